From an optimization exercise on the open Yosys and OpenROAD flow, aimed at small area; shortcuts taken in it are not production practice. At most, simulation tests tie the RTL to the original design; equivalence was not proved. The runs stand in the order in which they began. Some may have run side by side, so a run need not build on the results above it, and the first need not be the original design. Some runs may be left out. An edit can pass the tests and still lose a function that they never use. The RTL of run 2 was laid out without a check of its function. No activity file was given, so power comes from the tool's default toggle rates.

==> design/flow/design.v <==
module count_fifo #(
    parameter DATA_WIDTH = 8,
    parameter FIFO_DEPTH = 4
) (
    input logic clk,
    input logic rst,
    input logic wr_en,
    input logic rd_en,
    input logic [DATA_WIDTH-1:0] wdata,
    output logic [DATA_WIDTH-1:0] rdata,
    output logic full,
    output logic empty
);
  localparam ADDR_WIDTH = $clog2(FIFO_DEPTH);
  logic [DATA_WIDTH-1:0] fifo_mem[FIFO_DEPTH];
  logic [ADDR_WIDTH-1:0] write_ptr, read_ptr;
  logic [ADDR_WIDTH-1:0] fifo_count;
  always_ff @(posedge clk) begin
    if (rst) begin
      write_ptr  <= 0;
      read_ptr   <= 0;
      fifo_count <= 0;
    end else begin
      case ({
        wr_en, rd_en
      })
        2'b10:   fifo_count <= fifo_count + 1;
        2'b01:   fifo_count <= fifo_count - 1;
        default: fifo_count <= fifo_count;
      endcase
      if (wr_en && !full) begin
        fifo_mem[write_ptr] <= wdata;
        write_ptr <= write_ptr + 1;
      end
      if (rd_en && !empty) begin
        rdata <= fifo_mem[read_ptr];
        read_ptr <= read_ptr + 1;
      end
    end
  end
  assign full  = (fifo_count == FIFO_DEPTH);
  assign empty = (fifo_count == 0);
endmodule
module le_fifo #(
    parameter DATA_WIDTH = 8,
    parameter FIFO_DEPTH = 4
) (
    input logic clk,
    input logic rst,
    input logic wr_en,
    input logic rd_en,
    input logic [DATA_WIDTH-1:0] wdata,
    output logic [DATA_WIDTH-1:0] rdata,
    output logic full,
    output logic empty
);
  localparam ADDR_WIDTH = $clog2(FIFO_DEPTH);
  logic [DATA_WIDTH-1:0] fifo_mem[FIFO_DEPTH];
  logic [ADDR_WIDTH-1:0] write_ptr, read_ptr;
  always_ff @(posedge clk) begin
    if (rst) begin
      write_ptr <= 0;
      read_ptr  <= 0;
    end else begin
      if (wr_en && !full) begin
        fifo_mem[write_ptr] <= wdata;
        write_ptr <= write_ptr + 1;
      end
      if (rd_en && !empty) begin
        rdata <= fifo_mem[read_ptr];
        read_ptr <= read_ptr + 1;
      end
    end
  end
  assign full  = ((write_ptr + 1'b1) == read_ptr);
  assign empty = (write_ptr == read_ptr);
endmodule
module wbit_fifo #(
    parameter DATA_WIDTH = 8,
    parameter FIFO_DEPTH = 4
) (
    input logic clk,
    input logic rst,
    input logic wr_en,
    input logic rd_en,
    input logic [DATA_WIDTH-1:0] wdata,
    output logic [DATA_WIDTH-1:0] rdata,
    output logic full,
    output logic empty
);
  localparam ADDR_WIDTH = $clog2(FIFO_DEPTH);
  logic [DATA_WIDTH-1:0] fifo_mem[FIFO_DEPTH];
  logic [ADDR_WIDTH:0] write_ptr, read_ptr;
  logic wrap_around;
  always_ff @(posedge clk) begin
    if (rst) begin
      write_ptr <= 0;
      read_ptr  <= 0;
      rdata     <= '0;
    end else begin
      if (wr_en && !full) begin
        fifo_mem[write_ptr[ADDR_WIDTH-1:0]] <= wdata;
        write_ptr <= write_ptr + 1;
      end
      if (rd_en && !empty) begin
        rdata <= fifo_mem[read_ptr[ADDR_WIDTH-1:0]];
        read_ptr <= read_ptr + 1;
      end
    end
  end
  assign wrap_around = (write_ptr[ADDR_WIDTH] ^ read_ptr[ADDR_WIDTH]);
  assign full = wrap_around & (write_ptr[ADDR_WIDTH-1:0] == read_ptr[ADDR_WIDTH-1:0]);
  assign empty = (write_ptr == read_ptr);
endmodule
`timescale 1ns / 1ps
module uart_tx #(
    parameter DATA_WIDTH = 8,
    parameter FIFO_DEPTH = 16
) (
    input  logic        clk_i,
    input  logic        rst_ni,
    input  logic [15:0] baud_div_i,
    input  logic        tx_wen_i,     
    input  logic        tx_en_i,      
    input  logic [ 7:0] din_i,        
    output logic        empty_o,
    output logic        full_o,
    output logic        tx_bit_o
);
  logic        rd_en;
  logic [ 7:0] data;
  logic [ 7:0] data_q;   
  logic [ 3:0] bit_counter;   
  logic        baud_clk;
  logic [15:0] baud_counter;   
  typedef enum logic [1:0] {
    IDLE,
    SENDING_START,
    SENDING_DATA,
    SENDING_STOP
  } state_t;
  state_t state, nextstate;
  wbit_fifo #(
      .DATA_WIDTH(DATA_WIDTH),
      .FIFO_DEPTH(FIFO_DEPTH)
  ) uut (
      .clk  (clk_i),
      .rst  (!rst_ni),
      .wr_en(tx_wen_i),
      .rd_en(rd_en),
      .wdata(din_i),
      .rdata(data),
      .full (full_o),
      .empty(empty_o)
  );   
  always_comb begin
    nextstate = state;
    rd_en     = 1'b0;
    case (state)
      IDLE: begin
        if (tx_en_i && !empty_o) begin
          nextstate = SENDING_START;   
          rd_en = 1'b1;   
        end
      end
      SENDING_START: begin
        if (baud_counter == baud_div_i - 16'b1) begin   
          nextstate = SENDING_DATA;
        end
      end
      SENDING_DATA: begin
        if (baud_counter == baud_div_i - 16'b1 && (bit_counter == 7)) begin
          nextstate = SENDING_STOP;
        end
      end
      SENDING_STOP: begin
        if (baud_counter == baud_div_i - 16'b1) begin
          if (tx_en_i && !empty_o) begin
            nextstate = SENDING_START;
            rd_en = 1'b1;
          end else begin
            nextstate = IDLE;
            rd_en = 1'b0;
          end
        end
      end
    endcase
    case (state)
      IDLE:          tx_bit_o = 1'b1;
      SENDING_START: tx_bit_o = 1'b0;
      SENDING_DATA:  tx_bit_o = data_q[bit_counter];
      SENDING_STOP:  tx_bit_o = 1'b1;
    endcase
  end
  always_ff @(posedge clk_i) begin
    if (!rst_ni) begin
      state        <= IDLE;
      bit_counter  <= 4'd0;
      baud_counter <= 16'd0;
      data_q       <= '0;
    end else begin
      state <= nextstate;
      if (state != IDLE) begin
        if (baud_counter == baud_div_i - 1) begin
          baud_counter <= 0;
        end else begin
          baud_counter <= baud_counter + 1;
        end
      end else begin
        bit_counter <= 0;
      end
      if (baud_counter == baud_div_i - 1) begin
        case (state)
          IDLE: begin
            bit_counter <= 0;
          end
          SENDING_START: begin
            bit_counter <= 0;
            data_q <= data;
          end
          SENDING_DATA: begin
            if (bit_counter == 7) begin
              bit_counter <= 0;
            end else begin
              bit_counter <= bit_counter + 1;
            end
          end
          SENDING_STOP: begin
            bit_counter <= 0;
          end
        endcase
      end
    end
  end
endmodule
module uart_rx #(
    parameter DATA_WIDTH = 8,
    parameter FIFO_DEPTH = 16
) (
    input logic        clk_i,        
    input logic        rst_ni,       
    input logic [15:0] baud_div_i,   
    input logic        rx_ren_i,     
    input logic        rx_en_i,      
    input logic        rx_bit_i,     
    output logic [DATA_WIDTH-1:0] dout_o,    
    output logic                  empty_o,   
    output logic                  full_o     
);
  localparam COUNTER_WIDTH = $clog2(DATA_WIDTH + 1);
  logic                      rx_we;   
  logic [   DATA_WIDTH -1:0] rx_data_reg;   
  logic [COUNTER_WIDTH -1:0] bit_counter;   
  logic [              15:0] baud_counter;   
  typedef enum logic [2:0] {
    IDLE,
    START_BIT,
    DATA_BITS,
    STOP_BIT
  } state_t;
  state_t state, next_state;
  logic mid_tick;
  logic end_tick;
  assign mid_tick = (baud_counter == (baud_div_i >> 1) - 1);   
  assign end_tick = (baud_counter == baud_div_i - 1);
  wbit_fifo #(
      .DATA_WIDTH(DATA_WIDTH),
      .FIFO_DEPTH(FIFO_DEPTH)
  ) rx_buffer (
      .clk  (clk_i),
      .rst  (!rst_ni),
      .wr_en(rx_we),
      .rd_en(rx_ren_i),
      .wdata(rx_data_reg),
      .rdata(dout_o),
      .full (full_o),
      .empty(empty_o)
  );
  assign rx_we = (state == STOP_BIT) && end_tick;
  always_comb begin
    next_state = state;
    case (state)
      IDLE: begin
        if (rx_en_i && !rx_bit_i && !full_o) begin   
          next_state = START_BIT;
        end
      end
      START_BIT: begin
        if (mid_tick) begin   
          if (!rx_bit_i) begin
            next_state = DATA_BITS;
          end else begin
            next_state = IDLE;
          end
        end
      end
      DATA_BITS: begin
        if (mid_tick && (bit_counter == DATA_WIDTH - 1)) begin
          next_state = STOP_BIT;
        end
      end
      STOP_BIT: begin
        if (mid_tick) begin
          if (rx_bit_i == 1'b1) begin   
            next_state = IDLE;
          end
        end
      end
    endcase
  end
  always_ff @(posedge clk_i) begin
    if (!rst_ni) begin
      state        <= IDLE;
      baud_counter <= '0;
      bit_counter  <= '0;
      rx_data_reg  <= '0;
    end else begin
      state <= next_state;
      if (state == IDLE || end_tick) begin
        baud_counter <= '0;
      end else begin
        baud_counter <= baud_counter + 1'b1;
      end
    end
    if (mid_tick) begin
      if (state == DATA_BITS) begin
        rx_data_reg[bit_counter] <= rx_bit_i;
        if (bit_counter < DATA_WIDTH - 1) begin
          bit_counter <= bit_counter + 1'b1;
        end
      end else if (state == START_BIT) begin
        bit_counter <= '0;
      end
    end
  end
endmodule
module uart #(
    parameter DATA_WIDTH = 8,
    parameter FIFO_DEPTH = 16
) (
    input  logic        clk_i,        
    input  logic        rst_ni,       
    input  logic        stb_i,        
    input  logic [ 1:0] adr_i,        
    input  logic [ 3:0] byte_sel_i,   
    input  logic        we_i,         
    input  logic [31:0] data_i,       
    output logic [31:0] data_o,       
    input  logic        uart_rx_i,    
    output logic        uart_tx_o     
);
  logic                                                                                                               [          15:0] baud_div_reg;   
  logic                                                                                                                                tx_en_reg;   
  logic                                                                                                                                rx_en_reg;   
  logic                                                                                                                                tx_full_o;   
  logic                                                                                                                                rx_full_o;   
  logic                                                                                                                                tx_empty_o;   
  logic                                                                                                                                rx_empty_o;   
  logic                                                                                                                                rx_frame_error;   
  logic                                                                                                                                tx_wen;   
  logic                                                                                                                                rx_ren;   
  logic                                                                                                               [DATA_WIDTH-1:0] dout_0;   
  logic                                                                                                               [          31:0] rdata;
  logic                                                                                                                                rd_state;
  enum logic [1:0] {UART_BAUD_ADDR = 2'b00, UART_CTRL_ADDR = 2'b01, UART_STATUS_ADDR = 2'b10, UART_DATA_ADDR = 2'b11}                  uart_reg_e;
  uart_tx #(
      .DATA_WIDTH(DATA_WIDTH),
      .FIFO_DEPTH(FIFO_DEPTH)
  ) uart_tx_inst (
      .clk_i     (clk_i),
      .rst_ni    (rst_ni),
      .baud_div_i(baud_div_reg),
      .tx_wen_i  (tx_wen),
      .tx_en_i   (tx_en_reg),
      .din_i     (data_i[DATA_WIDTH-1:0]),
      .empty_o   (tx_empty_o),
      .full_o    (tx_full_o),
      .tx_bit_o  (uart_tx_o)
  );
  uart_rx #(
      .DATA_WIDTH(DATA_WIDTH),
      .FIFO_DEPTH(FIFO_DEPTH)
  ) uart_rx_inst (
      .clk_i     (clk_i),
      .rst_ni    (rst_ni),
      .baud_div_i(baud_div_reg),
      .rx_ren_i  (rx_ren),
      .rx_en_i   (rx_en_reg),
      .dout_o    (dout_0),
      .empty_o   (rx_empty_o),
      .full_o    (rx_full_o),
      .rx_bit_i  (uart_rx_i)
  );
  always_ff @(posedge clk_i) begin
    if (!rst_ni) begin
      baud_div_reg <= 16'd0;
      tx_en_reg    <= 1'b0;
      rx_en_reg    <= 1'b0;
    end else if (stb_i && we_i) begin
      unique case (adr_i)
        UART_BAUD_ADDR: begin
          if (byte_sel_i[0] || byte_sel_i[1]) baud_div_reg <= data_i[15:0];
        end
        UART_CTRL_ADDR: begin
          if (byte_sel_i[0]) begin
            tx_en_reg <= data_i[0];
            rx_en_reg <= data_i[1];
          end
        end
        default: ;   
      endcase
    end
  end
  always_comb begin
    tx_wen = 1'b0;
    rx_ren = 1'b0;
    if (stb_i) begin
      unique case (adr_i)
        UART_DATA_ADDR: begin
          if (we_i) begin
            tx_wen = ~tx_full_o;
          end else begin
            rx_ren = ~rx_empty_o;
          end
        end
        default: ;
      endcase
    end
  end
  always_ff @(posedge clk_i) begin
    if (!rst_ni) begin
      rdata <= '0;
      rd_state <= '0;   
    end else begin
      rdata <= rdata;
      rd_state <= stb_i && adr_i == UART_DATA_ADDR && !we_i;
      if (stb_i) begin
        unique case (adr_i)
          UART_BAUD_ADDR:   rdata <= {16'b0, baud_div_reg};
          UART_CTRL_ADDR:   rdata <= {29'b0, rx_en_reg, tx_en_reg};
          UART_STATUS_ADDR: rdata <= {27'b0, rx_frame_error, rx_empty_o, rx_full_o, tx_empty_o, tx_full_o};
          default:          rdata <= '0;
        endcase
      end
    end
  end
  assign data_o = rd_state ? {{(32 - DATA_WIDTH) {1'b0}}, dout_0} : rdata;
  assign rx_frame_error = 1'b0;   
endmodule
==> design/flow/run.sh <==
#!/bin/bash
# synth_recipe.tcl (not shown) runs the flow's synth.tcl, then flattens the netlist and writes it again
# the make line also repeats each setting of config.mk as NAME=value (left out here)
make -C /OpenROAD-flow-scripts/flow DESIGN_CONFIG=/design/flow/config.mk WORK_HOME=/design/flow/orfs CLKGATE_MAP_FILE= SYNTH_SCRIPT=/design/flow/synth_recipe.tcl finish
==> design/flow/config.mk <==
export PLATFORM = sky130hd
export DESIGN_NAME = uart
export DESIGN_NICKNAME = uart
export VERILOG_FILES = /design/flow/design.v
export SDC_FILE = /design/flow/constraint.sdc
export NUM_CORES = 4
export LEC_CHECK = 0
export CAP_MARGIN = 20
export CORE_MARGIN = 2
export CORE_UTILIZATION = 40
export SLEW_MARGIN = 20
==> design/flow/constraint.sdc <==
create_clock -name core_clock -period 5.0 [get_ports {clk_i}]
set_input_delay 1.0000 -clock core_clock [delete_from_list [all_inputs] [get_ports {clk_i}]]
set_output_delay 1.0000 -clock core_clock [all_outputs]
set_load 0.01 [all_outputs]
==> notes.md, run 1 <==
----------------------------------------------------
[Status]
  Status ... complete, no violations

[Floorplanning]
  Std cell rows ... 77
  Num ports ... 76
  Core footprint ... 0.04441 mm²
  Initial Utilization ... 40.74%
  Area of the die ... 0.04696 mm²
  Die Wd ... 216.7 µm
  Die height ... 216.7 µm

[Cells and area]
  Post-synthesis to final-layout area growth ... 13.52%
  Top library cells by usage in the layout, fill and taps aside ... 256 x edfxtp_1, 129 x dfxtp_1, 119 x nor2_1
  Nets ... 1528
  Final non-filler cell total ... 2078
  Most frequent standard cell in the layout excluding fill and tap cells ... edfxtp_1
  Fillcell total ... 3979
  Area of all placed cells without fillers ... 0.02054 mm²
  Largest registers ... uart_rx_inst.rx_buffer.fifo_mem x128, uart_tx_inst.uut.fifo_mem x128
  Share of layout cells above drive strength 1 ... 15.69%

[GRT]
  Antenna violations before repair ... 0
  Number of global-route vias before repair ... 10930
  Overall global routing resource usage ... 17.66%
  Largest net degree at the start of global routing ... 53
  GR Overflow Total ... 0
  First-pass GRT wire length ... 64050 µm

[Pwr]
  Share of total power consumed by net switching ... 22.55%
  Proportion of power drawn by flip-flops and latches ... 49.1%
  Part of the total power dissipated in combinational logic ... 5.6%
  Leakage dissipation ... 0.006914 µW
  Maximum VDD drop ... 371.2 µV
  Total power density per cell area ... 339.5 mW/mm²
  Clock power share ... 45.3%
  Switching power ... 1573 µW
  Int Power ... 5401 µW

[Synthesis]
  Flops & latches, synth ... 387
  Synth unique cells ... 80
  Number of warnings issued by yosys ... 4
  Most used DFF post-synth ... edfxtp_1
  Sequential cell area fraction in the yosys report ... 56.97%
  Number of cells produced by synthesis ... 1419
  Share of synthesized flip-flops with an asynchronous set or reset ... 0%
  Mapped Area ... 0.01810 mm²
  Synth Area per Inst ... 12.75 µm²
  Number of flops mapped to enable cells by yosys ... 256

[Timing]
  Period Utilization, post-route ... 82.69%
  RSZ-0062 raised after global routing ... no
  Setup TNS after final layout ... 0 ns
  Clk_skew ... 0.03931 ns
  Achievable clock frequency ... 0.2419 GHz
  Pins over their slew limit ... 0
  Final setup fails ... 0
  Minimum period implied by the final worst setup slack ... 4.134 ns
  Worst-Margin Slew ... 0.8266 ns
  Final number of hold-violating endpoints ... 0
  Headroom to the max-slew limit ... 44.69%

[Clocking]
  Clock latency (worst-skew pair) ... 0.60 ns
  Setup fix buffers added after clock tree synthesis ... 0
  CTS tree ... done
  Clk sink count ... 387
  Max Buffers Root-to-Sink ... 3
  Cell chosen for the clock root ... clkbuf_16
  Total of cells resized after clock tree synthesis ... 0
  Hold_buf cts ... 0
  H-tree level count ... 2
  Number of clock buffers inserted by TritonCTS ... 43
  Register clock-pin slew on the reported worst setup and hold paths ... 0.06 ns

[Route]
  Detailed-route DRC error count ... 0
  Vias per Instance ... 5.349
  Number of nets with antenna violations after detailed routing ... 0
  Routed wire per std cell ... 19.81 µm
  Via count ... 11120
  Wire length after detailed routing ... 41170 µm
  First-pass iteration count of the detailed router ... 7
  Iteration-0 DRC count of the detailed router ... 747

[Setup path]
  End of the worst register-to-register path ... uart_rx_inst.rx_buffer.fifo_mem[7][4]
  Launching point of the worst reg2reg path ... baud_div_reg[0]
  Worst EP arrival ... 4.43 ns
  Startpoint-to-endpoint class of the critical path ... flip-flop to flip-flop
  Data required time at the worst endpoint ... 5.30 ns
  Crit. End Element ... flip-flop
  Startpoint Class ... flip-flop
  Worst setup path end ... uart_rx_inst.rx_buffer.fifo_mem[7][4]
  R2r setup slk ... 0.87 ns
  Crit-path max FO ... 12
  Worst r2r path cells ... 11
  Crit. Startpoint ... baud_div_reg[0]

[Place]
  Port buffer count ... 41
  Placed Instances ... 2001
  Weighted congestion at the end of routability-driven global placement ... 0.9134
  DP Wirelength ... 27910 µm
  Total placed instance area ... 0.01912 mm²

[Worst hold path]
  Min-delay worst type ... flip-flop to flip-flop

[Flow run]
  MaxCap Viol Count ... 0

----------------------------------------------------
-- area by class of cell --
| type | count | area (µm²) | area share [%] |
|---|---|---|---|
| antenna | 1 | 2.502 | 0.01218 |
| multi-input combinational | 897 | 7191 | 35.00 |
| inverter | 42 | 157.7 | 0.7674 |
| timing repair buffer | 83 | 720.7 | 3.508 |
| clock buffer | 54 | 1147 | 5.585 |
| tap | 592 | 740.7 | 3.606 |
| sequential | 387 | 10310 | 50.20 |
| clock inverter | 22 | 271.5 | 1.322 |
-- synthesized netlist by cell type (all sizes together), types with 21 or more instances --
| cell | n | area, µm² |
|---|---|---|
| edfxtp | 256 | 7687 |
| dfxtp | 131 | 2623 |
| nor2 | 119 | 446.7 |
| nand2 | 102 | 382.9 |
| mux4 | 82 | 1847 |
| clkbuf | 70 | 262.8 |
| xnor2 | 66 | 578.1 |
| a21oi | 59 | 295.3 |
| nand3 | 44 | 220.2 |
| inv | 42 | 157.7 |
| buf | 38 | 236.5 |
| o21ai | 38 | 190.2 |
| xor2 | 38 | 332.8 |
| nor2b | 32 | 200.2 |
| ha | 31 | 387.9 |
| nor3 | 31 | 200.2 |
| mux2i | 24 | 240.2 |
| o21a | 21 | 157.7 |
-- worst min-delay path by stage --
stage                                            to  cells past startpoint  slack (ns)                      start
after floorplan           uart_tx_inst.uut.rdata[7]                      2        0.45  uart_tx_inst.uut.rdata[7]
after global placement    uart_tx_inst.uut.rdata[5]                      2        0.46  uart_tx_inst.uut.rdata[5]
after detailed placement  uart_tx_inst.uut.rdata[4]                      2        0.47  uart_tx_inst.uut.rdata[4]
after CTS                 uart_tx_inst.uut.rdata[5]                      2        0.48  uart_tx_inst.uut.rdata[5]
after global routing      uart_tx_inst.uut.rdata[7]                      2        0.51  uart_tx_inst.uut.rdata[7]
final                     uart_tx_inst.uut.rdata[5]                      2        0.47  uart_tx_inst.uut.rdata[5]
-- kinds of logic after synthesis --
logic type | Yosys count | share of synthesized area (%)
simple gates | 446 | 12.92
fa+ha+maj | 32 | 2.199
xor+xnor | 109 | 5.656
other cells | 1 | 0.02072
buf+inv | 150 | 3.630
mux | 119 | 12.34
compound gates | 175 | 6.264
flops | 387 | 56.97
-- critical path, cell delays in order (launching register included) --
cell     delay, ns
dfxtp_1       0.63
inv_1         0.14
ha_1          0.37
or3b_2        0.33
nor3_1        0.13
nor2_1        0.17
o21ai_0       0.10
or4_1         0.52
or4_1         0.61
or2_1         0.42
nor3_2        0.22
buf_4         0.22
-- stage by stage --
| step | util (%) | power [µW] | setup WS [ns] | hold slack, ns |
|---|---|---|---|---|
| after floorplan | - | 3757 | 0.9687 | 0.4539 |
| after global placement | 43.05 | 3877 | 0.9391 | 0.4642 |
| after detailed placement | 43.05 | 3881 | 0.8868 | 0.4696 |
| after CTS | 46.25 | 7051 | 0.8960 | 0.4771 |
| after global routing | 46.25 | 7210 | 0.6293 | 0.5140 |
| final | 46.25 | 6974 | 0.8657 | 0.4737 |
-- power groups by stage --
stage	sequential (µW)	combinational [µW]	clock, µW
finish	3420	392	3160
global route	3420	431	3350
CTS	3420	393	3240
detailed placement	3490	390	0
global placement	3490	387	0
floorplan	3480	275	0
-- per-layer routing --
| layer | up-vias | routed length (µm) | track usage (%) |
|---|---|---|---|
| li1 | 5279 | - | - |
| met1 | 5514 | 18710 | 24.01 |
| met2 | 266 | 19550 | 29.04 |
| met3 | 56 | 2016 | 3.284 |
| met4 | 0 | 892 | 4.886 |
| met5 | - | 0 | 0 |
==> run 2: changes to the inputs <==
==> design/flow/design.v (replaced) <==
module regfile16x8 (
    input  logic       clk,
    input  logic       we,
    input  logic [3:0] waddr,
    input  logic [7:0] wdata,
    input  logic [3:0] raddr,
    output logic [7:0] rdata
);
  logic [7:0] mem[16];
  always_ff @(posedge clk) begin
    if (we) mem[waddr] <= wdata;
  end
  assign rdata = mem[raddr];
endmodule
module uart_tx (
    input  logic        clk_i,
    input  logic        rst_ni,
    input  logic [15:0] baud_div_i,
    input  logic        tx_wen_i,     
    input  logic        tx_en_i,
    input  logic [ 7:0] din_i,
    output logic        empty_o,
    output logic        full_o,
    output logic        tx_bit_o
);
  localparam logic [1:0] IDLE = 2'd0, START = 2'd1, DATA = 2'd2, STOP = 2'd3;
  logic [1:0] state;
  logic [4:0] wptr, rptr;
  logic [7:0] rd;
  logic [7:0] shreg;
  logic [2:0] bit_cnt;
  logic [15:0] cnt;
  logic tick, pop, push;
  assign empty_o = (wptr == rptr);
  assign full_o  = (wptr[4] != rptr[4]) && (wptr[3:0] == rptr[3:0]);
  assign push    = tx_wen_i && !full_o;
  regfile16x8 mem (
      .clk  (clk_i),
      .we   (push),
      .waddr(wptr[3:0]),
      .wdata(din_i),
      .raddr(rptr[3:0]),
      .rdata(rd)
  );
  assign tick = (cnt == baud_div_i - 16'd1);
  assign pop  = tx_en_i && !empty_o && (state == IDLE || (state == STOP && tick));
  always_ff @(posedge clk_i) begin
    if (!rst_ni) begin
      state   <= IDLE;
      wptr    <= '0;
      rptr    <= '0;
      bit_cnt <= '0;
      cnt     <= '0;
    end else begin
      if (push) wptr <= wptr + 5'd1;
      if (pop) rptr <= rptr + 5'd1;
      if (state != IDLE) cnt <= tick ? 16'd0 : cnt + 16'd1;
      if (state == DATA && tick) bit_cnt <= bit_cnt + 3'd1;
      case (state)
        IDLE:  if (pop) state <= START;
        START: if (tick) state <= DATA;
        DATA:  if (tick && bit_cnt == 3'd7) state <= STOP;
        STOP:  if (tick) state <= pop ? START : IDLE;
      endcase
    end
  end
  always_ff @(posedge clk_i) begin
    if (pop) shreg <= rd;
  end
  always_comb begin
    case (state)
      START:   tx_bit_o = 1'b0;
      DATA:    tx_bit_o = shreg[bit_cnt];
      default: tx_bit_o = 1'b1;
    endcase
  end
endmodule
module uart_rx (
    input  logic        clk_i,
    input  logic        rst_ni,
    input  logic [15:0] baud_div_i,
    input  logic        rx_ren_i,     
    input  logic        rx_en_i,
    input  logic        rx_bit_i,
    output logic [ 7:0] last_o,       
    output logic        empty_o,
    output logic        full_o
);
  localparam logic [1:0] IDLE = 2'd0, START = 2'd1, DATA = 2'd2, STOP = 2'd3;
  logic [1:0] state;
  logic [4:0] wq, lq;
  logic [7:0] rd;
  logic [7:0] shreg;
  logic [2:0] bit_cnt;
  logic [15:0] cnt;
  logic popped;
  logic mid, fin, push, pop;
  logic [4:0] wnext;
  assign empty_o = (wq == lq);
  assign full_o  = (wq[4] != lq[4]) && (wq[3:0] == lq[3:0]);
  assign mid  = (cnt == (baud_div_i >> 1) - 16'd1);
  assign fin  = (cnt == baud_div_i - 16'd1);
  assign push = (state == STOP) && fin && !full_o;
  assign pop  = rx_ren_i && !empty_o;
  assign wnext = wq + 5'd1;
  regfile16x8 mem (
      .clk  (clk_i),
      .we   (push),
      .waddr(wnext[3:0]),
      .wdata(shreg),
      .raddr(lq[3:0]),
      .rdata(rd)
  );
  assign last_o = popped ? rd : 8'd0;
  always_ff @(posedge clk_i) begin
    if (!rst_ni) begin
      state   <= IDLE;
      wq      <= '1;
      lq      <= '1;
      popped  <= 1'b0;
      bit_cnt <= '0;
      cnt     <= '0;
    end else begin
      if (push) wq <= wnext;
      if (pop) begin
        lq     <= lq + 5'd1;
        popped <= 1'b1;
      end
      cnt <= (state == IDLE || fin) ? 16'd0 : cnt + 16'd1;
      if (state == DATA && mid) bit_cnt <= bit_cnt + 3'd1;
      case (state)
        IDLE:  if (rx_en_i && !rx_bit_i && !full_o) state <= START;
        START: if (mid) state <= rx_bit_i ? IDLE : DATA;
        DATA:  if (mid && bit_cnt == 3'd7) state <= STOP;
        STOP:  if (mid && rx_bit_i) state <= IDLE;
      endcase
    end
  end
  always_ff @(posedge clk_i) begin
    if (state == DATA && mid) shreg <= {rx_bit_i, shreg[7:1]};
  end
endmodule
module uart #(
    parameter DATA_WIDTH = 8,
    parameter FIFO_DEPTH = 16
) (
    input  logic        clk_i,
    input  logic        rst_ni,
    input  logic        stb_i,
    input  logic [ 1:0] adr_i,
    input  logic [ 3:0] byte_sel_i,
    input  logic        we_i,
    input  logic [31:0] data_i,
    output logic [31:0] data_o,
    input  logic        uart_rx_i,
    output logic        uart_tx_o
);
  logic [15:0] baud_div_reg;
  logic tx_en_reg, rx_en_reg;
  logic tx_full, tx_empty, rx_full, rx_empty;
  logic [7:0] rx_last;
  logic [1:0] adr_q;
  logic [3:0] status_q;
  uart_tx uart_tx_inst (
      .clk_i     (clk_i),
      .rst_ni    (rst_ni),
      .baud_div_i(baud_div_reg),
      .tx_wen_i  (stb_i && we_i && adr_i == 2'd3),
      .tx_en_i   (tx_en_reg),
      .din_i     (data_i[7:0]),
      .empty_o   (tx_empty),
      .full_o    (tx_full),
      .tx_bit_o  (uart_tx_o)
  );
  uart_rx uart_rx_inst (
      .clk_i     (clk_i),
      .rst_ni    (rst_ni),
      .baud_div_i(baud_div_reg),
      .rx_ren_i  (stb_i && !we_i && adr_i == 2'd3),
      .rx_en_i   (rx_en_reg),
      .rx_bit_i  (uart_rx_i),
      .last_o    (rx_last),
      .empty_o   (rx_empty),
      .full_o    (rx_full)
  );
  always_ff @(posedge clk_i) begin
    if (!rst_ni) begin
      baud_div_reg <= 16'd0;
      tx_en_reg    <= 1'b0;
      rx_en_reg    <= 1'b0;
    end else if (stb_i && we_i) begin
      if (adr_i == 2'd0 && (byte_sel_i[0] || byte_sel_i[1])) baud_div_reg <= data_i[15:0];
      if (adr_i == 2'd1 && byte_sel_i[0]) begin
        tx_en_reg <= data_i[0];
        rx_en_reg <= data_i[1];
      end
    end
  end
  always_ff @(posedge clk_i) begin
    adr_q    <= adr_i;
    status_q <= {rx_empty, rx_full, tx_empty, tx_full};
  end
  always_comb begin
    case (adr_q)
      2'd0:    data_o = {16'b0, baud_div_reg};
      2'd1:    data_o = {30'b0, rx_en_reg, tx_en_reg};
      2'd2:    data_o = {28'b0, status_q};
      default: data_o = {24'b0, rx_last};
    endcase
  end
endmodule
--- a/design/flow/config.mk
+++ b/design/flow/config.mk
@@ -5,7 +5,10 @@
 export SDC_FILE = /design/flow/constraint.sdc
 export NUM_CORES = 4
 export LEC_CHECK = 0
+export ABC_AREA = 1
 export CAP_MARGIN = 20
 export CORE_MARGIN = 2
-export CORE_UTILIZATION = 40
+export CORE_UTILIZATION = 60
+export CTS_BUF_LIST = sky130_fd_sc_hd__clkbuf_4 sky130_fd_sc_hd__clkbuf_8
+export CTS_CLUSTER_SIZE = 30
 export SLEW_MARGIN = 20
==> notes.md, run 2 <==
----------------------------------------------------
[Status]
  Status ... complete, no violations

[Synthesis]
  Number of cells produced by synthesis ... 1608 (+13%)
  Number of flops mapped to enable cells by yosys ... 272 (+6.3%)
  Top post-synthesis cells by area ... edfxtp_1 50%, dfxtp_1 11%, nor2_1 6.2%, o21ai_0 4.8%, nand2_1 4.7%
  Simple-gate share of the synthesized area ... 17.18% (+4.3 points)
  Share of synthesized flip-flops with an asynchronous set or reset ... 0% (unchanged)
  Mapped Area ... 0.01635 mm² (-9.7%)
  Adder and majority gate portion of the synthesized area ... 2.143% (-0.056 points)
  Mux contribution to synthesized area ... 0.7959% (-12 points)
  Post-Synth XOR/XNOR Area ... 3.252% (-2.4 points)
  Synthesized-area fraction occupied by ao, oa, aoi and oai cells ... 10.39% (+4.1 points)
  Number of warnings issued by yosys ... 4 (unchanged)
  Portion of synthesized cell area occupied by the leading cell type ... 49.96% (+7.5 points)
  Synth unique cells ... 52 (-35%)
  Sequential cell area fraction in the yosys report ... 61.10% (+4.1 points)
  Dominant cell by count in the synthesized netlist ... edfxtp_1
  Flops & latches, synth ... 363 (-6.2%)
  Commonest cells in the netlist ... 272 x edfxtp_1, 268 x nor2_1, 206 x nand2_1
  Largest area contributor in the synthesized netlist ... edfxtp_1
  Most used DFF post-synth ... edfxtp_1
  Synth Area per Inst ... 10.17 µm² (-20%)
  Main combinational cell family by area after synthesis ... simple AND/OR/NAND/NOR gates

[Floorplanning]
  Area of the die ... 0.02858 mm² (-39%)
  Num ports ... 76 (unchanged)
  Die Wd ... 169.1 µm (-22%)
  Initial Utilization ... 60.83% (+20 points)
  Std cell rows ... 60 (-22%)
  Die height ... 169.1 µm (-22%)
  Core footprint ... 0.02688 mm² (-39%)

[Setup path]
  Crit. End Element ... output port
  Data required time at the worst endpoint ... 4.00 ns (-1.30 ns)
  R2r setup slk ... 1.79 ns (+0.92 ns)
  Top cell by count, worst path ... o21ai_0
  Cell-by-cell trace of the critical path ... inv_2, buf_4, o21ai_0, o22ai_1, o21ai_0, o22ai_1, nand2_1, o21ai_0, clkdlybuf4s50_1
  Startpoint-to-endpoint class of the critical path ... flip-flop to output port
  Crit-path max FO ... 36 (+24)
  End of the worst register-to-register path ... uart_rx_inst.mem.mem[8][1]
  Top cell family by delay on the critical path ... buffers and inverters
  Buf+Inv Stages, Crit Path ... 3 (+1)
  Worst r2r path cells ... 13 (+2)
  Cell with the largest stage delay on the worst path ... clkdlybuf4s50_1
  Worst EP arrival ... 3.33 ns (-1.10 ns)
  Startpoint Class ... flip-flop
  Delay of the slowest cell on the worst path ... 0.62 ns (about the same)
  Launching point of the worst reg2reg path ... baud_div_reg[1]
  WP depth ... 9 (-2)

[Pwr]
  Leakage dissipation ... 0.006738 µW (-2.5%)
  Total power density per cell area ... 346.3 mW/mm² (+2.0%)
  Maximum VDD drop ... 283.8 µV (-24%)

[Clocking]
  CTS tree ... done
  Register clock-pin slew on the reported worst setup and hold paths ... 0.06 ns (about the same)
  Max Buffers Root-to-Sink ... 3 (unchanged)
  Clk sink count ... 363 (-6.2%)
  Clock latency (worst-skew pair) ... 0.62 ns (+0.02 ns)
  Cell chosen for the clock root ... clkbuf_8
  H-tree level count ... 2 (unchanged)
  Total of cells resized after clock tree synthesis ... 0 (unchanged)
  Setup fix buffers added after clock tree synthesis ... 0 (unchanged)
  Number of clock buffers inserted by TritonCTS ... 61 (+42%)
  Hold_buf cts ... 0 (unchanged)

[Route]
  Number of nets with antenna violations after detailed routing ... 0 (unchanged)
  Via count ... 11750 (+5.7%)
  Wire length after detailed routing ... 38320 µm (-6.9%)
  Vias per Instance ... 5.672 (+6.0%)
  Detailed-route DRC error count ... 0 (unchanged)
  Iteration-0 DRC count of the detailed router ... 851 (+14%)
  First-pass iteration count of the detailed router ... 5 (-2)
  Routed wire per std cell ... 18.50 µm (-6.6%)

[Cells and area]
  Largest registers ... uart_rx_inst.mem.mem x128, uart_tx_inst.mem.mem x128
  Final non-filler cell total ... 2071 (-0.34%)
  Antenna diodes ... 0 (-1)
  Area of all placed cells without fillers ... 0.01832 mm² (-11%)
  Post-synthesis to final-layout area growth ... 12.04%
  Share of layout cells above drive strength 1 ... 10.00% (-5.7 points)
  Fillcell total ... 2131 (-46%)
  Most frequent standard cell in the layout excluding fill and tap cells ... edfxtp_1
  Nets ... 1751 (+15%)
  Top library cells by usage in the layout, fill and taps aside ... 272 x edfxtp_1, 268 x nor2_1, 206 x nand2_1

[GRT]
  Largest net degree at the start of global routing ... 69 (+30%)
  First-pass GRT wire length ... 59400 µm (-7.3%)
  GR Overflow Total ... 0 (unchanged)
  Overall global routing resource usage ... 26.93% (+9.3 points)
  Antenna violations before repair ... 0 (unchanged)
  Number of global-route vias before repair ... 11030 (+0.86%)

[Timing]
  Headroom to the max-slew limit ... 34.21% (-10 points)
  Final worst hold slack ... 0.4663 ns (-0.007374 ns)
  RSZ-0062 raised after global routing ... no
  Setup TNS after final layout ... 0 ns (unchanged)
  Final setup fails ... 0 (unchanged)
  Worst-Margin Slew ... 0.9845 ns (+0.1578 ns)
  Period Utilization, post-route ... 86.58% (+3.9 points)
  Pins over their slew limit ... 0 (unchanged)
  Clk_skew ... 0.02853 ns (-0.01077 ns)
  Minimum period implied by the final worst setup slack ... 4.329 ns (+0.1947 ns)
  Final number of hold-violating endpoints ... 0 (unchanged)
  Achievable clock frequency ... 0.2310 GHz (-4.5%)

[Worst hold path]
  Worst Hold Endpoint ... uart_rx_inst.popped
  Beginning of the worst hold path ... uart_rx_inst.popped
  Min-delay worst type ... flip-flop to flip-flop
  Hold path cells ... 2 (unchanged)

[Place]
  Weighted congestion at the end of routability-driven global placement ... 0.8868 (-2.9%)
  DP Wirelength ... 25720 µm (-7.9%)
  Total placed instance area ... 0.01710 mm² (-11%)
  Port buffer count ... 41 (unchanged)
  Placed Instances ... 1958 (-2.1%)

[Flow run]
  MaxCap Viol Count ... 0 (unchanged)

----------------------------------------------------
[run 2: changes by cell type after synthesis, moves of 24 or more]
cell	delta
nor2_1	+149
o21ai_0	+122
nand2_1	+104
mux4_2	-82
inv_1	+75
nand3_1	+58
xnor2_1	-42
dfxtp_1	-40
nor2b_1	-32
a21oi_1	-24
[run 2: worst max path at each step]
stage | start | to | slack, ns
finish | flip-flop | data_o[7] | 0.67
global route | flip-flop | data_o[7] | 0.45
CTS | flip-flop | data_o[3] | 0.65
detailed placement | flip-flop | data_o[3] | 1.32
global placement | flip-flop | data_o[3] | 1.33
floorplan | baud_div_reg[1] | uart_rx_inst.mem.mem[10][0] | 2.09
[run 2: report_power, final]
part           switching (µW)  internal, µW  total (µW)
combinational             319           170         488
sequential               34.7          3240        3280
clock                    1160          1420        2580
[run 2: cell families (layout without fill, tap and decap cells)]
family          after synthesis  after routing
other cells                   1             16
xor+xnor                     59             59
mux                          13             13
compound gates              286            286
fa+ha+maj                    28             28
flops                       363            363
simple gates                657            657
buf+inv                     201            308
[run 2: cell type report]
| cell class | instances | area [µm²] | area share, % |
|---|---|---|---|
| inverter | 126 | 474.2 | 2.589 |
| sequential | 363 | 9993 | 54.56 |
| multi-input combinational | 1059 | 5580 | 30.46 |
| tap | 341 | 426.7 | 2.329 |
| timing repair buffer | 69 | 620.6 | 3.388 |
| clock buffer | 92 | 1104 | 6.025 |
| clock inverter | 21 | 118.9 | 0.6489 |
[run 2: metal layers]
layer	up-vias	part of all wire [%]	GRT usage (%)
met1	5565	44	37.47
met3	73	5.6	3.998
met2	368	47	43.92
li1	5741	-	-
met5	-	0	0
met4	0	2.8	9.067
[run 2: through the flow]
step	worst slack [ns]	total power [µW]	utilization (%)
3_5_place_dp	1.323	3823	63.61
5_1_grt	0.4466	6587	68.16
4_1_cts	0.6503	6389	68.16
6_report	0.6710	6343	68.16
3_3_place_gp	1.334	3813	63.61
2_1_floorplan	2.089	3675	-
[run 2: worst min-delay path, stage by stage (launching register included)]
cell,delay (ns)
dfxtp_1,0.29
inv_1,0.06
a21oi_1,0.06
==> run 3: changes to the inputs <==
--- a/design/flow/design.v
+++ b/design/flow/design.v
@@ -10,7 +10,10 @@
   always_ff @(posedge clk) begin
     if (we) mem[waddr] <= wdata;
   end
-  assign rdata = mem[raddr];
+  always_comb begin
+    rdata = '0;
+    for (int i = 0; i < 16; i++) rdata = rdata | (mem[i] & {8{raddr == 4'(i)}});
+  end
 endmodule
 module uart_tx (
     input  logic        clk_i,
@@ -23,14 +26,13 @@
     output logic        full_o,
     output logic        tx_bit_o
 );
-  localparam logic [1:0] IDLE = 2'd0, START = 2'd1, DATA = 2'd2, STOP = 2'd3;
-  logic [1:0] state;
+  localparam logic [3:0] IDLE = 4'b0110, START = 4'b0111, STOP = 4'b0000;
+  logic [3:0] seq;
   logic [4:0] wptr, rptr;
   logic [7:0] rd;
   logic [7:0] shreg;
-  logic [2:0] bit_cnt;
-  logic [15:0] cnt;
-  logic tick, pop, push;
+  logic [15:0] cnt;   
+  logic idle, stop, tick, pop, push;
   assign empty_o = (wptr == rptr);
   assign full_o  = (wptr[4] != rptr[4]) && (wptr[3:0] == rptr[3:0]);
   assign push    = tx_wen_i && !full_o;
@@ -42,38 +44,30 @@
       .raddr(rptr[3:0]),
       .rdata(rd)
   );
-  assign tick = (cnt == baud_div_i - 16'd1);
-  assign pop  = tx_en_i && !empty_o && (state == IDLE || (state == STOP && tick));
+  assign idle = (seq == IDLE);
+  assign stop = (seq == STOP);
+  assign tick = (cnt == 16'd1);
+  assign pop  = tx_en_i && !empty_o && (idle || (stop && tick));
   always_ff @(posedge clk_i) begin
     if (!rst_ni) begin
-      state   <= IDLE;
-      wptr    <= '0;
-      rptr    <= '0;
-      bit_cnt <= '0;
-      cnt     <= '0;
+      seq  <= IDLE;
+      wptr <= '0;
+      rptr <= '0;
     end else begin
       if (push) wptr <= wptr + 5'd1;
       if (pop) rptr <= rptr + 5'd1;
-      if (state != IDLE) cnt <= tick ? 16'd0 : cnt + 16'd1;
-      if (state == DATA && tick) bit_cnt <= bit_cnt + 3'd1;
-      case (state)
-        IDLE:  if (pop) state <= START;
-        START: if (tick) state <= DATA;
-        DATA:  if (tick && bit_cnt == 3'd7) state <= STOP;
-        STOP:  if (tick) state <= pop ? START : IDLE;
-      endcase
+      if (stop) begin
+        if (tick) seq <= {3'b011, pop};
+      end else if (idle ? pop : tick) begin
+        seq <= seq + 4'd1;
+      end
     end
   end
   always_ff @(posedge clk_i) begin
+    cnt <= (idle || tick) ? baud_div_i : cnt - 16'd1;
     if (pop) shreg <= rd;
   end
-  always_comb begin
-    case (state)
-      START:   tx_bit_o = 1'b0;
-      DATA:    tx_bit_o = shreg[bit_cnt];
-      default: tx_bit_o = 1'b1;
-    endcase
-  end
+  assign tx_bit_o = seq[3] ? shreg[seq[2:0]] : !seq[0];
 endmodule
 module uart_rx (
     input  logic        clk_i,
@@ -86,21 +80,23 @@
     output logic        empty_o,
     output logic        full_o
 );
-  localparam logic [1:0] IDLE = 2'd0, START = 2'd1, DATA = 2'd2, STOP = 2'd3;
-  logic [1:0] state;
+  localparam logic [3:0] IDLE = 4'b0110, START = 4'b0111, STOP = 4'b0000;
+  logic [3:0] seq;
   logic [4:0] wq, lq;
   logic [7:0] rd;
   logic [7:0] shreg;
-  logic [2:0] bit_cnt;
-  logic [15:0] cnt;
+  logic [14:0] cnt;
+  logic half;   
   logic popped;
-  logic mid, fin, push, pop;
+  logic idle, zhi, mid, fin, push, pop;
   logic [4:0] wnext;
   assign empty_o = (wq == lq);
   assign full_o  = (wq[4] != lq[4]) && (wq[3:0] == lq[3:0]);
-  assign mid  = (cnt == (baud_div_i >> 1) - 16'd1);
-  assign fin  = (cnt == baud_div_i - 16'd1);
-  assign push = (state == STOP) && fin && !full_o;
+  assign idle = (seq == IDLE);
+  assign zhi  = (cnt[14:1] == 14'd0);
+  assign mid  = !half && zhi && cnt[0];
+  assign fin  = half && zhi && (cnt[0] != baud_div_i[0]);
+  assign push = (seq == STOP) && fin && !full_o;
   assign pop  = rx_ren_i && !empty_o;
   assign wnext = wq + 5'd1;
   regfile16x8 mem (
@@ -114,30 +110,30 @@
   assign last_o = popped ? rd : 8'd0;
   always_ff @(posedge clk_i) begin
     if (!rst_ni) begin
-      state   <= IDLE;
-      wq      <= '1;
-      lq      <= '1;
-      popped  <= 1'b0;
-      bit_cnt <= '0;
-      cnt     <= '0;
+      seq    <= IDLE;
+      wq     <= '1;
+      lq     <= '1;
+      popped <= 1'b0;
     end else begin
       if (push) wq <= wnext;
       if (pop) begin
         lq     <= lq + 5'd1;
         popped <= 1'b1;
       end
-      cnt <= (state == IDLE || fin) ? 16'd0 : cnt + 16'd1;
-      if (state == DATA && mid) bit_cnt <= bit_cnt + 3'd1;
-      case (state)
-        IDLE:  if (rx_en_i && !rx_bit_i && !full_o) state <= START;
-        START: if (mid) state <= rx_bit_i ? IDLE : DATA;
-        DATA:  if (mid && bit_cnt == 3'd7) state <= STOP;
-        STOP:  if (mid && rx_bit_i) state <= IDLE;
-      endcase
+      if (idle) begin
+        if (rx_en_i && !rx_bit_i && !full_o) seq <= START;
+      end else if (mid) begin
+        if (seq == START && rx_bit_i) seq <= IDLE;
+        else if (seq == STOP) begin
+          if (rx_bit_i) seq <= IDLE;
+        end else seq <= seq + 4'd1;
+      end
     end
   end
   always_ff @(posedge clk_i) begin
-    if (state == DATA && mid) shreg <= {rx_bit_i, shreg[7:1]};
+    cnt  <= (idle || mid || fin) ? baud_div_i[15:1] : cnt - 15'd1;
+    half <= idle ? 1'b0 : half ^ (mid || fin);
+    if (seq[3] && mid) shreg <= {rx_bit_i, shreg[7:1]};
   end
 endmodule
 module uart #(
==> design/flow/flow/run.sh (new file) <==
#!/bin/bash
set -euo pipefail
bash standard.sh "CTS_ARGS=-sink_clustering_enable -repair_clock_nets -dont_use_dummy_load -buf_list {sky130_fd_sc_hd__clkbuf_4 sky130_fd_sc_hd__clkbuf_8}" finish > standard.log 2>&1
==> design/flow/standard.sh (new file) <==
#!/bin/bash
# synth_recipe.tcl (not shown) runs the flow's synth.tcl, then flattens the netlist and writes it again
# the make line also repeats each setting of config.mk as NAME=value (left out here)
make -C /OpenROAD-flow-scripts/flow DESIGN_CONFIG=/design/flow/config.mk WORK_HOME=/design/flow/orfs CLKGATE_MAP_FILE= SYNTH_SCRIPT=/design/flow/synth_recipe.tcl "${@:-finish}"
--- a/design/flow/config.mk
+++ b/design/flow/config.mk
@@ -9,6 +9,4 @@
 export CAP_MARGIN = 20
 export CORE_MARGIN = 2
 export CORE_UTILIZATION = 60
-export CTS_BUF_LIST = sky130_fd_sc_hd__clkbuf_4 sky130_fd_sc_hd__clkbuf_8
-export CTS_CLUSTER_SIZE = 30
 export SLEW_MARGIN = 20
removed: design/flow/run.sh
==> notes.md, run 3 <==
----------------------------------------------------
[Status]
  Status ... complete, no violations

[Synthesis]
  Number of flops mapped to enable cells by yosys ... 272 (unchanged)
  Flops & latches, synth ... 357 (-1.7%)
  Largest area contributor in the synthesized netlist ... edfxtp_1
  Number of warnings issued by yosys ... 4 (unchanged)
  Number of cells produced by synthesis ... 1403 (-13%)
  Sequential cell area fraction in the yosys report ... 65.79% (+4.7 points)
  Synth Area per Inst ... 10.69 µm² (+5.2%)
  Top post-synthesis cells by area ... edfxtp_1 54%, dfxtp_1 11%, nand2_1 9.2%, nor2_1 4.0%, nand3_1 2.6%
  Commonest cells in the netlist ... 369 x nand2_1, 272 x edfxtp_1, 158 x nor2_1
  Share of synthesized flip-flops with an asynchronous set or reset ... 0% (unchanged)
  Main combinational cell family by area after synthesis ... simple AND/OR/NAND/NOR gates
  Simple-gate share of the synthesized area ... 20.97% (+3.8 points)
  Synthesized-area fraction occupied by ao, oa, aoi and oai cells ... 4.854% (-5.5 points)
  Adder and majority gate portion of the synthesized area ... 2.168% (+0.026 points)
  Post-Synth XOR/XNOR Area ... 2.160% (-1.1 points)
  Portion of synthesized cell area occupied by the leading cell type ... 54.45% (+4.5 points)
  Most used DFF post-synth ... edfxtp_1
  Mapped Area ... 0.01500 mm² (-8.2%)
  Dominant cell by count in the synthesized netlist ... nand2_1
  Synth unique cells ... 48 (-7.7%)
  Mux contribution to synthesized area ... 0% (-0.80 points)

[Pwr]
  Share of total power consumed by net switching ... 21.56% (-2.3 points)
  Proportion of power drawn by flip-flops and latches ... 58.6% (+6.9 points)
  Part of the total power dissipated in combinational logic ... 5.4% (-2.3 points)
  Clock power share ... 35.9% (-4.7 points)
  Switching power ... 1183 µW (-22%)
  Total power density per cell area ... 333.2 mW/mm² (-3.8%)
  Int Power ... 4304 µW (-11%)
  Overall Power ... 5487 µW (-13%)
  Leakage dissipation ... 0.006050 µW (-10%)
  Maximum VDD drop ... 259.0 µV (-8.7%)

[Setup path]
  Worst EP arrival ... 3.35 ns (+0.02 ns)
  Startpoint-to-endpoint class of the critical path ... flip-flop to output port
  Cell with the largest stage delay on the worst path ... nor2_1
  Top cell by count, worst path ... nand2_1
  Delay of the slowest cell on the worst path ... 0.67 ns (+0.05 ns)
  Startpoint Class ... flip-flop
  Crit-path max FO ... 7 (-81%)
  Cell-by-cell trace of the critical path ... ha_1, inv_1, nor2_1, nand2_1, nand4_1, nor2_1, nand2_1, nand2_1, o21ai_1, clkdlybuf4s50_1
  Crit. End Element ... output port
  Data required time at the worst endpoint ... 4.00 ns (about the same)

[Clocking]
  Number of clock buffers inserted by TritonCTS ... 57 (-6.6%)
  Total of cells resized after clock tree synthesis ... 0 (unchanged)
  H-tree level count ... 2 (unchanged)
  Hold_buf cts ... 0 (unchanged)
  Register clock-pin slew on the reported worst setup and hold paths ... 0.05 ns (about the same)
  Clock latency (worst-skew pair) ... 0.61 ns (about the same)
  Max Buffers Root-to-Sink ... 3 (unchanged)
  Setup fix buffers added after clock tree synthesis ... 0 (unchanged)
  CTS tree ... done
  Clk sink count ... 357 (-1.7%)
  Cell chosen for the clock root ... clkbuf_8

[Floorplanning]
  Core footprint ... 0.02446 mm² (-9.0%)
  Area of the die ... 0.02628 mm² (-8.0%)
  Die height ... 162.1 µm (-4.1%)
  Std cell rows ... 57 (-5.0%)
  Die Wd ... 162.1 µm (-4.1%)
  Initial Utilization ... 61.33% (+0.49 points)
  Num ports ... 76 (unchanged)

[Route]
  First-pass iteration count of the detailed router ... 5 (unchanged)
  Detailed-route DRC error count ... 0 (unchanged)
  Routed wire per std cell ... 18.88 µm (+2.0%)
  Iteration-0 DRC count of the detailed router ... 991 (+16%)
  Vias per Instance ... 5.558 (-2.0%)
  Via count ... 10060 (-14%)
  Wire length after detailed routing ... 34160 µm (-11%)
  Number of nets with antenna violations after detailed routing ... 0 (unchanged)

[Worst hold path]
  Min-delay worst type ... flip-flop to flip-flop

[Place]
  DP Wirelength ... 23520 µm (-8.5%)
  Weighted congestion at the end of routability-driven global placement ... 0.8389 (-5.4%)
  Port buffer count ... 41 (unchanged)

[Timing]
  Setup TNS after final layout ... 0 ns (unchanged)
  Period Utilization, post-route ... 87.02% (+0.44 points)
  Worst-Margin Slew ... 1.025 ns (+0.04021 ns)
  Headroom to the max-slew limit ... 31.44% (-2.8 points)
  Final setup fails ... 0 (unchanged)
  Pins over their slew limit ... 0 (unchanged)
  Minimum period implied by the final worst setup slack ... 4.351 ns (+0.02181 ns)
  Final number of hold-violating endpoints ... 0 (unchanged)
  Achievable clock frequency ... 0.2298 GHz (-0.50%)
  Clk_skew ... 0.07747 ns (+0.04894 ns)
  RSZ-0062 raised after global routing ... no

[Cells and area]
  Post-synthesis to final-layout area growth ... 9.783%
  Top library cells by usage in the layout, fill and taps aside ... 369 x nand2_1, 272 x edfxtp_1, 156 x nor2_1
  Antenna diodes ... 0 (unchanged)
  Most frequent standard cell in the layout excluding fill and tap cells ... nand2_1
  Share of layout cells above drive strength 1 ... 7.609% (-2.4 points)
  Nets ... 1556 (-11%)
  Largest registers ... uart_rx_inst.mem.mem x128, uart_tx_inst.mem.mem x128

[GRT]
  Antenna violations before repair ... 0 (unchanged)
  Number of global-route vias before repair ... 9747 (-12%)
  First-pass GRT wire length ... 53130 µm (-11%)
  Largest net degree at the start of global routing ... 39 (-43%)
  Overall global routing resource usage ... 26.66% (-0.27 points)
  GR Overflow Total ... 0 (unchanged)

[Flow run]
  MaxCap Viol Count ... 0 (unchanged)

----------------------------------------------------
[run 3: critical path, delay by kind of cell (launching register included)]
kind / cells / cell delay (ns)
AND/OR/NAND/NOR: 6 / 1.18
buffers and inverters: 2 / 0.70
flip-flops: 1 / 0.45
adder cells (fa/ha/maj): 1 / 0.28
AO/OA/AOI/OAI: 1 / 0.19
[run 3: logic make-up (layout without fill, tap and decap cells)]
| family | count (synthesis) | count (layout) |
|---|---|---|
| AND/OR/NAND/NOR | 718 | 718 |
| flip-flops | 357 | 357 |
| buffers and inverters | 139 | 206 |
| AO/OA/AOI/OAI | 125 | 125 |
| XOR/XNOR | 37 | 37 |
| adder cells (fa/ha/maj) | 26 | 26 |
| other | 1 | 16 |
[run 3: worst paths after layout]
check / slack (ns) / cells after the start / endpoint / from
hold reg to reg: 0.46 / 2 / uart_tx_inst.cnt[12] / baud_div_reg[12]
hold / removal: 0.46 / 2 / uart_tx_inst.cnt[12] / baud_div_reg[12]
setup reg to reg: 2.48 / 9 / uart_rx_inst.mem.mem[11][1] / uart_rx_inst.cnt[5]
setup / recovery: 0.65 / 10 / data_o[5] / uart_rx_inst.lq[0]
[run 3: power by group through the flow]
stage	Sequential (µW)	Combinational, µW	Clock (µW)
6_report	3220	299	1970
5_1_grt	3220	338	2110
4_1_cts	3220	299	2000
3_5_place_dp	3280	297	0
3_3_place_gp	3280	291	0
2_1_floorplan	3270	218	0
[run 3: per-layer routing]
layer  track usage [%]  vias up  wire length (µm)  part of all wire [%]
li1                  -     4874                 -                     -
met1             38.79     4748             15200                    44
met2             41.03      377             15280                    45
met3             5.107       56              2917                   8.5
met4             8.568        0               766                   2.2
met5                 0        -                 0                     0
[run 3: through the flow]
step	util, %	cell area [µm²]	setup WS (ns)	instances	hold slack [ns]
5_1_grt	67.33	16470	0.5097	1809	0.5037
3_5_place_dp	64.10	15680	1.299	1752	0.4538
4_1_cts	67.31	16460	0.7071	1809	0.4667
3_3_place_gp	64.10	15680	1.335	1752	0.4437
6_report	67.33	16470	0.6492	1809	0.4642
2_1_floorplan	-	15060	2.544	1418	0.4283
[run 3: cell type report]
| class | count | area [µm²] |
|---|---|---|
| Clock buffer | 57 | 784.5 |
| Fill cell | 1921 | 7993 |
| Timing Repair Buffer | 42 | 417.9 |
| Tap cell | 324 | 405.4 |
| Sequential cell | 357 | 9869 |
| Multi-Input combinational cell | 922 | 4588 |
| Inverter | 107 | 404.1 |
==> run 4: changes to the inputs <==
==> design/flow/flow/run.sh (replaced) <==
#!/bin/bash
set -euo pipefail
bash standard.sh "CTS_ARGS=-sink_clustering_enable -repair_clock_nets -dont_use_dummy_load -buf_list {sky130_fd_sc_hd__clkbuf_16} -sink_clustering_size 40 -sink_clustering_max_diameter 60" finish > standard.log 2>&1
==> notes.md, run 4 <==
----------------------------------------------------
[Synthesis]
  Flops & latches, synth ... 357 (unchanged)
  Share of synthesized flip-flops with an asynchronous set or reset ... 0% (unchanged)
  Portion of synthesized cell area occupied by the leading cell type ... 54.45% (unchanged)
  Dominant cell by count in the synthesized netlist ... nand2_1
  Largest area contributor in the synthesized netlist ... edfxtp_1
  Mapped Area ... 0.01500 mm² (unchanged)
  Number of cells produced by synthesis ... 1403 (unchanged)
  Number of warnings issued by yosys ... 4 (unchanged)
  Mux contribution to synthesized area ... 0% (unchanged)
  Adder and majority gate portion of the synthesized area ... 2.168% (unchanged)
  Number of flops mapped to enable cells by yosys ... 272 (unchanged)
  Simple-gate share of the synthesized area ... 20.97% (unchanged)
  Synthesized-area fraction occupied by ao, oa, aoi and oai cells ... 4.854% (unchanged)
  Synth Area per Inst ... 10.69 µm² (unchanged)
  Most used DFF post-synth ... edfxtp_1
  Post-Synth XOR/XNOR Area ... 2.160% (unchanged)
  Top post-synthesis cells by area ... edfxtp_1 54%, dfxtp_1 11%, nand2_1 9.2%, nor2_1 4.0%, nand3_1 2.6%
  Synth unique cells ... 48 (unchanged)
  Sequential cell area fraction in the yosys report ... 65.79% (unchanged)
  Main combinational cell family by area after synthesis ... simple AND/OR/NAND/NOR gates
  Commonest cells in the netlist ... 369 x nand2_1, 272 x edfxtp_1, 158 x nor2_1

[Setup path]
  Delay of the slowest cell on the worst path ... 0.67 ns (about the same)
  Cell with the largest stage delay on the worst path ... nor2_1
  End of the worst register-to-register path ... uart_rx_inst.mem.mem[8][1]
  Cell-by-cell trace of the critical path ... ha_1, inv_1, nor2_1, nand2_1, nand4_1, nor2_1, nand2_1, nand2_1, o21ai_1, clkdlybuf4s50_1
  R2r setup slk ... 2.46 ns (-0.02 ns)
  Launching point of the worst reg2reg path ... uart_rx_inst.cnt[5]
  Startpoint Class ... flip-flop
  Crit. End Element ... output port
  Crit-path max FO ... 7 (unchanged)
  Crit. Startpoint ... uart_rx_inst.lq[0]
  Worst r2r path cells ... 9 (unchanged)
  Worst EP arrival ... 3.33 ns (-0.02 ns)
  Data required time at the worst endpoint ... 4.00 ns (about the same)
  Worst setup path end ... data_o[4]
  Startpoint-to-endpoint class of the critical path ... flip-flop to output port
  Top cell by count, worst path ... nand2_1

[Route]
  Detailed-route DRC error count ... 0 (unchanged)
  Wire length after detailed routing ... 33960 µm (-0.59%)
  Routed wire per std cell ... 19.09 µm (+1.1%)
  First-pass iteration count of the detailed router ... 5 (unchanged)
  Iteration-0 DRC count of the detailed router ... 1011 (+2.0%)
  Via count ... 9950 (-1.0%)
  Vias per Instance ... 5.593 (+0.62%)
  Number of nets with antenna violations after detailed routing ... 0 (unchanged)

[Floorplanning]
  Initial Utilization ... 61.33% (unchanged)
  Core footprint ... 0.02446 mm² (unchanged)
  Die height ... 162.1 µm (unchanged)
  Num ports ... 76 (unchanged)
  Std cell rows ... 57 (unchanged)
  Area of the die ... 0.02628 mm² (unchanged)
  Die Wd ... 162.1 µm (unchanged)

[GRT]
  Overall global routing resource usage ... 26.38% (-0.28 points)
  GR Overflow Total ... 0 (unchanged)
  Antenna violations before repair ... 0 (unchanged)
  Largest net degree at the start of global routing ... 39 (unchanged)
  First-pass GRT wire length ... 52760 µm (-0.70%)
  Number of global-route vias before repair ... 9498 (-2.6%)

[Cells and area]
  Fillcell total ... 1922 (+0.052%)
  Most frequent standard cell in the layout excluding fill and tap cells ... nand2_1
  Nets ... 1526 (-1.9%)
  Top library cells by usage in the layout, fill and taps aside ... 369 x nand2_1, 272 x edfxtp_1, 156 x nor2_1
  Area of all placed cells without fillers ... 0.01636 mm² (-0.66%)
  Sequential cell area ... 0.009869 mm² (unchanged)
  Largest registers ... uart_rx_inst.mem.mem x128, uart_tx_inst.mem.mem x128
  Antenna diodes ... 0 (unchanged)
  Area of combinational cells with multiple inputs ... 0.004588 mm² (unchanged)
  Share of layout cells above drive strength 1 ... 5.704% (-1.9 points)
  Post-synthesis to final-layout area growth ... 9.058%

[Clocking]
  Clk sink count ... 357 (unchanged)
  Setup fix buffers added after clock tree synthesis ... 0 (unchanged)
  CTS tree ... done
  Number of clock buffers inserted by TritonCTS ... 27 (-53%)
  Register clock-pin slew on the reported worst setup and hold paths ... 0.08 ns (+0.03 ns)
  Hold_buf cts ... 0 (unchanged)
  Cell chosen for the clock root ... clkbuf_16
  Max Buffers Root-to-Sink ... 3 (unchanged)
  Clock latency (worst-skew pair) ... 0.57 ns (-0.04 ns)
  H-tree level count ... 1 (-1)
  Total of cells resized after clock tree synthesis ... 0 (unchanged)

[Timing]
  Minimum period implied by the final worst setup slack ... 4.329 ns (-0.02221 ns)
  Setup TNS after final layout ... 0 ns (unchanged)
  RSZ-0062 raised after global routing ... no
  Final setup fails ... 0 (unchanged)
  Headroom to the max-slew limit ... 31.96% (+0.53 points)
  Clk_skew ... 0.05163 ns (-0.02584 ns)
  Worst-Margin Slew ... 1.017 ns (-0.007890 ns)
  Final number of hold-violating endpoints ... 0 (unchanged)
  Pins over their slew limit ... 0 (unchanged)
  Achievable clock frequency ... 0.2310 GHz (+0.51%)
  Period Utilization, post-route ... 86.57% (-0.44 points)

[Pwr]
  Leakage dissipation ... 0.005973 µW (-1.3%)
  Total power density per cell area ... 329.1 mW/mm² (-1.2%)
  Maximum VDD drop ... 275.0 µV (+6.2%)

[Place]
  Weighted congestion at the end of routability-driven global placement ... 0.8389 (unchanged)
  DP Wirelength ... 23520 µm (unchanged)
  Port buffer count ... 41 (unchanged)
  Total placed instance area ... 0.01568 mm² (unchanged)

[Status]
  Status ... complete, no violations

[Worst hold path]
  Min-delay worst type ... flip-flop to flip-flop

[Flow run]
  MaxCap Viol Count ... 0 (unchanged)

----------------------------------------------------
## run 4: cell counts after synthesis
Identical to the previous run, type by type.
## run 4: cell families (layout without fill, tap and decap cells)
| logic type | count (synthesis) | count (layout) |
|---|---|---|
| other | 1 | 16 |
| adder cells (fa/ha/maj) | 26 | 26 |
| AND/OR/NAND/NOR | 718 | 718 |
| XOR/XNOR | 37 | 37 |
| flip-flops | 357 | 357 |
| buffers and inverters | 139 | 176 |
| AO/OA/AOI/OAI | 125 | 125 |
## run 4: area by class of cell
class	count	share of cell area (%)
repair buffers	42	2.554
flip-flops and latches	357	60.32
inverters	107	2.470
well taps	324	2.478
clock buffers	27	4.130
multi-input cells	922	28.04
## run 4: through the flow
stage	util [%]	hold WS [ns]	std cells	worst slack, ns	total power, µW
floorplan	-	0.4283	1418	2.544	3489
global placement	64.10	0.4437	1752	1.335	3568
detailed placement	64.10	0.4538	1752	1.299	3575
CTS	66.86	0.4721	1779	0.7049	5401
global route	66.88	0.5126	1779	0.5041	5546
finish	66.88	0.4710	1779	0.6714	5384
## run 4: worst max-delay path, delay by kind of cell, from the launching register on
kind	cells	cell delay, ns
buf+inv	2	0.70
fa+ha+maj	1	0.28
simple gates	6	1.18
compound gates	1	0.17
flops	1	0.45
## run 4: per-layer routing
layer / part of all wire (%) / vias to the layer above / track usage (%)
met5: 0 / - / 0
met4: 2.1 / 0 / 6.557
met3: 8.0 / 44 / 5.031
met2: 45 / 348 / 40.81
met1: 45 / 4736 / 39.02
li1: - / 4822 / -
## run 4: worst min path at each step
stage | startpoint | to | slack [ns] | depth (start not counted)
global route | baud_div_reg[2] | uart_rx_inst.cnt[1] | 0.51 | 2
finish | baud_div_reg[2] | uart_rx_inst.cnt[1] | 0.47 | 2
detailed placement | baud_div_reg[2] | uart_rx_inst.cnt[1] | 0.45 | 2
floorplan | baud_div_reg[2] | uart_rx_inst.cnt[1] | 0.43 | 2
CTS | baud_div_reg[2] | uart_rx_inst.cnt[1] | 0.47 | 2
global placement | baud_div_reg[2] | uart_rx_inst.cnt[1] | 0.44 | 2
## run 4: power breakdown
| group | internal (µW) | total [µW] | switching [µW] | leakage [µW] |
|---|---|---|---|---|
| sequential | 3190 | 3210 | 22.4 | 0.00313 |
| clock | 948 | 1870 | 925 | 0.000333 |
| combinational | 111 | 299 | 188 | 0.00251 |
==> run 5: changes to the inputs <==
==> design/flow/flow/run.sh (replaced) <==
#!/bin/bash
set -euo pipefail
bash standard.sh "CTS_ARGS=-sink_clustering_enable -repair_clock_nets -dont_use_dummy_load -buf_list {sky130_fd_sc_hd__clkbuf_8} -sink_clustering_size 16 -sink_clustering_max_diameter 50" finish > standard.log 2>&1
==> notes.md, run 5 <==
----------------------------------------------------
[Status]
  Status ... complete, no violations

[Cells and area]
  Antenna diodes ... 0 (unchanged)
  Top library cells by usage in the layout, fill and taps aside ... 369 x nand2_1, 272 x edfxtp_1, 156 x nor2_1
  Share of layout cells above drive strength 1 ... 6.220% (+0.52 points)
  Nets ... 1534 (+0.52%)
  Post-synthesis to final-layout area growth ... 7.765%
  Most frequent standard cell in the layout excluding fill and tap cells ... nand2_1
  Final core utilization ... 66.09% (-0.79 points)
  Fillcell total ... 1959 (+1.9%)
  Largest registers ... uart_rx_inst.mem.mem x128, uart_tx_inst.mem.mem x128

[Floorplanning]
  Die Wd ... 162.1 µm (unchanged)
  Std cell rows ... 57 (unchanged)
  Die height ... 162.1 µm (unchanged)
  Core footprint ... 0.02446 mm² (unchanged)
  Initial Utilization ... 61.33% (unchanged)
  Area of the die ... 0.02628 mm² (unchanged)
  Num ports ... 76 (unchanged)

[Clocking]
  Clk sink count ... 357 (unchanged)
  Max Buffers Root-to-Sink ... 3 (unchanged)
  Hold_buf cts ... 0 (unchanged)
  Register clock-pin slew on the reported worst setup and hold paths ... 0.08 ns (about the same)
  Setup fix buffers added after clock tree synthesis ... 0 (unchanged)
  Total of cells resized after clock tree synthesis ... 0 (unchanged)
  CTS tree ... done
  Cell chosen for the clock root ... clkbuf_8
  Clock latency (worst-skew pair) ... 0.56 ns (about the same)
  H-tree level count ... 2 (+1)
  Number of clock buffers inserted by TritonCTS ... 35 (+30%)

[Synthesis]
  Number of flops mapped to enable cells by yosys ... 272 (unchanged)
  Most used DFF post-synth ... edfxtp_1
  Synth Area per Inst ... 10.69 µm² (unchanged)
  Portion of synthesized cell area occupied by the leading cell type ... 54.45% (unchanged)
  Number of warnings issued by yosys ... 4 (unchanged)
  Largest area contributor in the synthesized netlist ... edfxtp_1
  Sequential cell area fraction in the yosys report ... 65.79% (unchanged)
  Flops & latches, synth ... 357 (unchanged)
  Commonest cells in the netlist ... 369 x nand2_1, 272 x edfxtp_1, 158 x nor2_1
  Top post-synthesis cells by area ... edfxtp_1 54%, dfxtp_1 11%, nand2_1 9.2%, nor2_1 4.0%, nand3_1 2.6%
  Dominant cell by count in the synthesized netlist ... nand2_1
  Number of cells produced by synthesis ... 1403 (unchanged)
  Share of synthesized flip-flops with an asynchronous set or reset ... 0% (unchanged)
  Synth unique cells ... 48 (unchanged)
  Mapped Area ... 0.01500 mm² (unchanged)

[GRT]
  Antenna violations before repair ... 0 (unchanged)
  Largest net degree at the start of global routing ... 39 (unchanged)
  Number of global-route vias before repair ... 9496 (-0.021%)
  Overall global routing resource usage ... 26.55% (+0.17 points)
  GR Overflow Total ... 0 (unchanged)
  First-pass GRT wire length ... 52830 µm (+0.14%)

[Worst hold path]
  Min-delay worst type ... flip-flop to flip-flop
  Hold path cells ... 2 (unchanged)

[Timing]
  RSZ-0062 raised after global routing ... no
  Achievable clock frequency ... 0.2342 GHz (+1.4%)
  Worst-Margin Slew ... 1.038 ns (+0.02133 ns)
  Clk_skew ... 0.04561 ns (-0.006026 ns)
  Headroom to the max-slew limit ... 30.54% (-1.4 points)
  Minimum period implied by the final worst setup slack ... 4.269 ns (-0.05942 ns)
  Final setup fails ... 0 (unchanged)
  Setup TNS after final layout ... 0 ns (unchanged)
  Period Utilization, post-route ... 85.38% (-1.2 points)
  Pins over their slew limit ... 0 (unchanged)
  Final setup margin ... 0.7308 ns (+0.05942 ns)
  Final number of hold-violating endpoints ... 0 (unchanged)

[Setup path]
  Worst EP arrival ... 3.27 ns (-0.06 ns)
  Data required time at the worst endpoint ... 4.00 ns (about the same)
  Crit. End Element ... output port
  Worst r2r path cells ... 9 (unchanged)
  Crit-path max FO ... 7 (unchanged)
  Startpoint Class ... flip-flop
  Startpoint-to-endpoint class of the critical path ... flip-flop to output port

[Place]
  Place WS ... 1.299 ns (unchanged)
  Weighted congestion at the end of routability-driven global placement ... 0.8389 (unchanged)
  Port buffer count ... 41 (unchanged)
  DP Wirelength ... 23520 µm (unchanged)

[Route]
  Number of nets with antenna violations after detailed routing ... 0 (unchanged)
  Via count ... 9966 (+0.16%)
  First-pass iteration count of the detailed router ... 5 (unchanged)
  Detailed-route DRC error count ... 0 (unchanged)
  Iteration-0 DRC count of the detailed router ... 1038 (+2.7%)
  Wire length after detailed routing ... 34000 µm (+0.11%)
  Routed wire per std cell ... 19.02 µm (-0.34%)
  Vias per Instance ... 5.577 (-0.29%)

[Pwr]
  Maximum VDD drop ... 261.1 µV (-5.1%)
  Total power density per cell area ... 311.3 mW/mm² (-5.4%)
  Leakage dissipation ... 0.005891 µW (-1.4%)

[Flow run]
  MaxCap Viol Count ... 0 (unchanged)

----------------------------------------------------
## run 5: metal layers
layer | global-route usage (%) | up-vias | part of all wire [%] | routed length [µm]
met5 | 0 | - | 0 | 0
met4 | 6.919 | 0 | 2.2 | 740
met3 | 5.669 | 58 | 8.8 | 2978
met2 | 40.54 | 389 | 45 | 15130
met1 | 39.22 | 4690 | 45 | 15150
li1 | - | 4829 | - | -
## run 5: final cells by class
cell class / instances / area [µm²] / area share, %
flip-flops and latches: 357 / 9869 / 61.05
repair buffers: 42 / 417.9 / 2.585
inverters: 107 / 404.1 / 2.500
well taps: 324 / 405.4 / 2.508
multi-input cells: 922 / 4588 / 28.38
clock buffers: 35 / 481.7 / 2.980
## run 5: final timing paths
check                      startpoint                          to  slack, ns
hold / removal        baud_div_reg[2]         uart_rx_inst.cnt[1]       0.47
hold reg to reg       baud_div_reg[2]         uart_rx_inst.cnt[1]       0.47
setup / recovery   uart_rx_inst.lq[0]                   data_o[0]       0.73
setup reg to reg  uart_rx_inst.cnt[5]  uart_rx_inst.mem.mem[8][1]       2.45
## run 5: through the flow
stage	total power [µW]	cell area, µm²	cells	hold slack [ns]
4_1_cts	5060	16160	1787	0.4785
3_5_place_dp	3575	15680	1752	0.4538
6_report	5033	16170	1787	0.4740
3_3_place_gp	3568	15680	1752	0.4437
5_1_grt	5203	16170	1787	0.5083
2_1_floorplan	3489	15060	1418	0.4283
## run 5: where the power goes
| group | switching [µW] | internal, µW |
|---|---|---|
| clock network | 896 | 627 |
| registers | 22.3 | 3190 |
| logic | 188 | 111 |
## run 5: critical path: stages, from the launching register on
cell and delay, ns:
dfxtp_1 0.45, ha_1 0.28, inv_1 0.12, nor2_1 0.62
nand2_1 0.12, nand4_1 0.13, nor2_1 0.09, nand2_1 0.14
nand2_1 0.07, nand3_1 0.15, clkdlybuf4s50_1 0.57
## run 5: cell families after synthesis
group | after synthesis | share of synthesized area (%)
AO/OA/AOI/OAI | 125 | 4.854
XOR/XNOR | 37 | 2.160
adder cells (fa/ha/maj) | 26 | 2.168
buffers and inverters | 139 | 4.037
flip-flops | 357 | 65.79
other | 1 | 0.02500
AND/OR/NAND/NOR | 718 | 20.97
==> run 6: changes to the inputs <==
==> design/flow/flow/run.sh (replaced) <==
#!/bin/bash
set -euo pipefail
bash standard.sh "CTS_ARGS=-sink_clustering_enable -repair_clock_nets -dont_use_dummy_load -buf_list {sky130_fd_sc_hd__clkbuf_8} -sink_clustering_size 16 -sink_clustering_max_diameter 50" REMOVE_ABC_BUFFERS=1 POST_FLOORPLAN_TCL=$PWD/flow/downsize.tcl finish > standard.log 2>&1
==> design/flow/flow/downsize.tcl (new file) <==
# Swap every standard cell for the smallest cell of its family (same
# function and pins, another drive strength). The placement and CTS repair
# steps that follow size up whatever then needs it.
set db [ord::get_db]
set block [[$db getChip] getBlock]
set dont_use {}
if {[info exists ::env(DONT_USE_CELLS)]} { set dont_use $::env(DONT_USE_CELLS) }
array set best {}
foreach lib [$db getLibs] {
  foreach m [$lib getMasters] {
    set n [$m getName]
    if {![regexp {^(sky130_fd_sc_hd__[a-z0-9]+)_([0-9]+)$} $n -> base drive]} { continue }
    set skip 0
    foreach p $dont_use { if {[string match $p $n]} { set skip 1 } }
    if {$skip} { continue }
    set a [expr {[$m getWidth] * [$m getHeight]}]
    # smallest area; on a tie the stronger drive
    if {![info exists best($base)] || $a < [lindex $best($base) 0] ||
        ($a == [lindex $best($base) 0] && $drive > [lindex $best($base) 2])} {
      set best($base) [list $a $m $drive]
    }
  }
}
set swapped 0
set saved 0
foreach inst [$block getInsts] {
  set m [$inst getMaster]
  set n [$m getName]
  if {![regexp {^(sky130_fd_sc_hd__[a-z0-9]+)_([0-9]+)$} $n -> base drive]} { continue }
  if {[string match "*tap*" $base] || [string match "*fill*" $base] || [string match "*decap*" $base]} { continue }
  if {![info exists best($base)]} { continue }
  set nm [lindex $best($base) 1]
  if {[$nm getName] eq $n} { continue }
  set a0 [expr {[$m getWidth] * [$m getHeight]}]
  if {[$inst swapMaster $nm]} {
    incr swapped
    set saved [expr {$saved + $a0 - [lindex $best($base) 0]}]
  }
}
puts "downsize: swapped $swapped cells, area saved [expr {$saved / 1e6}] um2"
==> notes.md, run 6 <==
----------------------------------------------------
[Timing]
  Worst-Margin Slew ... 1.195 ns (+0.1568 ns)
  Period Utilization, post-route ... 88.64% (+3.3 points)
  Minimum period implied by the final worst setup slack ... 4.432 ns (+0.1627 ns)
  Final worst hold slack ... 0.4507 ns (-0.02325 ns)
  Clk_skew ... 0.05150 ns (+0.005891 ns)
  Achievable clock frequency ... 0.2256 GHz (-3.7%)
  Final setup fails ... 0 (unchanged)
  Headroom to the max-slew limit ... 20.05% (-10 points)
  RSZ-0062 raised after global routing ... no
  Final number of hold-violating endpoints ... 0 (unchanged)
  Final setup margin ... 0.5682 ns (-0.1627 ns)
  Pins over their slew limit ... 0 (unchanged)
  Setup TNS after final layout ... 0 ns (unchanged)

[Route]
  First-pass iteration count of the detailed router ... 5 (unchanged)
  Highest Signal Layer ... met4
  Via count ... 10040 (+0.74%)
  Met1 layer wirelength in the final routing ... 15340 µm (+1.3%)
  Iteration-0 DRC count of the detailed router ... 924 (-11%)
  Number of nets with antenna violations after detailed routing ... 0 (unchanged)
  Vias per Instance ... 5.615 (+0.69%)
  Wire length on met3 ... 2880 µm (-3.3%)
  Wire length after detailed routing ... 33440 µm (-1.6%)
  Routed wire per std cell ... 18.70 µm (-1.7%)
  Detailed-route DRC error count ... 0 (unchanged)
  Met2 wirelength from detailed routing ... 14590 µm (-3.6%)

[Place]
  Weighted congestion at the end of routability-driven global placement ... 0.8771 (+4.6%)
  Port buffer count ... 41 (unchanged)
  Total placed instance area ... 0.01551 mm² (-1.1%)
  DP Wirelength ... 23190 µm (-1.4%)
  Place WS ... 1.022 ns (-0.2769 ns)

[Floorplanning]
  Initial Utilization ... 61.33% (unchanged)
  Die Wd ... 162.1 µm (unchanged)
  Std cell rows ... 57 (unchanged)
  Die height ... 162.1 µm (unchanged)
  Num ports ... 76 (unchanged)
  Area of the die ... 0.02628 mm² (unchanged)
  Core footprint ... 0.02446 mm² (unchanged)

[Clocking]
  Hold_buf cts ... 0 (unchanged)
  Total of cells resized after clock tree synthesis ... 0 (unchanged)
  Number of clock buffers inserted by TritonCTS ... 35 (unchanged)
  Setup fix buffers added after clock tree synthesis ... 0 (unchanged)
  Register clock-pin slew on the reported worst setup and hold paths ... 0.05 ns (-0.03 ns)
  Cell chosen for the clock root ... clkbuf_8
  Clock latency (worst-skew pair) ... 0.55 ns (about the same)
  Max Buffers Root-to-Sink ... 3 (unchanged)
  H-tree level count ... 2 (unchanged)
  Clk sink count ... 357 (unchanged)
  CTS tree ... done

[Pwr]
  Proportion of power drawn by flip-flops and latches ... 64.1% (+0.3 points)
  Share of total power consumed by net switching ... 21.69% (-0.29 points)
  Part of the total power dissipated in combinational logic ... 5.7% (-0.2 points)
  Switching power ... 1087 µW (-1.8%)
  Maximum VDD drop ... 272.3 µV (+4.3%)
  Int Power ... 3924 µW (about the same)
  Clock power share ... 30.2% (about the same)
  Leakage dissipation ... 0.005803 µW (-1.5%)
  Total power density per cell area ... 313.3 mW/mm² (+0.65%)

[GRT]
  Overall global routing resource usage ... 26.12% (-0.43 points)
  Largest net degree at the start of global routing ... 39 (unchanged)
  First-pass GRT wire length ... 51850 µm (-1.9%)
  Number of global-route vias before repair ... 9282 (-2.3%)
  Antenna violations before repair ... 0 (unchanged)
  GR Overflow Total ... 0 (unchanged)

[Setup path]
  Data required time at the worst endpoint ... 4.00 ns (about the same)
  Worst EP arrival ... 3.43 ns (+0.16 ns)
  Startpoint-to-endpoint class of the critical path ... flip-flop to output port
  Crit-path max FO ... 8 (+1)
  Crit. End Element ... output port
  Startpoint Class ... flip-flop

[Cells and area]
  Nets ... 1535 (+0.065%)
  Fillcell total ... 1930 (-1.5%)
  Post-synthesis to final-layout area growth ... 6.597%
  Share of layout cells above drive strength 1 ... 10.04% (+3.8 points)
  Antenna diodes ... 0 (unchanged)
  Top library cells by usage in the layout, fill and taps aside ... 382 x nand2_1, 272 x edfxtp_1, 177 x nor2_1
  Area of all placed cells without fillers ... 0.01599 mm² (-1.1%)
  Most frequent standard cell in the layout excluding fill and tap cells ... nand2_1
  Largest registers ... uart_rx_inst.mem.mem x128, uart_tx_inst.mem.mem x128
  Final core utilization ... 65.37% (-0.72 points)

[Synthesis]
  Number of warnings issued by yosys ... 4 (unchanged)
  Portion of synthesized cell area occupied by the leading cell type ... 54.45% (unchanged)
  Synth unique cells ... 48 (unchanged)
  Flops & latches, synth ... 357 (unchanged)
  Number of cells produced by synthesis ... 1403 (unchanged)
  Commonest cells in the netlist ... 369 x nand2_1, 272 x edfxtp_1, 158 x nor2_1
  Number of flops mapped to enable cells by yosys ... 272 (unchanged)
  Top post-synthesis cells by area ... edfxtp_1 54%, dfxtp_1 11%, nand2_1 9.2%, nor2_1 4.0%, nand3_1 2.6%
  Largest area contributor in the synthesized netlist ... edfxtp_1
  Dominant cell by count in the synthesized netlist ... nand2_1
  Share of synthesized flip-flops with an asynchronous set or reset ... 0% (unchanged)
  Mapped Area ... 0.01500 mm² (unchanged)
  Sequential cell area fraction in the yosys report ... 65.79% (unchanged)
  Most used DFF post-synth ... edfxtp_1
  Synth Area per Inst ... 10.69 µm² (unchanged)

[Worst hold path]
  Min-delay worst type ... flip-flop to flip-flop

[Flow run]
  MaxCap Viol Count ... 0 (unchanged)

[Status]
  Status ... complete, no violations

----------------------------------------------------
[run 6: cell counts after synthesis]
Identical to the previous run, type by type.
[run 6: worst paths after layout]
check | cells after the start | start | to | slack [ns]
setup / recovery | 10 | uart_rx_inst.lq[0] | data_o[7] | 0.57
hold / removal | 2 | uart_rx_inst.popped | uart_rx_inst.popped | 0.45
setup reg to reg | 8 | uart_rx_inst.cnt[13] | uart_rx_inst.mem.mem[8][7] | 1.89
hold reg to reg | 2 | uart_rx_inst.popped | uart_rx_inst.popped | 0.45
[run 6: metal layers]
layer	GRT usage [%]	vias up
met5	0	-
met4	5.953	0
met3	4.316	50
met2	39.09	384
met1	40.54	4759
li1	-	4847
[run 6: cells by family after synthesis]
logic type	Yosys count	synth area share [%]
xor+xnor	37	2.160
simple gates	718	20.97
flops	357	65.79
buf+inv	139	4.037
other cells	1	0.02500
compound gates	125	4.854
fa+ha+maj	26	2.168
[run 6: final cells by class]
| type | count | area [µm²] | area share [%] |
|---|---|---|---|
| clock buffers | 35 | 481.7 | 3.012 |
| repair buffers | 43 | 425.4 | 2.660 |
| well taps | 324 | 405.4 | 2.535 |
| multi-input cells | 922 | 4408 | 27.56 |
| flip-flops and latches | 357 | 9869 | 61.72 |
| inverters | 107 | 401.6 | 2.512 |
[run 6: power by group through the flow]
stage | registers, µW | logic [µW] | clock network (µW)
2_1_floorplan | 3270 | 203 | 0
3_3_place_gp | 3280 | 280 | 0
5_1_grt | 3220 | 322 | 1670
4_1_cts | 3210 | 286 | 1560
3_5_place_dp | 3280 | 285 | 0
6_report | 3210 | 284 | 1520
[run 6: worst max-delay path: stages, from the launching register on]
cell	delay (ns)
dfxtp_1	0.47
ha_1	0.29
inv_2	0.08
nor2_1	0.75
nand2_1	0.10
nand4_1	0.20
nor2_1	0.07
nand2_1	0.06
nand2_1	0.10
o21ai_1	0.21
clkdlybuf4s50_1	0.59
[run 6: stage by stage]
step           power, µW  instances
2_1_floorplan       3475       1386
3_3_place_gp        3558       1753
3_5_place_dp        3563       1753
4_1_cts             5054       1788
5_1_grt             5206       1788
6_report            5011       1788
==> run 7: changes to the inputs <==
==> design/flow/flow/run.sh (replaced) <==
#!/bin/bash
set -euo pipefail
bash standard.sh "CTS_ARGS=-sink_clustering_enable -repair_clock_nets -dont_use_dummy_load -buf_list {sky130_fd_sc_hd__clkbuf_4} -sink_clustering_size 12 -sink_clustering_max_diameter 40" REMOVE_ABC_BUFFERS=1 POST_FLOORPLAN_TCL=$PWD/flow/downsize.tcl finish > standard.log 2>&1
==> notes.md, run 7 <==
----------------------------------------------------
[Status]
  Status ... complete, no violations

[Timing]
  Clk_skew ... 0.07897 ns (+0.02747 ns)
  Minimum period implied by the final worst setup slack ... 4.625 ns (+0.1931 ns)
  RSZ-0062 raised after global routing ... no
  Final worst hold slack ... 0.4520 ns (+0.001254 ns)
  Pins over their slew limit ... 0 (unchanged)
  Setup TNS after final layout ... 0 ns (unchanged)
  Headroom to the max-slew limit ... 18.10% (-1.9 points)
  Period Utilization, post-route ... 92.50% (+3.9 points)
  Achievable clock frequency ... 0.2162 GHz (-4.2%)
  Final number of hold-violating endpoints ... 0 (unchanged)
  Worst-Margin Slew ... 1.224 ns (+0.02913 ns)
  Final setup fails ... 0 (unchanged)

[Floorplanning]
  Core footprint ... 0.02446 mm² (unchanged)
  Area of the die ... 0.02628 mm² (unchanged)
  Std cell rows ... 57 (unchanged)
  Die height ... 162.1 µm (unchanged)
  Initial Utilization ... 61.33% (unchanged)
  Num ports ... 76 (unchanged)
  Die Wd ... 162.1 µm (unchanged)

[Setup path]
  Worst r2r path cells ... 8 (unchanged)
  Startpoint-to-endpoint class of the critical path ... flip-flop to output port
  Crit-path max FO ... 8 (unchanged)
  Crit. End Element ... output port
  Launching point of the worst reg2reg path ... uart_rx_inst.cnt[13]
  Crit. Startpoint ... uart_rx_inst.lq[0]
  Data required time at the worst endpoint ... 4.00 ns (about the same)
  R2r setup slk ... 1.86 ns (-0.03 ns)
  Worst EP arrival ... 3.62 ns (+0.19 ns)
  End of the worst register-to-register path ... uart_rx_inst.mem.mem[8][4]
  Startpoint Class ... flip-flop
  Worst setup path end ... data_o[7]

[Synthesis]
  Commonest cells in the netlist ... 369 x nand2_1, 272 x edfxtp_1, 158 x nor2_1
  Flops & latches, synth ... 357 (unchanged)
  Sequential cell area fraction in the yosys report ... 65.79% (unchanged)
  Adder and majority gate portion of the synthesized area ... 2.168% (unchanged)
  Dominant cell by count in the synthesized netlist ... nand2_1
  Mux contribution to synthesized area ... 0% (unchanged)
  Number of warnings issued by yosys ... 4 (unchanged)
  Simple-gate share of the synthesized area ... 20.97% (unchanged)
  Main combinational cell family by area after synthesis ... simple AND/OR/NAND/NOR gates
  Post-Synth XOR/XNOR Area ... 2.160% (unchanged)
  Share of synthesized flip-flops with an asynchronous set or reset ... 0% (unchanged)
  Number of cells produced by synthesis ... 1403 (unchanged)
  Portion of synthesized cell area occupied by the leading cell type ... 54.45% (unchanged)
  Top post-synthesis cells by area ... edfxtp_1 54%, dfxtp_1 11%, nand2_1 9.2%, nor2_1 4.0%, nand3_1 2.6%
  Synthesized-area fraction occupied by ao, oa, aoi and oai cells ... 4.854% (unchanged)
  Most used DFF post-synth ... edfxtp_1
  Largest area contributor in the synthesized netlist ... edfxtp_1
  Number of flops mapped to enable cells by yosys ... 272 (unchanged)
  Mapped Area ... 0.01500 mm² (unchanged)
  Synth unique cells ... 48 (unchanged)
  Synth Area per Inst ... 10.69 µm² (unchanged)

[GRT]
  Largest net degree at the start of global routing ... 39 (unchanged)
  Number of global-route vias before repair ... 9401 (+1.3%)
  Overall global routing resource usage ... 26.17% (+0.051 points)
  GR Overflow Total ... 0 (unchanged)
  First-pass GRT wire length ... 52000 µm (+0.28%)
  Antenna violations before repair ... 1 (+1)

[Pwr]
  Total power density per cell area ... 302.3 mW/mm² (-3.5%)
  Leakage dissipation ... 0.005759 µW (-0.77%)
  Maximum VDD drop ... 253.4 µV (-6.9%)
  Overall Power ... 4795 µW (-4.3%)

[Cells and area]
  Most frequent standard cell in the layout excluding fill and tap cells ... nand2_1
  Largest registers ... uart_rx_inst.mem.mem x128, uart_tx_inst.mem.mem x128
  Nets ... 1545 (+0.65%)
  Post-synthesis to final-layout area growth ... 5.721%
  Top library cells by usage in the layout, fill and taps aside ... 382 x nand2_1, 272 x edfxtp_1, 176 x nor2_1
  Share of layout cells above drive strength 1 ... 10.72% (+0.68 points)
  Fillcell total ... 1960 (+1.6%)

[Worst hold path]
  Min-delay worst type ... flip-flop to flip-flop

[Clocking]
  Number of clock buffers inserted by TritonCTS ... 45 (+29%)
  Total of cells resized after clock tree synthesis ... 0 (unchanged)
  Register clock-pin slew on the reported worst setup and hold paths ... 0.09 ns (+0.04 ns)
  Cell chosen for the clock root ... clkbuf_4
  Clk sink count ... 357 (unchanged)
  H-tree level count ... 2 (unchanged)
  Clock latency (worst-skew pair) ... 0.71 ns (+0.16 ns)
  Setup fix buffers added after clock tree synthesis ... 0 (unchanged)
  CTS tree ... done
  Max Buffers Root-to-Sink ... 3 (unchanged)
  Hold_buf cts ... 0 (unchanged)

[Place]
  Weighted congestion at the end of routability-driven global placement ... 0.8771 (unchanged)
  Port buffer count ... 41 (unchanged)
  DP Wirelength ... 23190 µm (unchanged)

[Route]
  Iteration-0 DRC count of the detailed router ... 945 (+2.3%)
  Wire length after detailed routing ... 33630 µm (+0.56%)
  Via count ... 10070 (+0.29%)
  Detailed-route DRC error count ... 0 (unchanged)
  Vias per Instance ... 5.588 (-0.49%)
  Number of nets with antenna violations after detailed routing ... 0 (unchanged)
  Routed wire per std cell ... 18.66 µm (-0.23%)
  First-pass iteration count of the detailed router ... 7 (+2)

[Flow run]
  MaxCap Viol Count ... 0 (unchanged)

----------------------------------------------------
==> run 7: changes by cell type in the layout (fill, tap and decap cells not counted), sizes merged <==
cell / before / now
clkbuf: 35 / 45
diode: 0 / 4
==> run 7: cell families (layout without fill, tap and decap cells) <==
| logic type | count (synthesis) | after routing |
|---|---|---|
| buffers and inverters | 139 | 195 |
| flip-flops | 357 | 357 |
| AO/OA/AOI/OAI | 125 | 125 |
| other | 1 | 20 |
| AND/OR/NAND/NOR | 718 | 718 |
| adder cells (fa/ha/maj) | 26 | 26 |
| XOR/XNOR | 37 | 37 |
==> run 7: where the power goes <==
part | switching, µW | leakage [µW] | internal (µW)
registers | 23.3 | 0.00313 | 3190
logic | 174 | 0.00242 | 109
clock network | 887 | 0.000207 | 414
==> run 7: worst min-delay path by stage <==
stage                     slack, ns             endpoint  cells past startpoint                 from
after detailed placement       0.45  uart_rx_inst.popped                      2  uart_rx_inst.popped
final                          0.45  uart_tx_inst.cnt[4]                      2      baud_div_reg[4]
after global placement         0.44  uart_rx_inst.popped                      2  uart_rx_inst.popped
after CTS                      0.46  uart_rx_inst.popped                      2  uart_rx_inst.popped
after floorplan                0.43  uart_rx_inst.cnt[1]                      2      baud_div_reg[2]
after global routing           0.47  uart_tx_inst.cnt[4]                      2      baud_div_reg[4]
==> run 7: stage by stage <==
stage	setup slack, ns	utilization [%]	cells	instance area, µm²
global placement	1.110	63.40	1753	15510
global route	0.3492	64.84	1802	15860
CTS	0.4445	64.78	1798	15850
floorplan	2.544	-	1386	14860
detailed placement	1.022	63.40	1753	15510
finish	0.3751	64.84	1802	15860
==> run 7: area by class of cell <==
type	instances	area, µm²	area share [%]
well taps	324	405.4	2.556
multi-input cells	922	4410	27.81
inverters	107	401.6	2.532
flip-flops and latches	357	9869	62.23
clock buffers	45	337.8	2.130
diodes	4	10.01	0.06311
repair buffers	43	425.4	2.682
==> run 7: routing by layer <==
layer / track usage, % / vias up / share of wire (%)
met5: 0 / - / 0
met4: 6.557 / 0 / 2.1
met3: 4.877 / 59 / 8.5
met2: 39.30 / 388 / 44
met1: 39.86 / 4731 / 46
li1: - / 4891 / -
==> run 7: critical path, cell delays in order (launching register included) <==
cell	delay, ns
dfxtp_1	0.49
ha_1	0.28
inv_2	0.08
nor2_1	0.77
nand2_1	0.10
nand4_1	0.22
nor2_1	0.07
nand2_1	0.06
nand2_1	0.09
o21ai_1	0.20
clkdlybuf4s50_1	0.59
==> run 8: changes to the inputs <==
==> design/flow/flow/run.sh (replaced) <==
#!/bin/bash
set -euo pipefail
bash standard.sh "CTS_ARGS=-sink_clustering_enable -repair_clock_nets -dont_use_dummy_load -buf_list {sky130_fd_sc_hd__clkbuf_8} -sink_clustering_size 20 -sink_clustering_max_diameter 50" "BUFFER_PORTS_ARGS=-buffer_cell sky130_fd_sc_hd__buf_1" REMOVE_ABC_BUFFERS=1 POST_FLOORPLAN_TCL=$PWD/flow/downsize.tcl finish > standard.log 2>&1
--- a/design/flow/config.mk
+++ b/design/flow/config.mk
@@ -8,5 +8,5 @@
 export ABC_AREA = 1
 export CAP_MARGIN = 20
 export CORE_MARGIN = 2
-export CORE_UTILIZATION = 60
+export CORE_UTILIZATION = 70
 export SLEW_MARGIN = 20
==> notes.md, run 8 <==
----------------------------------------------------
[Floorplanning]
  Initial Utilization ... 71.36% (+10 points)
  Core footprint ... 0.02102 mm² (-14%)
  Num ports ... 76 (unchanged)
  Die Wd ... 150.4 µm (-7.2%)
  Die height ... 150.4 µm (-7.2%)
  Area of the die ... 0.02262 mm² (-14%)
  Std cell rows ... 53 (-7.0%)

[Timing]
  RSZ-0062 raised after global routing ... no
  Clk_skew ... 0.08145 ns (+0.002482 ns)
  Period Utilization, post-route ... 77.23% (-15 points)
  Headroom to the max-slew limit ... 29.78% (+12 points)
  Final setup fails ... 0 (unchanged)
  Minimum period implied by the final worst setup slack ... 3.862 ns (-0.7633 ns)
  Final number of hold-violating endpoints ... 0 (unchanged)
  Final setup margin ... 1.138 ns (+0.7633 ns)
  Achievable clock frequency ... 0.2590 GHz (+20%)
  Pins over their slew limit ... 0 (unchanged)
  Setup TNS after final layout ... 0 ns (unchanged)
  Worst-Margin Slew ... 1.053 ns (-0.1707 ns)
  Final worst hold slack ... 0.4697 ns (+0.01772 ns)

[Synthesis]
  Synth Area per Inst ... 10.69 µm² (unchanged)
  Synth unique cells ... 48 (unchanged)
  Commonest cells in the netlist ... 369 x nand2_1, 272 x edfxtp_1, 158 x nor2_1
  Number of cells produced by synthesis ... 1403 (unchanged)
  Portion of synthesized cell area occupied by the leading cell type ... 54.45% (unchanged)
  Dominant cell by count in the synthesized netlist ... nand2_1
  Sequential cell area fraction in the yosys report ... 65.79% (unchanged)
  Share of synthesized flip-flops with an asynchronous set or reset ... 0% (unchanged)
  Largest area contributor in the synthesized netlist ... edfxtp_1
  Most used DFF post-synth ... edfxtp_1
  Top post-synthesis cells by area ... edfxtp_1 54%, dfxtp_1 11%, nand2_1 9.2%, nor2_1 4.0%, nand3_1 2.6%
  Number of warnings issued by yosys ... 4 (unchanged)
  Flops & latches, synth ... 357 (unchanged)
  Number of flops mapped to enable cells by yosys ... 272 (unchanged)
  Mapped Area ... 0.01500 mm² (unchanged)

[Worst hold path]
  Min-delay worst type ... flip-flop to flip-flop
  Hold path cells ... 2 (unchanged)

[GRT]
  Antenna violations before repair ... 0 (-1)
  Number of global-route vias before repair ... 9254 (-1.6%)
  Overall global routing resource usage ... 28.91% (+2.7 points)
  GR Overflow Total ... 0 (unchanged)
  First-pass GRT wire length ... 49380 µm (-5.0%)
  Largest net degree at the start of global routing ... 39 (unchanged)

[Clocking]
  Register clock-pin slew on the reported worst setup and hold paths ... 0.08 ns (about the same)
  Max Buffers Root-to-Sink ... 3 (unchanged)
  Clock latency (worst-skew pair) ... 0.62 ns (-0.09 ns)
  Number of clock buffers inserted by TritonCTS ... 31 (-31%)
  Total of cells resized after clock tree synthesis ... 0 (unchanged)
  H-tree level count ... 1 (-1)
  Setup fix buffers added after clock tree synthesis ... 0 (unchanged)
  CTS tree ... done
  Hold_buf cts ... 0 (unchanged)
  Cell chosen for the clock root ... clkbuf_8
  Clk sink count ... 357 (unchanged)

[Cells and area]
  Antenna diodes ... 0 (-4)
  Most frequent standard cell in the layout excluding fill and tap cells ... nand2_1
  Top library cells by usage in the layout, fill and taps aside ... 382 x nand2_1, 272 x edfxtp_1, 177 x nor2_1
  Fillcell total ... 1472 (-25%)
  Share of layout cells above drive strength 1 ... 9.739% (-0.98 points)
  Post-synthesis to final-layout area growth ... 4.020%
  Nets ... 1529 (-1.0%)
  Largest registers ... uart_rx_inst.mem.mem x128, uart_tx_inst.mem.mem x128

[Place]
  Place WS ... 1.511 ns (+0.4893 ns)
  Port buffer count ... 41 (unchanged)
  DP Wirelength ... 22240 µm (-4.1%)
  Weighted congestion at the end of routability-driven global placement ... 0.8669 (-1.2%)

[Route]
  Detailed-route DRC error count ... 0 (unchanged)
  Vias per Instance ... 5.849 (+4.7%)
  Number of nets with antenna violations after detailed routing ... 0 (unchanged)
  Via count ... 10140 (+0.68%)
  Wire length after detailed routing ... 32010 µm (-4.8%)
  Routed wire per std cell ... 18.47 µm (-1.0%)
  First-pass iteration count of the detailed router ... 5 (-2)
  Iteration-0 DRC count of the detailed router ... 1050 (+11%)

[Status]
  Status ... complete, no violations

[Pwr]
  Maximum VDD drop ... 352.1 µV (+39%)
  Total power density per cell area ... 313.0 mW/mm² (+3.5%)
  Leakage dissipation ... 0.005662 µW (-1.7%)
  Clock power share ... 28.8% (+1.7 points)
  Proportion of power drawn by flip-flops and latches ... 65.8% (-1.2 points)
  Int Power ... 3830 µW (+3.2%)
  Share of total power consumed by net switching ... 21.57% (-1.1 points)
  Part of the total power dissipated in combinational logic ... 5.5% (-0.4 points)
  Switching power ... 1054 µW (-2.9%)

[Setup path]
  Crit. End Element ... output port
  Crit-path max FO ... 8 (unchanged)
  Data required time at the worst endpoint ... 4.00 ns (about the same)
  Worst EP arrival ... 2.86 ns (-0.76 ns)
  Worst r2r path cells ... 8 (unchanged)
  Startpoint Class ... flip-flop
  Startpoint-to-endpoint class of the critical path ... flip-flop to output port

[Flow run]
  MaxCap Viol Count ... 0 (unchanged)

----------------------------------------------------
-- run 8: path summary, 6_finish.rpt --
kind / start / slack [ns] / to
hold reg to reg: baud_div_reg[10] / 0.47 / uart_tx_inst.cnt[10]
hold / removal: baud_div_reg[10] / 0.47 / uart_tx_inst.cnt[10]
setup reg to reg: uart_rx_inst.cnt[13] / 2.22 / uart_rx_inst.mem.mem[5][7]
setup / recovery: uart_rx_inst.lq[1] / 1.14 / data_o[0]
-- run 8: worst max-delay path, stage by stage, from the launching register on --
cell     delay, ns
dfxtp_1       0.47
ha_1          0.23
inv_2         0.08
nor2_1        0.60
nand2_1       0.15
nand4_1       0.19
nor2_1        0.07
nand2_1       0.11
nand2_1       0.06
nand3_1       0.15
buf_1         0.17
-- run 8: cells by family (layout without fill, tap and decap cells) --
logic type | count (synthesis) | in the layout | synth area share [%]
other cells | 1 | 16 | 0.02500
simple gates | 718 | 718 | 20.97
xor+xnor | 37 | 37 | 2.160
buf+inv | 139 | 179 | 4.037
compound gates | 125 | 125 | 4.854
fa+ha+maj | 26 | 26 | 2.168
flops | 357 | 357 | 65.79
-- run 8: power by group through the flow --
stage	clock network (µW)	registers, µW	logic, µW
final	1400	3210	267
after detailed placement	0	3280	265
after CTS	1410	3210	267
after global placement	0	3280	259
after floorplan	0	3270	203
after global routing	1500	3220	305
-- run 8: per-layer routing --
metal	GRT usage, %	vias to the layer above	part of all wire [%]
li1	-	4842	-
met1	43.30	4737	42
met2	44.91	497	45
met3	5.061	61	11
met4	6.745	0	2.2
met5	0	-	0
-- run 8: final cells by class --
type	instances	area, µm²	share of cell area (%)
multi-input cells	922	4408	28.25
clock buffers	31	426.7	2.734
well taps	275	344.1	2.205
inverters	107	401.6	2.574
flip-flops and latches	357	9869	63.25
repair buffers	41	155.1	0.9942
-- run 8: stage by stage --
step	util (%)	power, µW	area, µm²	cells
after CTS	74.23	4893	15610	1733
after global placement	72.20	3538	15180	1702
after global routing	74.23	5025	15610	1733
final	74.23	4884	15610	1733
after detailed placement	72.20	3544	15180	1702
after floorplan	-	3475	14860	1386
==> run 9: changes to the inputs <==
==> design/flow/flow/run.sh (replaced) <==
#!/bin/bash
set -euo pipefail
bash standard.sh "CTS_ARGS=-sink_clustering_enable -repair_clock_nets -dont_use_dummy_load -buf_list {sky130_fd_sc_hd__clkbuf_4} -sink_clustering_size 10 -sink_clustering_max_diameter 35" "BUFFER_PORTS_ARGS=-buffer_cell sky130_fd_sc_hd__buf_1" REMOVE_ABC_BUFFERS=1 POST_FLOORPLAN_TCL=$PWD/flow/downsize.tcl finish > standard.log 2>&1
--- a/design/flow/config.mk
+++ b/design/flow/config.mk
@@ -8,5 +8,5 @@
 export ABC_AREA = 1
 export CAP_MARGIN = 20
 export CORE_MARGIN = 2
-export CORE_UTILIZATION = 70
+export CORE_UTILIZATION = 60
 export SLEW_MARGIN = 20
==> notes.md, run 9 <==
----------------------------------------------------
[Cells and area]
  Share of layout cells above drive strength 1 ... 11.15% (+1.4 points)
  Largest registers ... uart_rx_inst.mem.mem x128, uart_tx_inst.mem.mem x128
  Fillcell total ... 2016 (+37%)
  Nets ... 1551 (+1.4%)
  Final non-filler cell total ... 1805 (+4.2%)
  Final core utilization ... 63.95% (-10 points)
  Post-synthesis to final-layout area growth ... 4.270%
  Area of all placed cells without fillers ... 0.01564 mm² (+0.24%)
  Most frequent standard cell in the layout excluding fill and tap cells ... nand2_1
  Top library cells by usage in the layout, fill and taps aside ... 382 x nand2_1, 272 x edfxtp_1, 176 x nor2_1

[Route]
  Iteration-0 DRC count of the detailed router ... 977 (-7.0%)
  First-pass iteration count of the detailed router ... 5 (unchanged)
  Via count ... 9989 (-1.5%)
  Detailed-route DRC error count ... 0 (unchanged)
  Number of nets with antenna violations after detailed routing ... 0 (unchanged)
  Routed wire per std cell ... 18.77 µm (+1.6%)
  Wire length after detailed routing ... 33880 µm (+5.8%)
  Vias per Instance ... 5.534 (-5.4%)

[Pwr]
  Share of total power consumed by net switching ... 22.45% (+0.88 points)
  Proportion of power drawn by flip-flops and latches ... 66.3% (+0.5 points)
  Total power density per cell area ... 309.7 mW/mm² (-1.0%)
  Part of the total power dissipated in combinational logic ... 5.6% (about the same)
  Clock power share ... 28.1% (-0.7 points)
  Maximum VDD drop ... 201.7 µV (-43%)
  Switching power ... 1088 µW (+3.2%)
  Int Power ... 3757 µW (-1.9%)
  Leakage dissipation ... 0.005683 µW (+0.37%)

[Clocking]
  Hold_buf cts ... 0 (unchanged)
  Max Buffers Root-to-Sink ... 3 (unchanged)
  Register clock-pin slew on the reported worst setup and hold paths ... 0.10 ns (+0.02 ns)
  Clock latency (worst-skew pair) ... 0.72 ns (+0.10 ns)
  Cell chosen for the clock root ... clkbuf_4
  Setup fix buffers added after clock tree synthesis ... 0 (unchanged)
  H-tree level count ... 2 (+1)
  Clk sink count ... 357 (unchanged)
  Number of clock buffers inserted by TritonCTS ... 52 (+68%)
  CTS tree ... done
  Total of cells resized after clock tree synthesis ... 0 (unchanged)

[Place]
  Place WS ... 1.430 ns (-0.08125 ns)
  Placed Instances ... 1752 (+2.9%)
  Port buffer count ... 41 (unchanged)
  Weighted congestion at the end of routability-driven global placement ... 0.8627 (-0.48%)
  Total placed instance area ... 0.01525 mm² (+0.45%)
  DP Wirelength ... 23100 µm (+3.8%)

[Timing]
  Achievable clock frequency ... 0.2425 GHz (-6.4%)
  Final setup margin ... 0.8762 ns (-0.2622 ns)
  Clk_skew ... 0.09364 ns (+0.01219 ns)
  Period Utilization, post-route ... 82.48% (+5.2 points)
  Final setup fails ... 0 (unchanged)
  Setup TNS after final layout ... 0 ns (unchanged)
  Headroom to the max-slew limit ... 23.54% (-6.2 points)
  Worst-Margin Slew ... 1.143 ns (+0.08936 ns)
  Minimum period implied by the final worst setup slack ... 4.124 ns (+0.2622 ns)
  Pins over their slew limit ... 0 (unchanged)
  Final number of hold-violating endpoints ... 0 (unchanged)
  RSZ-0062 raised after global routing ... no

[Floorplanning]
  Initial Utilization ... 61.33% (-10 points)
  Std cell rows ... 57 (+7.5%)
  Die Wd ... 162.1 µm (+7.8%)
  Die height ... 162.1 µm (+7.8%)
  Core footprint ... 0.02446 mm² (+16%)
  Num ports ... 76 (unchanged)
  Area of the die ... 0.02628 mm² (+16%)

[Synthesis]
  Sequential cell area fraction in the yosys report ... 65.79% (unchanged)
  Number of cells produced by synthesis ... 1403 (unchanged)
  Synth unique cells ... 48 (unchanged)
  Most used DFF post-synth ... edfxtp_1
  Largest area contributor in the synthesized netlist ... edfxtp_1
  Dominant cell by count in the synthesized netlist ... nand2_1
  Number of warnings issued by yosys ... 4 (unchanged)
  Top post-synthesis cells by area ... edfxtp_1 54%, dfxtp_1 11%, nand2_1 9.2%, nor2_1 4.0%, nand3_1 2.6%
  Synth Area per Inst ... 10.69 µm² (unchanged)
  Portion of synthesized cell area occupied by the leading cell type ... 54.45% (unchanged)
  Share of synthesized flip-flops with an asynchronous set or reset ... 0% (unchanged)
  Number of flops mapped to enable cells by yosys ... 272 (unchanged)
  Flops & latches, synth ... 357 (unchanged)
  Commonest cells in the netlist ... 369 x nand2_1, 272 x edfxtp_1, 158 x nor2_1
  Mapped Area ... 0.01500 mm² (unchanged)

[GRT]
  First-pass GRT wire length ... 51840 µm (+5.0%)
  Antenna violations before repair ... 1 (+1)
  Largest net degree at the start of global routing ... 39 (unchanged)
  Overall global routing resource usage ... 26.13% (-2.8 points)
  Number of global-route vias before repair ... 9224 (-0.32%)
  GR Overflow Total ... 0 (unchanged)

[Flow run]
  MaxCap Viol Count ... 0 (unchanged)

[Worst hold path]
  Min-delay worst type ... flip-flop to flip-flop

[Setup path]
  Worst EP arrival ... 3.12 ns (+0.26 ns)
  Crit-path max FO ... 8 (unchanged)
  Crit. End Element ... output port
  Startpoint Class ... flip-flop
  Startpoint-to-endpoint class of the critical path ... flip-flop to output port
  Data required time at the worst endpoint ... 4.00 ns (about the same)

[Status]
  Status ... complete, no violations

----------------------------------------------------
## run 9: cell count changes in the layout (fill, tap and decap cells not counted), sizes merged
cell and change:
clkbuf +21, buf +1, diode +1
## run 9: cell type report
class,count,area (µm²),area share [%]
Sequential cell,357,9869,63.09
Multi-Input combinational cell,922,4410,28.20
Tap cell,324,405.4,2.592
Inverter,107,401.6,2.568
Clock buffer,52,390.4,2.496
Timing Repair Buffer,42,162.7,1.040
Antenna cell,1,2.502,0.01600
## run 9: metrics by stage
| step | power [µW] | hold slack (ns) |
|---|---|---|
| after detailed placement | 3548 | 0.4418 |
| after floorplan | 3475 | 0.4283 |
| after global placement | 3544 | 0.4381 |
| after CTS | 4891 | 0.4562 |
| after global routing | 5038 | 0.4736 |
| final | 4844 | 0.4557 |
## run 9: cell families after synthesis
kind of cell | count (synthesis) | synth area share (%)
and+or+nand+nor | 718 | 20.97
buffers and inverters | 139 | 4.037
adders and majority gates | 26 | 2.168
xor gates and xnor gates | 37 | 2.160
DFF | 357 | 65.79
other | 1 | 0.02500
AOI/OAI and AO/OA | 125 | 4.854
## run 9: final timing paths
kind / start / to / slack (ns) / cells past startpoint
max: uart_rx_inst.lq[1] / data_o[3] / 0.88 / 10
min: uart_rx_inst.popped / uart_rx_inst.popped / 0.46 / 2
max reg2reg: uart_rx_inst.cnt[13] / uart_rx_inst.mem.mem[8][4] / 1.92 / 8
min reg2reg: uart_rx_inst.popped / uart_rx_inst.popped / 0.46 / 2
## run 9: critical path, stage by stage, from the launching register on
cell and delay, ns:
dfxtp_1 0.46, ha_1 0.29, inv_2 0.08, nor2_1 0.74, nand2_1 0.11, nand4_1 0.21, nor2_1 0.08, nand2_1 0.13
nand2_1 0.07, nand3_1 0.13, buf_1 0.17
## run 9: power groups by stage
| stage | Combinational (µW) | Clock (µW) | Sequential [µW] |
|---|---|---|---|
| 6_report | 269 | 1360 | 3210 |
| 5_1_grt | 307 | 1520 | 3220 |
| 4_1_cts | 271 | 1410 | 3210 |
| 3_5_place_dp | 269 | 0 | 3280 |
| 3_3_place_gp | 265 | 0 | 3280 |
| 2_1_floorplan | 203 | 0 | 3270 |
## run 9: metal layers
metal  track usage [%]  wire, µm  vias up
li1                  -         -     4903
met1             39.57     15420     4686
met2             39.42     14930      353
met4             6.356       593        0
met5                 0         0        -
met3             5.082      2940       47
==> run 10: changes to the inputs <==
==> design/flow/flow/run.sh (replaced) <==
#!/bin/bash
set -euo pipefail
bash standard.sh "CTS_ARGS=-sink_clustering_enable -repair_clock_nets -dont_use_dummy_load -buf_list {sky130_fd_sc_hd__clkbuf_4} -sink_clustering_size 10 -sink_clustering_max_diameter 35" "BUFFER_PORTS_ARGS=-buffer_cell sky130_fd_sc_hd__buf_1" REMOVE_ABC_BUFFERS=1 POST_FLOORPLAN_TCL=$PWD/flow/post_fp.tcl finish > standard.log 2>&1
==> design/flow/flow/post_fp.tcl (new file) <==
# Area recovery after floorplan: re-map the combinational logic for area
# with OpenROAD's restructure (ABC), then take every cell to the smallest
# drive strength of its family. Later repair steps size up what needs it.
set rmp_dir [file normalize rmp_work]
file mkdir $rmp_dir
set lib [lindex $::env(LIB_FILES) 0]
restructure -target area -liberty_file $lib \
  -tielo_port sky130_fd_sc_hd__conb_1/LO -tiehi_port sky130_fd_sc_hd__conb_1/HI \
  -work_dir $rmp_dir -abc_logfile $rmp_dir/abc.log
source [file join [file dirname [info script]] downsize.tcl]
==> notes.md, run 10 <==
----------------------------------------------------
[Synthesis]
  Flops & latches, synth ... 357 (unchanged)
  Dominant cell by count in the synthesized netlist ... nand2_1
  Synth unique cells ... 48 (unchanged)
  Top post-synthesis cells by area ... edfxtp_1 54%, dfxtp_1 11%, nand2_1 9.2%, nor2_1 4.0%, nand3_1 2.6%
  Number of flops mapped to enable cells by yosys ... 272 (unchanged)
  Portion of synthesized cell area occupied by the leading cell type ... 54.45% (unchanged)
  Number of cells produced by synthesis ... 1403 (unchanged)
  Synth Area per Inst ... 10.69 µm² (unchanged)
  Mapped Area ... 0.01500 mm² (unchanged)
  Share of synthesized flip-flops with an asynchronous set or reset ... 0% (unchanged)
  Commonest cells in the netlist ... 369 x nand2_1, 272 x edfxtp_1, 158 x nor2_1
  Number of warnings issued by yosys ... 4 (unchanged)
  Largest area contributor in the synthesized netlist ... edfxtp_1
  Sequential cell area fraction in the yosys report ... 65.79% (unchanged)
  Most used DFF post-synth ... edfxtp_1

[Floorplanning]
  Die height ... 162.1 µm (unchanged)
  Initial Utilization ... 61.33% (unchanged)
  Std cell rows ... 57 (unchanged)
  Die Wd ... 162.1 µm (unchanged)

[Status]
  Run Error ... Error: floorplan.tcl, 161 can't create directory "/OpenROAD-flow-scripts/flow/rmp_work": read-only file system
  Fail Step ... floorplan
  Status ... aborted with a tool error

----------------------------------------------------
run 10: cell counts after synthesis:
Identical to the previous run, type by type.
run 10: cell families after synthesis:
kind of cell	synth area share, %
compound gates	4.854
xor+xnor	2.160
fa+ha+maj	2.168
buf+inv	4.037
flops	65.79
other cells	0.02500
simple gates	20.97

-- static timing again, ports no longer ideal --
In the flow no input, the clock included, has a driving cell. The finished layouts below were timed again as built, in two steps. Step 1 assumes that a clkbuf_16 drives the clock port and a buf_2 every other input. Step 2 adds t to the input delays and takes it off the output delays; t is the mean of the earliest and latest rising clock arrival at the registers after step 1. Input paths then give back, and output paths get back, about the clock's delay inside the block. a / b / c = ideal ports / drivers / drivers and shift; a / b = the first two.
| run | t (ns) | slack for setup (ns) | slew at the worst register clock pin (ns) |
|---|---|---|---|
| run 1 | 0.633 | 0.866 / 0.866 / 0.866 | 0.07 / 0.07 |
| run 2 | 0.651 | 0.671 / 0.627 / 1.278 | 0.07 / 0.07 |
| run 3 | 0.623 | 0.649 / 0.602 / 1.225 | 0.06 / 0.06 |
| run 4 | 0.599 | 0.671 / 0.619 / 1.217 | 0.09 / 0.09 |
| run 5 | 0.580 | 0.731 / 0.685 / 1.265 | 0.10 / 0.10 |
| run 6 | 0.570 | 0.568 / 0.524 / 0.999 | 0.10 / 0.10 |
| run 7 | 0.718 | 0.375 / 0.331 / 0.975 | 0.12 / 0.12 |
| run 8 | 0.623 | 1.138 / 1.093 / 1.424 | 0.11 / 0.11 |
| run 9 | 0.715 | 0.876 / 0.830 / 1.343 | 0.11 / 0.11 |
After both steps setup and hold are still met in every run listed.
